Context: an optimization exercise on an open-source flow, tuned for small area. The choices shown serve that exercise and are no tape-out recipe. Where RTL was checked, it was by simulation tests only, not by an equivalence proof against the original. Runs are listed by start time; runs that overlapped did not see each other's results, and the first one shown may already differ from the original design. Not every run is shown, and edits may drop behaviour that the tests do not exercise. Only the layout flow was run in run 1; the RTL was not checked for function there. The clock cells of runs 7 and 8 come from the design's own scripts or RTL, not from TritonCTS. The clock port is modelled as an ideal driver, which makes a skipped or thinned clock tree look cheaper than it is; a real chip needs a root buffer or a tree. Power is estimated from default activity; no workload was simulated.

==> design.v <==
module motor_driver (
    input  wire       clk,
    input  wire       rst_n,
    input  wire       en,
    input  wire [7:0] speed,
    input  wire       direction,
    output wire       pwm_out,
    output reg        in1,
    output reg        in2
);
    reg [7:0] counter;
    always @(posedge clk or negedge rst_n) begin
        if (!rst_n) begin
            counter <= 8'b0;
        end else begin
            counter <= counter + 1'b1;
        end
    end
    assign pwm_out = (en) ? (counter < speed) : 1'b0;
    always @(*) begin
        if (!en) begin
            in1 = 1'b0;
            in2 = 1'b0;
        end else begin
            if (direction == 1'b0) begin
                in1 = 1'b1;
                in2 = 1'b0;
            end else begin
                in1 = 1'b0;
                in2 = 1'b1;
            end
        end
    end
endmodule
module robot_drive_system (
    input  wire        clk,
    input  wire        rst_n,
    input  wire [2:0]  cmd,
    input  wire [7:0]  base_speed,
    output wire        left_pwm,
    output wire        left_in1,
    output wire        left_in2,
    output wire        right_pwm,
    output wire        right_in1,
    output wire        right_in2,
    output reg         robot_busy
);
    localparam CMD_STOP   = 3'b000;
    localparam CMD_FWD    = 3'b001;
    localparam CMD_LEFT   = 3'b010;
    localparam CMD_RIGHT  = 3'b011;
    localparam CMD_UTURN  = 3'b100;
    localparam IDLE         = 2'b00;
    localparam MANUAL       = 2'b01;
    localparam UTURN_ACTIVE = 2'b10;
    reg [1:0] state, next_state;
    reg [31:0] timer;
    parameter UTURN_TICKS = 32'd50_000_000;
    reg left_en, right_en;
    reg left_dir, right_dir;
    reg [7:0] left_speed, right_speed;
    always @(posedge clk or negedge rst_n) begin
        if (!rst_n) begin
            state <= IDLE;
            timer <= 0;
        end else begin
            state <= next_state;
            if (state == UTURN_ACTIVE) 
                timer <= timer + 1;
            else 
                timer <= 0;
        end
    end
    always @(*) begin
        next_state  = state;
        left_en     = 0; right_en    = 0;
        left_dir    = 0; right_dir   = 0;
        left_speed  = 0; right_speed = 0;
        robot_busy  = 0;
        case (state)
            IDLE: begin
                if (cmd == CMD_UTURN) next_state = UTURN_ACTIVE;
                else if (cmd != CMD_STOP) next_state = MANUAL;
            end
            MANUAL: begin
                case (cmd)
                    CMD_FWD: begin
                        left_en = 1; left_dir = 0; left_speed = base_speed;
                        right_en = 1; right_dir = 0; right_speed = base_speed;
                    end
                    CMD_LEFT: begin
                        left_en = 1; left_dir = 1; left_speed = base_speed;
                        right_en = 1; right_dir = 0; right_speed = base_speed;
                    end
                    CMD_RIGHT: begin
                        left_en = 1; left_dir = 0; left_speed = base_speed;
                        right_en = 1; right_dir = 1; right_speed = base_speed;
                    end
                    CMD_STOP: begin
                        next_state = IDLE;
                    end
                    CMD_UTURN: begin
                        next_state = UTURN_ACTIVE;
                    end
                    default: next_state = IDLE;
                endcase
            end
            UTURN_ACTIVE: begin
                robot_busy = 1;
                left_en = 1; left_dir = 1; left_speed = base_speed;
                right_en = 1; right_dir = 0; right_speed = base_speed;
                if (timer >= UTURN_TICKS) begin
                    next_state = IDLE;
                end
            end
        endcase
    end
    motor_driver u_motor_left (
        .clk(clk), .rst_n(rst_n),
        .en(left_en),
        .speed(left_speed),
        .direction(left_dir),
        .pwm_out(left_pwm),
        .in1(left_in1),
        .in2(left_in2)
    );
    motor_driver u_motor_right (
        .clk(clk), .rst_n(rst_n),
        .en(right_en),
        .speed(right_speed),
        .direction(right_dir),
        .pwm_out(right_pwm),
        .in1(right_in1),
        .in2(right_in2)
    );
endmodule
module t1b_ultrasonic(
    input  wire        clk_50M, 
    input  wire        reset, 
    input  wire        echo_rx,
    output reg         trig,
    output wire        op,
    output wire [15:0] distance_out
);
    localparam INIT_DELAY   = 3'd0;
    localparam PRE_TRIGGER  = 3'd1; 
    localparam TRIGGER      = 3'd2;
    localparam MEASURE_ECHO = 3'd3;
    localparam WAIT         = 3'd4;
    reg [2:0]  state;
    reg [8:0]  counter_50M;      
    reg [19:0] trig_timer;      
    reg [16:0] echo_count;      
    reg [15:0] distance_reg; 
    reg        echo_rx_dly;         
    assign distance_out = distance_reg;
    assign op = (distance_reg > 0 && distance_reg < 70) ? 1'b1 : 1'b0;
    always @(posedge clk_50M) begin
        if (reset == 0) begin
            state <= INIT_DELAY;
            trig <= 1'b0;
            counter_50M <= 0;
            trig_timer <= 0;
        end else begin
            if (trig_timer < 600_000) 
                trig_timer <= trig_timer + 1;
            case(state)
                INIT_DELAY: begin 
                    counter_50M <= counter_50M + 1;
                    if (counter_50M >= 50) begin 
                        counter_50M <= 0;
                        state <= TRIGGER;
                    end
                end
                PRE_TRIGGER: begin 
                    counter_50M <= counter_50M + 1;
                    if (counter_50M >= 51) begin 
                        counter_50M <= 0;
                        state <= TRIGGER;
                    end
                end
                TRIGGER: begin 
                    if (counter_50M == 0) 
                        trig <= 1'b1; 
                    counter_50M <= counter_50M + 1;
                    if (counter_50M >= 500) begin 
                        trig <= 1'b0;       
                        trig_timer <= 0;    
                        counter_50M <= 0;
                        state <= MEASURE_ECHO;
                    end
                end
                MEASURE_ECHO: begin 
                    if (!echo_rx) state <= WAIT; 
                end
                WAIT: begin 
                    if (trig_timer >= 600_000) begin
                        counter_50M <= 0;
                        state <= PRE_TRIGGER;
                    end
                end
                default: state <= INIT_DELAY; 
            endcase
        end
    end
    always @(posedge clk_50M) begin 
         if (reset == 0) begin
            echo_count <= 0;
        end else begin
            if (echo_rx) 
                echo_count <= echo_count + 1;
            else 
                echo_count <= 0;
        end
    end
    always @(posedge clk_50M) begin 
        if (reset == 0) begin
            distance_reg <= 0;
            echo_rx_dly  <= 1'b0;
        end
        else begin
            echo_rx_dly <= echo_rx;
            if (echo_rx_dly && !echo_rx) begin
                distance_reg <= ((echo_count * 34) / 10000) - 1;
            end
            if (counter_50M == 500 && echo_count == 0 && !echo_rx) begin 
                 distance_reg <= 16'd0;
            end
        end
    end
endmodule
module wall_follower_logic (
    input  wire        clk,
    input  wire        rst_n,
    input  wire [15:0] dist_left,
    input  wire [15:0] dist_front,
    input  wire [15:0] dist_right,
    output reg  [2:0]  drive_cmd
);
    localparam CMD_STOP   = 3'b000;
    localparam CMD_FWD    = 3'b001;
    localparam CMD_LEFT   = 3'b010;
    localparam CMD_RIGHT  = 3'b011;
    parameter WALL_DIST_MIN = 16'd15; 
    parameter WALL_DIST_MAX = 16'd30;
    parameter FRONT_STOP    = 16'd20;
    always @(posedge clk or negedge rst_n) begin
        if (!rst_n) begin
            drive_cmd <= CMD_STOP;
        end else begin
            if (dist_front > 0 && dist_front < FRONT_STOP) begin
                drive_cmd <= CMD_RIGHT;
            end
            else if (dist_left > 0 && dist_left < WALL_DIST_MIN) begin
                drive_cmd <= CMD_RIGHT; 
            end
            else if (dist_left > WALL_DIST_MAX || dist_left == 0) begin
                drive_cmd <= CMD_LEFT;
            end
            else begin
                drive_cmd <= CMD_FWD;
            end
        end
    end
endmodule
module wall_following_robot_top (
    input  wire        clk_50M,
    input  wire        rst_n,
    input  wire        echo_left,
    input  wire        echo_front,
    input  wire        echo_right,
    output wire        trig_left,
    output wire        trig_front,
    output wire        trig_right,
    output wire        left_pwm,
    output wire        left_in1,
    output wire        left_in2,
    output wire        right_pwm,
    output wire        right_in1,
    output wire        right_in2,
    output wire [2:0]  state_leds
);
    wire [15:0] dist_left;
    wire [15:0] dist_front;
    wire [15:0] dist_right;
    wire [2:0]  drive_cmd;
    wire        robot_busy;
    wire        op_l, op_f, op_r;
    t1b_ultrasonic sensor_L (
        .clk_50M(clk_50M), .reset(rst_n), .echo_rx(echo_left), 
        .trig(trig_left), .op(op_l), .distance_out(dist_left)
    );
    t1b_ultrasonic sensor_F (
        .clk_50M(clk_50M), .reset(rst_n), .echo_rx(echo_front), 
        .trig(trig_front), .op(op_f), .distance_out(dist_front)
    );
    t1b_ultrasonic sensor_R (
        .clk_50M(clk_50M), .reset(rst_n), .echo_rx(echo_right), 
        .trig(trig_right), .op(op_r), .distance_out(dist_right)
    );
    wall_follower_logic u_brain (
        .clk(clk_50M),
        .rst_n(rst_n),
        .dist_left(dist_left),
        .dist_front(dist_front),
        .dist_right(dist_right),
        .drive_cmd(drive_cmd)
    );
    assign state_leds = drive_cmd;
    robot_drive_system u_drive_sys (
        .clk(clk_50M),
        .rst_n(rst_n),
        .cmd(drive_cmd),
        .base_speed(8'd180),
        .left_pwm(left_pwm),   .left_in1(left_in1),   .left_in2(left_in2),
        .right_pwm(right_pwm), .right_in1(right_in1), .right_in2(right_in2),
        .robot_busy(robot_busy)
    );
endmodule
==> run.sh <==
#!/bin/bash
# synth_recipe.tcl (not shown) runs the flow's synth.tcl, then flattens the netlist and writes it again
# the make line also repeats each setting of config.mk as NAME=value (left out here)
make -C /OpenROAD-flow-scripts/flow DESIGN_CONFIG=/design/flow/config.mk WORK_HOME=/design/flow/orfs CLKGATE_MAP_FILE= SYNTH_SCRIPT=/design/flow/synth_recipe.tcl finish
==> config.mk <==
export PLATFORM = sky130hd
export DESIGN_NAME = wall_following_robot_top
export DESIGN_NICKNAME = wall_following_robot_top
export VERILOG_FILES = /design/flow/design.v
export SDC_FILE = /design/flow/constraint.sdc
export NUM_CORES = 4
export LEC_CHECK = 0
export CAP_MARGIN = 20
export CORE_MARGIN = 2
export CORE_UTILIZATION = 40
export SLEW_MARGIN = 20
==> constraint.sdc <==
create_clock -name core_clock -period 20.0 [get_ports {clk_50M}]
set_input_delay 4.0000 -clock core_clock [delete_from_list [all_inputs] [get_ports {clk_50M}]]
set_output_delay 4.0000 -clock core_clock [all_outputs]
set_load 0.01 [all_outputs]
==> results of run 1 <==
## layer usage
layer  track usage, %  vias up  wire (um)
met5                0        -          0
met4             3.71        0        408
met3             1.58       36       1220
met2             30.1      309      19100
met1             26.3     7738      21700
li1                 -     8300          -
## synth_stat cells, types with 18 or more instances
| cell type | n |
|---|---|
| xnor2_1 | 114 |
| o211ai_1 | 28 |
| ha_1 | 79 |
| nor2b_1 | 22 |
| a21o_1 | 28 |
| a21oi_1 | 147 |
| nand2_1 | 195 |
| o21ai_1 | 20 |
| dfxtp_1 | 167 |
| clkbuf_1 | 51 |
| a211oi_1 | 33 |
| and3_1 | 44 |
| and2_1 | 35 |
| inv_1 | 56 |
| a211o_1 | 18 |
| or3_1 | 27 |
| nor2_1 | 258 |
| a31oi_1 | 30 |
| nor3_1 | 64 |
| mux2i_1 | 19 |
| o21ai_0 | 95 |
| xor2_1 | 92 |
| nor4_1 | 29 |
| dfrtp_1 | 19 |
| o21a_1 | 33 |
| nand2b_1 | 22 |
| nand4_1 | 32 |
| nand3_1 | 102 |
## per-stage QoR
step,utilization (%),cell area (sq um)
after floorplan,-,17400
after global placement,42.0,18000
after detailed placement,42.0,18000
after CTS,43.4,18700
after global routing,43.4,18700
final,43.4,18700
## path summary, 6_finish.rpt
kind / startpoint / to / slack, ns / cells past startpoint
min reg2reg: sensor_L.distance_reg[10] / sensor_L.distance_reg[10] / 0.46 / 2
min in group asynchronous: rst_n / u_drive_sys.state[0] / 3.62 / 2
min: sensor_L.distance_reg[10] / sensor_L.distance_reg[10] / 0.46 / 2
max reg2reg: sensor_F.echo_count[3] / sensor_F.distance_reg[6] / 7.49 / 39
max: sensor_F.echo_count[3] / sensor_F.distance_reg[6] / 7.49 / 39
max in group asynchronous: rst_n / u_brain.drive_cmd[0] / 16.04 / 2
## final cells by class
cell class                      count  area [sq um]  share of cell area [%]
Clock buffer                       19           443                    2.37
Clock inverter                     13           174                   0.932
Inverter                           56           210                    1.13
Multi-Input combinational cell   1928         13100                    70.0
Sequential cell                   186          3820                    20.5
Tap cell                          585           732                    3.92
Timing Repair Buffer               25           220                    1.18
## kinds of logic after synthesis
logic type      Yosys count
buf+inv                 130
xor+xnor                211
flops                   186
compound gates          679
other cells               1
mux                      36
fa+ha+maj                84
simple gates            917
## report_power, final
part | switching [uW] | internal, uW | total (uW)
Clock | 156 | 194 | 350
Sequential | 15.5 | 384 | 399
Combinational | 46.9 | 39.6 | 86.5
Total | 218 | 617 | 835
## worst min-delay path: cells and delay by family, from the launching register on
kind,cells,cell delay (ns)
compound gates,1,0.05
simple gates,1,0.05
flops,1,0.31
==> flow_summary.yaml, run 1 <==
synth:
  synth_cell_types: 132
  synth_compound_area_share_pct: 29.2
  ys.flop_type: "dfxtp_1"
  synthArstFlopShare_pct: 10.2
  synth_top_family_by_area: "compound AO/OA/AOI/OAI gates"
  synth-edff-count: 0
  syn-num-nets: 2330
  seq_area_frac_synth_pct: 21.9
  ys_ff_latch: 186
  synthCells: 2244
  synth_top_area_share_pct: 19.2
  synth-simple-area-share_pct: 26.3
  synth_area_leader_cell: "dfxtp_1"
  yosysWarnings: 4
  muxShareOfSynthArea_pct: 2.36
  synth_area_sq_mm: 0.0174
  synthXorXnorAreaFrac_pct: 11.0
  yosys-top-cells-area: "dfxtp_1, xnor2_1, ha_1, nor2_1, xor2_1"
  syn_area_per_cell_sq_um: 7.76
  synthAdderAreaFrac_pct: 6.08
setup_path:
  cpPeakStageDelay_ns: 0.64
  worstPathMaxFanout: 15
  crit_path_start_kind: "flop"
  end_kind: "flop"
  cpLargestDelayFamily: "compound AO/OA/AOI/OAI gates"
  cp.arrival_ns: 12.89
  cp.required_ns: 20.37
  worstSetupPathType: "flop to flop"
  slowest_stage: "o21ai_2"
  cp_common_cell: "a21oi_1"
  critPathBufInv: 0
drt:
  drtIter0Drc: 1249
  vias: 16383
  drc: 0
  wl_um: 42400
  via_per_inst: 5.83
  routedWlPerCell_um: 15.1
  drt.antenna.violating_nets: 0
  drt_first_pass_iters: 5
finish:
  final_cell_mix: "nor2_1, nand2_1, dfxtp_1, a21oi_1, xnor2_1"
  num-fill-cells: 4403
  syn_to_final_growth_pct: 7.13
  diodes: 0
  drive_above_1_share_pct: 8.08
  final_cell_count_no_fill: 2812
  final_common_cell: "nor2_1"
  nets: 2300
  largest_registers: "sensor_F.trig_timer: 20 flops, sensor_L.trig_timer: 20 flops, sensor_R.trig_timer: 20 flops"
pwr:
  ir_drop_mv: 0.0616
  report.power.total_uw: 835
  power.density_cell_area_mw_per_mm2: 44.8
  leakage_uw: 0.00723
die:
  rows: 76
  die_x_um: 213
  dieArea_sq_mm: 0.0452
  start_util_pct: 40.5
  die_h_um: 213
  io_pins: 17
  core_sq_mm: 0.0430
global_routing:
  first_global_vias: 14953
  grt_first_pass_wirelength_um: 71600
  grt_max_degree: 43
  grt_antenna_before_repair: 0
  gr-total-overflow: 0
  track_usage_pct: 18.4
run:
  maxCapViolCount: 0
timing:
  layout_setup_ws_ns: 7.49
  whs_ns: 0.458
  tightest_slew_ns: 0.928
  rsz0062_at_grt: "false"
  skew_ns: 0.0130
  drv_slew: 0
  max_freq_mhz: 79.9
  finalHoldViolCount: 0
  fin_crit_ns: 12.51
  timing.slew.headroom_pct: 37.7
  fin_crit_sh_pct: 62.6
  setup_viol: 0
  finalSetupTns_ns: 0
placement:
  routabilityCongestion: 0.860
  portBuffers: 15
  post-dp-hpwl_um: 32500
  dp.cells: 2780
  pre_cts_ws_ns: 7.72
cts:
  clock_path_buffers: 2
  clk_latency_ns: 0.44
  cts_tree: "yes"
  post-cts-setup-buffers: 0
  clk_pin_slew_ns: 0.08
  htree_levels: 4
  cts_root_buffer: "clkbuf_16"
  ctsHoldBuffers: 0
  cts_resized: 0
  cts_buffers: 17
  cts.sinks: 186
min_path:
  hold_class: "flop to flop"
outcome:
  status: "timing/DRC/antenna clean"
==> inputs of run 2 (changes only) <==
==> design.v (replaced) <==
module motor_driver (
    input  wire clk,
    input  wire rst_n,
    output wire pwm_out
);
    reg [7:0] counter;
    always @(posedge clk or negedge rst_n) begin
        if (!rst_n)
            counter <= 8'b0;
        else
            counter <= counter + 1'b1;
    end
    assign pwm_out = counter < 8'd180;
endmodule
module robot_drive_system (
    input  wire       clk,
    input  wire       rst_n,
    input  wire [1:0] cmd,
    output wire       left_pwm,
    output wire       left_in1,
    output wire       left_in2,
    output wire       right_pwm,
    output wire       right_in1,
    output wire       right_in2
);
    reg manual;
    always @(posedge clk or negedge rst_n) begin
        if (!rst_n)
            manual <= 1'b0;
        else
            manual <= |cmd;
    end
    wire pwm;
    motor_driver u_pwm (.clk(clk), .rst_n(rst_n), .pwm_out(pwm));
    assign left_pwm  = manual & pwm;
    assign right_pwm = manual & pwm;
    assign left_in1  = manual & cmd[0];
    assign left_in2  = manual & ~cmd[0];
    assign right_in1 = manual & ~(cmd[1] & cmd[0]);
    assign right_in2 = manual & cmd[1] & cmd[0];
endmodule
module t1b_trigger (
    input  wire clk_50M,
    input  wire reset,
    input  wire echo_rx,
    output wire trig,
    output wire trig_end
);
    reg [19:0] t;
    reg        a, b, x;
    wire fb   = ~(t[19] ^ t[16]);
    wire d51  = (t & 20'h24c00) == (20'he07ff & 20'h24c00);
    wire d551 = (t & 20'h10272) == (20'h43220 & 20'h10272);
    wire dx   = (t & 20'hff6ff) == (20'h9a531 & 20'hff6ff);
    wire wexit = ~a & b & x;
    assign trig     = a & ~b;
    assign trig_end = a & ~b & d551;
    always @(posedge clk_50M) begin
        if (reset == 0) begin
            t <= 20'h00000;
            a <= 1'b0;
            b <= 1'b0;
            x <= 1'b0;
        end else begin
            t <= wexit ? 20'h80000 : {t[18:0], fb};
            x <= (x | dx) & ~wexit;
            case ({a, b})
                2'b00: if (d51)      a <= 1'b1;
                2'b10: if (d551)     b <= 1'b1;
                2'b11: if (!echo_rx) a <= 1'b0;
                2'b01: if (x)        b <= 1'b0;
            endcase
        end
    end
endmodule
module t1b_echo_left (
    input  wire       clk_50M,
    input  wire       reset,
    input  wire       echo_rx,
    input  wire       trig_end,
    output reg  [1:0] cls
);
    reg [16:0] e;
    reg [1:0]  r;
    reg        echo_rx_dly;
    wire en    = echo_rx & reset;
    wire fb    = ~(e[16] ^ e[13]) ^ (&e[15:0]);
    wire d588  = (e & 17'h17fff) == (17'h0c40c & 17'h17fff);
    wire d4705 = (e & 17'h07f07) == (17'h172b1 & 17'h07f07);
    wire d9411 = (e & 17'h0b3d6) == (17'h1acb6 & 17'h0b3d6);
    always @(posedge clk_50M) begin
        e           <= en ? {e[15:0], fb} : 17'd0;
        echo_rx_dly <= en;
        if (!en) r <= 2'b00;
        else case (r)
            2'b00: if (d588)  r <= 2'b01;
            2'b01: if (d4705) r <= 2'b10;
            2'b10: if (d9411) r <= 2'b00;
            default: ;
        endcase
        if (reset == 0)
            cls <= 2'b00;
        else if (!echo_rx && echo_rx_dly)
            cls <= r;
        else if (!echo_rx && trig_end)
            cls <= 2'b00;
    end
endmodule
module t1b_echo_front (
    input  wire clk_50M,
    input  wire reset,
    input  wire echo_rx,
    input  wire trig_end,
    output reg  near
);
    reg [16:0] e;
    reg        r;
    reg        echo_rx_dly;
    wire en    = echo_rx & reset;
    wire fb    = ~(e[16] ^ e[13]) ^ (&e[15:0]);
    wire d588  = (e & 17'h1ffff) == (17'h0c40c & 17'h1ffff);
    wire d6176 = (e & 17'h06e9b) == (17'h12d18 & 17'h06e9b);
    always @(posedge clk_50M) begin
        e           <= en ? {e[15:0], fb} : 17'd0;
        echo_rx_dly <= en;
        if (!en) r <= 1'b0;
        else if (!r ? d588 : d6176) r <= ~r;
        if (reset == 0)
            near <= 1'b0;
        else if (!echo_rx && echo_rx_dly)
            near <= r;
        else if (!echo_rx && trig_end)
            near <= 1'b0;
    end
endmodule
module wall_follower_logic (
    input  wire       clk,
    input  wire       rst_n,
    input  wire [1:0] left_cls,
    input  wire       front_near,
    output reg  [1:0] drive_cmd
);
    always @(posedge clk or negedge rst_n) begin
        if (!rst_n)
            drive_cmd <= 2'd0;
        else if (front_near || left_cls == 2'b01)
            drive_cmd <= 2'd3;
        else if (left_cls == 2'b10)
            drive_cmd <= 2'd1;
        else
            drive_cmd <= 2'd2;
    end
endmodule
module wall_following_robot_top (
    input  wire        clk_50M,
    input  wire        rst_n,
    input  wire        echo_left,
    input  wire        echo_front,
    input  wire        echo_right,
    output wire        trig_left,
    output wire        trig_front,
    output wire        trig_right,
    output wire        left_pwm,
    output wire        left_in1,
    output wire        left_in2,
    output wire        right_pwm,
    output wire        right_in1,
    output wire        right_in2,
    output wire [2:0]  state_leds
);
    wire       end_l, end_f, end_r;
    wire [1:0] left_cls;
    wire       front_near;
    wire [1:0] drive_cmd;
    t1b_trigger trig_L (.clk_50M(clk_50M), .reset(rst_n), .echo_rx(echo_left),
                        .trig(trig_left), .trig_end(end_l));
    t1b_trigger trig_F (.clk_50M(clk_50M), .reset(rst_n), .echo_rx(echo_front),
                        .trig(trig_front), .trig_end(end_f));
    t1b_trigger trig_R (.clk_50M(clk_50M), .reset(rst_n), .echo_rx(echo_right),
                        .trig(trig_right), .trig_end(end_r));
    t1b_echo_left  echo_L (.clk_50M(clk_50M), .reset(rst_n), .echo_rx(echo_left),
                           .trig_end(end_l), .cls(left_cls));
    t1b_echo_front echo_F (.clk_50M(clk_50M), .reset(rst_n), .echo_rx(echo_front),
                           .trig_end(end_f), .near(front_near));
    wall_follower_logic u_brain (
        .clk(clk_50M), .rst_n(rst_n),
        .left_cls(left_cls), .front_near(front_near),
        .drive_cmd(drive_cmd)
    );
    assign state_leds = {1'b0, drive_cmd};
    robot_drive_system u_drive_sys (
        .clk(clk_50M), .rst_n(rst_n), .cmd(drive_cmd),
        .left_pwm(left_pwm),   .left_in1(left_in1),   .left_in2(left_in2),
        .right_pwm(right_pwm), .right_in1(right_in1), .right_in2(right_in2)
    );
endmodule
==> run 2 against run 1 <==
Against the previous run:
- still clean on timing, DRC and antenna
- non-clock buffer count decreased by 6
- sequential power is 37% lower
- setup slack gained 6.6 ns
- worst hold slack got worse by 0.026 ns
- die area is 74% lower
- clock skew decreased by 0.0046 ns
- highest routed layer unchanged
==> flow_summary.yaml, run 2 <==
drt:
  m1WireLength_um: 3640
  drt.antenna.violating_nets: 0
  route.met3.wl_um: 275
  via_per_inst: 4.91
  top_layer: "met4"
  drtIter0Drc: 98
  vias: 2859
  dr_wl_met2_um: 3160
  drt_first_pass_iters: 6
  drc: 0
  routedWlPerCell_um: 12.5
  wl_um: 7290
timing:
  fin_crit_sh_pct: 29.5
  drv_slew: 0
  setup_viol: 0
  tightest_slew_ns: 0.567
  finalSetupTns_ns: 0
  max_freq_mhz: 170
  timing.slew.headroom_pct: 62.1
  rsz0062_at_grt: "false"
  fin_crit_ns: 5.89
  skew_ns: 0.00842
  finalHoldViolCount: 0
global_routing:
  grt_first_pass_wirelength_um: 12700
  first_global_vias: 2763
  grt_max_degree: 61
  grt_antenna_before_repair: 0
  track_usage_pct: 13.8
  gr-total-overflow: 0
synth:
  seq_area_frac_synth_pct: 56.2
  synthTopCellsByCount: "dfxtp_1, and2_1, and3_1"
  synthArstFlopShare_pct: 9.02
  synth_top_area_share_pct: 50.0
  yosys-top-cells-area: "dfxtp_1, and2_1, dfrtp_1, ha_1, and3_1"
  syn-num-nets: 431
  ys.flop_type: "dfxtp_1"
  ys_ff_latch: 122
  yosysWarnings: 6
  synthMostInstantiatedCell: "dfxtp_1"
  synth_area_sq_mm: 0.00444
  synthCells: 409
  synth-edff-count: 0
  syn_area_per_cell_sq_um: 10.9
  synth_area_leader_cell: "dfxtp_1"
  synth_cell_types: 47
cts:
  cts_root_buffer: "clkbuf_8"
  post-cts-setup-buffers: 0
  cts.sinks: 122
  clk_pin_slew_ns: 0.06
  ctsHoldBuffers: 0
  cts_resized: 0
  clock_path_buffers: 2
  cts_buffers: 17
  cts_tree: "yes"
  htree_levels: 4
  clk_latency_ns: 0.51
min_path:
  hold_depth: 1
  hold_class: "flop to flop"
  min_from: "trig_F.t[8]"
  min_to: "trig_F.t[9]"
finish:
  largest_registers: "trig_F.t: 20 flops, trig_L.t: 20 flops, trig_R.t: 20 flops"
  syn_to_final_growth_pct: 19.6
  nets: 451
  final_cell_mix: "dfxtp_1, and2_1, and3_1, inv_1, ha_1"
  drive_above_1_share_pct: 9.28
  final_area_sq_mm: 0.00531
  diodes: 0
  final_common_cell: "dfxtp_1"
  post-route-util_pct: 49.0
setup_path:
  cp.arrival_ns: 1.89
  r2r_end: "echo_L.r[1]"
  cpLargestDelayFamily: "buffers and inverters"
  worstPathMaxFanout: 5
  end_kind: "output pin"
  crit_path_start_kind: "flop"
  cp_common_cell: "nor2_1"
  cp.required_ns: 16.00
  path_cells: "nor2_1 -> nor2_1 -> o21ai_0 -> and2_1 -> clkdlybuf4s50_1"
  worstRegToRegCells: 4
  critPathBufInv: 1
  rr_startpoint: "echo_L.e[1]"
  cpPeakStageDelay_ns: 0.53
  worstSetupPathType: "flop to output pin"
  r2r_slack_ns: 18.18
  slowest_stage: "clkdlybuf4s50_1"
pwr:
  power.density_cell_area_mw_per_mm2: 110
  ir_drop_mv: 0.0463
  leakage_uw: 0.00221
die:
  core_sq_mm: 0.0108
  start_util_pct: 41.0
  dieArea_sq_mm: 0.0120
  io_pins: 17
  die_h_um: 109
  rows: 38
  die_x_um: 109
run:
  maxCapViolCount: 0
placement:
  post-dp-hpwl_um: 4910
  placed_area_sq_mm: 0.00472
  routabilityCongestion: 0.732
  portBuffers: 15
outcome:
  status: "timing/DRC/antenna clean"
==> run 2: cell types whose count changed after synthesis, sizes merged, moves of 56 or more <==
cell | previous run | this run
nand2 | 195 | 9
nor3 | 65 | 2
nand3 | 102 | 3
dfxtp | 167 | 111
o21ai | 123 | 6
xor2 | 93 | 2
nor2 | 259 | 5
a21oi | 154 | 7
xnor2 | 118 | 11
ha | 79 | 17
==> run 2: worst max-delay path by stage <==
stage / slack, ns / end / startpoint / cells after the start
6_report: 14.11 / right_pwm / u_drive_sys.u_pwm.counter[2] / 5
5_1_grt: 13.89 / right_pwm / u_drive_sys.u_pwm.counter[2] / 5
4_1_cts: 14.05 / right_pwm / u_drive_sys.u_pwm.counter[2] / 5
3_5_place_dp: 14.58 / echo_L.r[0] / echo_left / 4
3_3_place_gp: 14.62 / left_pwm / u_drive_sys.u_pwm.counter[2] / 5
2_1_floorplan: 15.03 / right_pwm / u_drive_sys.u_pwm.counter[2] / 5
==> run 2: area by class of cell <==
type                            instances  area (sq um)
Multi-Input combinational cell        250          1800
Timing Repair Buffer                   19           175
Clock buffer                           20           445
Sequential cell                       122          2500
Inverter                               19          71.3
Clock inverter                         12           148
Fill cell                             986          5530
Tap cell                              140           175
==> run 2: cell families after synthesis <==
family,synth area share [%]
buf+inv,3.30
simple gates,25.3
flops,56.2
xor+xnor,2.56
fa+ha+maj,4.79
compound gates,7.24
other cells,0.0844
mux,0.451
==> run 2: where the power goes <==
part	switching [uW]	leakage [uW]	total (uW)	internal [uW]
Sequential	4.51	0.00103	253	249
Combinational	17.3	0.000893	31.8	14.5
Clock	104	0.000290	299	195
Total	126	0.00221	584	459
==> run 2: through the flow <==
step                      worst slack [ns]  total power [uW]  std cells  hold WS [ns]
after detailed placement             14.58               290        550         0.414
after CTS                            14.05               591        582         0.438
final                                14.11               584        582         0.432
after global routing                 13.89               609        582         0.446
after floorplan                      15.03               281        409         0.406
after global placement               14.62               289        550         0.410
==> run 2: per-layer routing <==
| layer | vias to the layer above | GRT usage (%) |
|---|---|---|
| met2 | 62 | 20.3 |
| met1 | 1328 | 18.0 |
| met4 | 0 | 7.96 |
| met5 | - | 0 |
| met3 | 22 | 4.27 |
| li1 | 1447 | - |
==> inputs of run 3 (changes only) <==
--- a/design.v
+++ b/design.v
@@ -46,8 +46,10 @@
     output wire trig,
     output wire trig_end
 );
-    reg [19:0] t;
-    reg        a, b, x;
+    localparam [19:0] TINV = 20'haaaaa;
+    reg  [19:0] ts;
+    wire [19:0] t = ts ^ TINV;
+    reg         a, b, x;
     wire fb   = ~(t[19] ^ t[16]);
     wire d51  = (t & 20'h24c00) == (20'he07ff & 20'h24c00);
     wire d551 = (t & 20'h10272) == (20'h43220 & 20'h10272);
@@ -57,19 +59,15 @@
     assign trig_end = a & ~b & d551;
     always @(posedge clk_50M) begin
         if (reset == 0) begin
-            t <= 20'h00000;
+            ts <= TINV;
             a <= 1'b0;
             b <= 1'b0;
             x <= 1'b0;
         end else begin
-            t <= wexit ? 20'h80000 : {t[18:0], fb};
+            ts <= (wexit ? 20'h80000 : {t[18:0], fb}) ^ TINV;
             x <= (x | dx) & ~wexit;
-            case ({a, b})
-                2'b00: if (d51)      a <= 1'b1;
-                2'b10: if (d551)     b <= 1'b1;
-                2'b11: if (!echo_rx) a <= 1'b0;
-                2'b01: if (x)        b <= 1'b0;
-            endcase
+            a <= a ? (~b | echo_rx) : (~b & d51);
+            b <= b ? (a | ~x) : (a & d551);
         end
     end
 endmodule
@@ -80,27 +78,24 @@
     input  wire       trig_end,
     output reg  [1:0] cls
 );
-    reg [16:0] e;
-    reg [1:0]  r;
-    reg        echo_rx_dly;
+    localparam [16:0] EINV   = 17'h0aaaa;
+    localparam [16:0] ESTART = 17'h14b89;
+    reg  [16:0] es;
+    wire [16:0] e = es ^ EINV;
+    reg  [1:0]  r;
     wire en    = echo_rx & reset;
-    wire fb    = ~(e[16] ^ e[13]) ^ (&e[15:0]);
-    wire d588  = (e & 17'h17fff) == (17'h0c40c & 17'h17fff);
-    wire d4705 = (e & 17'h07f07) == (17'h172b1 & 17'h07f07);
-    wire d9411 = (e & 17'h0b3d6) == (17'h1acb6 & 17'h0b3d6);
+    wire ones  = &e[15:0];
+    wire fb    = ~(e[16] ^ e[13]) ^ ones;
+    wire d588  = ones & e[16];
+    wire d4705 = (e & 17'h0fb43) == (17'h1545b & 17'h0fb43);
+    wire d9411 = (e & 17'h00faf) == (17'h0cfaa & 17'h00faf);
     always @(posedge clk_50M) begin
-        e           <= en ? {e[15:0], fb} : 17'd0;
-        echo_rx_dly <= en;
-        if (!en) r <= 2'b00;
-        else case (r)
-            2'b00: if (d588)  r <= 2'b01;
-            2'b01: if (d4705) r <= 2'b10;
-            2'b10: if (d9411) r <= 2'b00;
-            default: ;
-        endcase
+        es <= (en ? {e[15:0], fb} : ESTART) ^ EINV;
+        r[1] <= en & (~r[0] | (r[1] ? ~d588 : d4705));
+        r[0] <= en & (r[1] ? (r[0] | d9411) : ~(r[0] & d4705));
         if (reset == 0)
             cls <= 2'b00;
-        else if (!echo_rx && echo_rx_dly)
+        else if (!echo_rx && r != 2'b00)
             cls <= r;
         else if (!echo_rx && trig_end)
             cls <= 2'b00;
@@ -113,18 +108,21 @@
     input  wire trig_end,
     output reg  near
 );
-    reg [16:0] e;
-    reg        r;
-    reg        echo_rx_dly;
+    localparam [16:0] EINV   = 17'h0aaaa;
+    localparam [16:0] ESTART = 17'h14b89;
+    reg  [16:0] es;
+    wire [16:0] e = es ^ EINV;
+    reg         r;
+    reg         echo_rx_dly;
     wire en    = echo_rx & reset;
-    wire fb    = ~(e[16] ^ e[13]) ^ (&e[15:0]);
-    wire d588  = (e & 17'h1ffff) == (17'h0c40c & 17'h1ffff);
-    wire d6176 = (e & 17'h06e9b) == (17'h12d18 & 17'h06e9b);
+    wire ones  = &e[15:0];
+    wire fb    = ~(e[16] ^ e[13]) ^ ones;
+    wire d588  = ones & e[16];
+    wire d6176 = (e & 17'h106ff) == (17'h0e914 & 17'h106ff);
     always @(posedge clk_50M) begin
-        e           <= en ? {e[15:0], fb} : 17'd0;
+        es          <= (en ? {e[15:0], fb} : ESTART) ^ EINV;
         echo_rx_dly <= en;
-        if (!en) r <= 1'b0;
-        else if (!r ? d588 : d6176) r <= ~r;
+        r           <= en & (r ? ~d6176 : d588);
         if (reset == 0)
             near <= 1'b0;
         else if (!echo_rx && echo_rx_dly)
--- a/config.mk
+++ b/config.mk
@@ -8,4 +8,7 @@
 export CAP_MARGIN = 20
 export CORE_MARGIN = 2
 export CORE_UTILIZATION = 40
+export CTS_BUF_LIST = sky130_fd_sc_hd__clkbuf_4
+export CTS_CLUSTER_DIAMETER = 100
+export CTS_CLUSTER_SIZE = 30
 export SLEW_MARGIN = 20
==> run 3 against run 2 <==
Against the previous run:
- still clean
- count of clock-buffer cells in the layout down 1
- design area shrank 17%
- via count is 13% lower
- wire length shrank 14%
==> flow_summary.yaml, run 3 <==
synth:
  synthCells: 373
  syn-num-nets: 379
  yosysWarnings: 6
  seq_area_frac_synth_pct: 64.5
  ys.flop_type: "dfxtp_1"
  syn_area_per_cell_sq_um: 10.3
  synthArstFlopShare_pct: 9.09
  yosys-top-cells-area: "dfxtp_1, dfrtp_1, nor2_1, nand2_1, xnor2_1"
  synth_area_leader_cell: "dfxtp_1"
  synthTopCellsByCount: "dfxtp_1, nor2_1, nand2_1"
  synth_top_area_share_pct: 57.3
  synth-edff-count: 0
  synth_cell_types: 47
  synthMostInstantiatedCell: "dfxtp_1"
  ys_ff_latch: 121
  synth_area_sq_mm: 0.00384
pwr:
  power.density_cell_area_mw_per_mm2: 98.8
  leakage_uw: 0.00169
  ir_drop_mv: 0.0479
placement:
  routabilityCongestion: 0.834
  post-dp-hpwl_um: 4280
  portBuffers: 15
  pre_cts_ws_ns: 14.43
die:
  io_pins: 17
  dieArea_sq_mm: 0.0104
  die_h_um: 102
  start_util_pct: 41.4
  die_x_um: 102
  rows: 35
  core_sq_mm: 0.00928
global_routing:
  grt_antenna_before_repair: 0
  gr-total-overflow: 0
  grt_max_degree: 33
  track_usage_pct: 13.9
  grt_first_pass_wirelength_um: 11100
  first_global_vias: 2463
run:
  maxCapViolCount: 0
timing:
  skew_ns: 0.0102
  tightest_slew_ns: 0.544
  fin_crit_ns: 5.87
  layout_setup_ws_ns: 14.13
  timing.slew.headroom_pct: 63.3
  finalSetupTns_ns: 0
  fin_crit_sh_pct: 29.4
  drv_slew: 0
  setup_viol: 0
  max_freq_mhz: 170
  finalHoldViolCount: 0
  rsz0062_at_grt: "false"
finish:
  diodes: 0
  drive_above_1_share_pct: 8.07
  num-fill-cells: 892
  nets: 403
  final_common_cell: "dfxtp_1"
  final_cell_mix: "dfxtp_1, nor2_1, nand2_1, clkbuf_4, clkdlybuf4s50_1"
  largest_registers: "trig_F.ts: 20 flops, trig_L.ts: 20 flops, trig_R.ts: 20 flops"
  syn_to_final_growth_pct: 14.1
cts:
  clk_pin_slew_ns: 0.09
  cts_tree: "yes"
  cts_resized: 0
  post-cts-setup-buffers: 0
  clock_path_buffers: 2
  ctsHoldBuffers: 0
  htree_levels: 4
  clk_latency_ns: 0.49
  cts_root_buffer: "clkbuf_4"
  cts_buffers: 17
  cts.sinks: 121
drt:
  drt_first_pass_iters: 4
  drc: 0
  drtIter0Drc: 44
  routedWlPerCell_um: 11.6
  drt.antenna.violating_nets: 0
  vias: 2481
  wl_um: 6260
  via_per_inst: 4.61
setup_path:
  worstPathMaxFanout: 4
  cp.required_ns: 16.00
  worstSetupPathType: "flop to output pin"
  end_kind: "output pin"
  crit_path_start_kind: "flop"
  cp.arrival_ns: 1.87
outcome:
  status: "timing/DRC/antenna clean"
min_path:
  hold_class: "flop to flop"
## run 3: cell type report
cell class                 instances  area [sq um]  area share [%]
clock inverter                    12           133            3.02
tap                              129           161            3.68
inverter                          12          45.0            1.03
sequential                       121          2480            56.5
multi-input combinational        229          1270            28.9
timing repair buffer              16           158            3.59
clock buffer                      19           143            3.25
## run 3: worst paths after layout
check / start / to / cells past startpoint / slack (ns)
max in group asynchronous: rst_n / u_drive_sys.u_pwm.counter[3] / 2 / 15.89
worst min-delay path: trig_L.ts[8] / trig_L.ts[9] / 1 / 0.37
min in group asynchronous: rst_n / u_drive_sys.u_pwm.counter[4] / 2 / 3.87
worst min register to register: trig_L.ts[8] / trig_L.ts[9] / 1 / 0.37
worst max-delay path: u_drive_sys.u_pwm.counter[2] / left_pwm / 5 / 14.13
worst max register to register: echo_L.es[1] / echo_L.es[0] / 4 / 18.55
## run 3: kinds of logic after synthesis
kind of cell / share of synthesized area (%)
AO/OA/AOI/OAI: 5.86
AND/OR/NAND/NOR: 23.8
buffers and inverters: 2.51
other: 0.0976
XOR/XNOR: 2.96
adder cells (fa/ha/maj): 0.326
flip-flops: 64.5
## run 3: worst max-delay path, cell delays in order (launching register included)
cell             delay, ns
dfrtp_1               0.43
nor2_1                0.11
nor2_1                0.05
o21ai_0               0.11
and2_1                0.15
clkdlybuf4s50_1       0.53
## run 3: where the power goes
part	total (uW)	internal [uW]	switching, uW	leakage, uW
registers	250	247	3.92	0.00103
clock network	168	86.3	81.2	0.000152
logic	15.3	7.32	7.94	0.000512
## run 3: through the flow
step | cell area, sq um | utilization, % | hold WS [ns] | cells | power (uW)
finish | 4390 | 47.2 | 0.370 | 538 | 433
global route | 4390 | 47.2 | 0.391 | 538 | 453
CTS | 4390 | 47.2 | 0.375 | 538 | 438
detailed placement | 4110 | 44.3 | 0.351 | 507 | 271
global placement | 4110 | 44.3 | 0.346 | 507 | 271
floorplan | 3840 | - | 0.343 | 373 | 264
## run 3: metal layers
metal | vias up | share of wire [%] | GRT usage (%) | wire length [um]
met4 | 0 | 2.1 | 7.08 | 129
met5 | - | 0 | 0 | 0
met3 | 13 | 3.6 | 5.34 | 223
met2 | 32 | 42 | 20.1 | 2660
li1 | 1291 | - | - | -
met1 | 1145 | 52 | 18.1 | 3250
==> inputs of run 4 (changes only) <==
==> flow/run.sh (new file) <==
#!/bin/bash
# Standard layout with smaller port buffers and a clock tree without dummy loads.
set -euo pipefail
export BUFFER_PORTS_ARGS="-buffer_cell sky130_fd_sc_hd__buf_1"
export CTS_ARGS="-sink_clustering_enable -repair_clock_nets -dont_use_dummy_load -buf_list sky130_fd_sc_hd__clkbuf_8 -sink_clustering_size 40 -sink_clustering_max_diameter 200"
bash standard.sh > standard.log 2>&1
==> standard.sh (new file) <==
#!/bin/bash
# synth_recipe.tcl (not shown) runs the flow's synth.tcl, then flattens the netlist and writes it again
# the make line also repeats each setting of config.mk as NAME=value (left out here)
make -C /OpenROAD-flow-scripts/flow DESIGN_CONFIG=/design/flow/config.mk WORK_HOME=/design/flow/orfs CLKGATE_MAP_FILE= SYNTH_SCRIPT=/design/flow/synth_recipe.tcl "${@:-finish}"
--- a/config.mk
+++ b/config.mk
@@ -7,8 +7,5 @@
 export LEC_CHECK = 0
 export CAP_MARGIN = 20
 export CORE_MARGIN = 2
-export CORE_UTILIZATION = 40
-export CTS_BUF_LIST = sky130_fd_sc_hd__clkbuf_4
-export CTS_CLUSTER_DIAMETER = 100
-export CTS_CLUSTER_SIZE = 30
+export CORE_UTILIZATION = 60
 export SLEW_MARGIN = 20
removed: run.sh
==> run 4 against run 3 <==
Against the previous run:
- utilization grew 19 points
- via count grew 0.20%
- worst hold slack lost 0.0049 ns
- critical path depth is the same
- power shrank 5.0%
- critical path type unchanged
- critical endpoint unchanged
==> flow_summary.yaml, run 4 <==
outcome:
  status: "timing/DRC/antenna clean"
timing:
  timing.slew.headroom_pct: 63.2
  fin_crit_sh_pct: 27.1
  finalSetupTns_ns: 0
  layout_setup_ws_ns: 14.59
  whs_ns: 0.365
  setup_viol: 0
  drv_slew: 0
  tightest_slew_ns: 0.545
  skew_ns: 0.0245
  fin_crit_ns: 5.41
  finalHoldViolCount: 0
  max_freq_mhz: 185
  rsz0062_at_grt: "false"
setup_path:
  worstSetupPathType: "flop to output pin"
  worstRegToRegCells: 4
  cp_common_cell: "nor2_1"
  cp.required_ns: 16.00
  cp.arrival_ns: 1.41
  worstPathMaxFanout: 4
  end_kind: "output pin"
  path_cells: "nor2_1 -> nor2_1 -> o21ai_0 -> and2_1 -> buf_1"
  cpPeakStageDelay_ns: 0.41
  slowest_stage: "dfrtp_1"
  crit_path_start_kind: "flop"
pwr:
  ir_drop_mv: 0.0636
  leakage_uw: 0.00162
  power.density_cell_area_mw_per_mm2: 98.3
  report.power.total_uw: 412
synth:
  synth_area_leader_cell: "dfxtp_1"
  synthTopCellsByCount: "dfxtp_1, nor2_1, nand2_1"
  yosys-top-cells-area: "dfxtp_1, dfrtp_1, nor2_1, nand2_1, xnor2_1"
  synth_cell_types: 47
  ys_ff_latch: 121
  synthArstFlopShare_pct: 9.09
  synth_top_family_by_area: "simple AND/OR/NAND/NOR gates"
  seq_area_frac_synth_pct: 64.5
  synth_top_area_share_pct: 57.3
  syn-num-nets: 379
  synth_compound_area_share_pct: 5.86
  synthMostInstantiatedCell: "dfxtp_1"
  synthXorXnorAreaFrac_pct: 2.96
  synthAdderAreaFrac_pct: 0.326
  synth_area_sq_mm: 0.00384
  muxShareOfSynthArea_pct: 0
  synthCells: 373
  ys.flop_type: "dfxtp_1"
  synth-edff-count: 0
  synth-simple-area-share_pct: 23.8
  yosysWarnings: 6
  syn_area_per_cell_sq_um: 10.3
placement:
  dp.cells: 455
  post-dp-hpwl_um: 4210
  portBuffers: 15
  routabilityCongestion: 0.811
  pre_cts_ws_ns: 14.76
min_path:
  hold_depth: 1
  hold_class: "flop to flop"
finish:
  drive_above_1_share_pct: 5.82
  nets: 403
  final_cell_mix: "dfxtp_1, nor2_1, nand2_1, clkbuf_8, buf_1"
  syn_to_final_growth_pct: 8.92
  largest_registers: "trig_F.ts: 20 flops, trig_L.ts: 20 flops, trig_R.ts: 20 flops"
  num-fill-cells: 525
  regArea_sq_mm: 0.00248
  diodes: 0
  final_cell_count_no_fill: 472
  final_common_cell: "dfxtp_1"
  multiInputGateArea_sq_mm: 0.00127
drt:
  drc: 0
  drtIter0Drc: 137
  vias: 2486
  drt_first_pass_iters: 4
  via_per_inst: 5.27
  drt.antenna.violating_nets: 0
  routedWlPerCell_um: 12.9
  wl_um: 6080
global_routing:
  grt_max_degree: 33
  grt_first_pass_wirelength_um: 11100
  track_usage_pct: 20.1
  first_global_vias: 2470
  gr-total-overflow: 0
  grt_antenna_before_repair: 0
cts:
  clock_path_buffers: 2
  cts_resized: 0
  cts_tree: "yes"
  cts_root_buffer: "clkbuf_8"
  cts.sinks: 121
  cts_buffers: 17
  clk_latency_ns: 0.42
  htree_levels: 4
  post-cts-setup-buffers: 0
  clk_pin_slew_ns: 0.07
  ctsHoldBuffers: 0
die:
  die_h_um: 84.0
  core_sq_mm: 0.00628
  io_pins: 17
  start_util_pct: 61.2
  dieArea_sq_mm: 0.00706
  rows: 29
  die_x_um: 84.0
run:
  maxCapViolCount: 0
==> run 4: report_power, final <==
| group | switching (uW) | internal, uW |
|---|---|---|
| Clock | 73.7 | 74.3 |
| Sequential | 3.89 | 247 |
| Combinational | 7.83 | 4.77 |
==> run 4: cell type report <==
type	count	share of cell area, %
sequential	121	59.2
multi-input combinational	229	30.3
clock buffer	17	5.59
tap	77	2.30
timing repair buffer	16	1.52
inverter	12	1.08
==> run 4: worst paths after layout <==
check | startpoint | endpoint | slack (ns)
worst max-delay path | u_drive_sys.u_pwm.counter[2] | left_pwm | 14.59
worst min-delay path | trig_F.ts[8] | trig_F.ts[9] | 0.37
worst max register to register | echo_L.es[10] | echo_L.es[0] | 18.58
worst min register to register | trig_F.ts[8] | trig_F.ts[9] | 0.37
max in group asynchronous | rst_n | u_drive_sys.u_pwm.counter[2] | 16.18
min in group asynchronous | rst_n | u_drive_sys.manual | 3.57
==> run 4: critical path, delay by kind of cell, from the launching register on <==
| kind | cells | cell delay (ns) |
|---|---|---|
| and+or+nand+nor | 3 | 0.32 |
| buffers and inverters | 1 | 0.15 |
| DFF | 1 | 0.41 |
| AOI/OAI and AO/OA | 1 | 0.14 |
==> run 4: logic make-up (layout without fill, tap and decap cells) <==
group / count (synthesis) / count (layout)
compound gates: 35 / 35
xor+xnor: 13 / 13
fa+ha+maj: 1 / 1
buf+inv: 23 / 45
flops: 121 / 121
other cells: 1 / 1
simple gates: 179 / 179
==> run 4: layer usage <==
| layer | vias up | share of wire (%) | track usage (%) |
|---|---|---|---|
| li1 | 1267 | - | - |
| met1 | 1167 | 50 | 26.9 |
| met2 | 40 | 44 | 28.8 |
| met3 | 12 | 3.9 | 7.52 |
| met4 | 0 | 1.8 | 9.24 |
| met5 | - | 0 | 0 |
==> run 4: per-stage QoR <==
| step | cell area [sq um] | utilization (%) |
|---|---|---|
| 3_5_place_dp | 3950 | 62.9 |
| 2_1_floorplan | 3840 | - |
| 5_1_grt | 4190 | 66.7 |
| 3_3_place_gp | 3950 | 62.9 |
| 6_report | 4190 | 66.7 |
| 4_1_cts | 4190 | 66.7 |
==> inputs of run 5 (changes only) <==
==> flow/run.sh (replaced) <==
#!/bin/bash
# Standard layout with smaller port buffers and a clock tree without dummy loads.
set -euo pipefail
export BUFFER_PORTS_ARGS="-buffer_cell sky130_fd_sc_hd__buf_1"
export CTS_ARGS="-sink_clustering_enable -repair_clock_nets -dont_use_dummy_load -buf_list sky130_fd_sc_hd__clkbuf_4"
bash standard.sh > standard.log 2>&1
--- a/config.mk
+++ b/config.mk
@@ -7,5 +7,5 @@
 export LEC_CHECK = 0
 export CAP_MARGIN = 20
 export CORE_MARGIN = 2
-export CORE_UTILIZATION = 60
+export CORE_UTILIZATION = 40
 export SLEW_MARGIN = 20
==> run 5 against run 4 <==
Against the previous run:
- register-to-register slack about the same
- sequential power about the same
- synthesized area stayed put
- non-clock buffer count is the same
- via count decreased by 0.40%
- sequential share of layout area rose by 0.59 points
- worst hold slack worse by 0.0073 ns
- first-iteration DRC count fell by 36%
- wire length up 1.6%
- cell count up 11%
- fmax decreased by 1.4%
- critical path type unchanged
==> flow_summary.yaml, run 5 <==
finish:
  final_cell_mix: "dfxtp_1, nor2_1, nand2_1, clkbuf_4, buf_1"
  largest_registers: "trig_F.ts: 20 flops, trig_L.ts: 20 flops, trig_R.ts: 20 flops"
  diodes: 0
  drive_above_1_share_pct: 5.82
  nets: 403
  final_common_cell: "dfxtp_1"
  post-route-util_pct: 44.6
  syn_to_final_growth_pct: 7.85
pwr:
  leakage_uw: 0.00158
  clockPowerShare_pct: 28.8
  combPwrFrac_pct: 3.4
  p_sw_share_pct: 21.5
  power.internal_uw: 290
  power.density_cell_area_mw_per_mm2: 89.2
  p_sw_uw: 79.7
  ir_drop_mv: 0.0371
  seqPwrFrac_pct: 67.7
timing:
  drv_slew: 0
  finalHoldViolCount: 0
  setup_viol: 0
  skew_ns: 0.0400
  fin_crit_ns: 5.49
  timing.slew.headroom_pct: 66.5
  rsz0062_at_grt: "false"
  tightest_slew_ns: 0.498
  max_freq_mhz: 182
  finalSetupTns_ns: 0
  fin_crit_sh_pct: 27.5
cts:
  cts_resized: 0
  post-cts-setup-buffers: 0
  ctsHoldBuffers: 0
  clock_path_buffers: 2
  cts_root_buffer: "clkbuf_4"
  cts_tree: "yes"
  cts_buffers: 17
  clk_pin_slew_ns: 0.11
  htree_levels: 4
  cts.sinks: 121
  clk_latency_ns: 0.49
run:
  maxCapViolCount: 0
drt:
  drt.antenna.violating_nets: 0
  wl_um: 6180
  vias: 2476
  drt_first_pass_iters: 4
  routedWlPerCell_um: 11.8
  drc: 0
  via_per_inst: 4.73
  drtIter0Drc: 87
global_routing:
  gr-total-overflow: 0
  grt_first_pass_wirelength_um: 10600
  track_usage_pct: 13.3
  grt_antenna_before_repair: 0
  first_global_vias: 2409
  grt_max_degree: 33
synth:
  seq_area_frac_synth_pct: 64.5
  syn_area_per_cell_sq_um: 10.3
  synthArstFlopShare_pct: 9.09
  synth_cell_types: 47
  synthMostInstantiatedCell: "dfxtp_1"
  synthTopCellsByCount: "dfxtp_1, nor2_1, nand2_1"
  muxShareOfSynthArea_pct: 0
  synth_top_family_by_area: "simple AND/OR/NAND/NOR gates"
  synth_top_area_share_pct: 57.3
  synth_area_leader_cell: "dfxtp_1"
  synth_area_sq_mm: 0.00384
  synth-simple-area-share_pct: 23.8
  yosys-top-cells-area: "dfxtp_1, dfrtp_1, nor2_1, nand2_1, xnor2_1"
  synth-edff-count: 0
  synthXorXnorAreaFrac_pct: 2.96
  synth_compound_area_share_pct: 5.86
  synthAdderAreaFrac_pct: 0.326
  syn-num-nets: 379
  synthCells: 373
  yosysWarnings: 6
  ys_ff_latch: 121
  ys.flop_type: "dfxtp_1"
setup_path:
  cpPeakStageDelay_ns: 0.42
  cpLargestDelayFamily: "flip-flops"
  slowest_stage: "dfrtp_1"
  rr_startpoint: "echo_L.es[9]"
  cp_common_cell: "nor2_1"
  end_kind: "output pin"
  critPathBufInv: 1
  cp.arrival_ns: 1.49
  crit_path_start_kind: "flop"
  worstRegToRegCells: 4
  path_cells: "nor2_1 -> nor2_1 -> o21ai_0 -> and2_1 -> buf_1"
  startpoint: "u_drive_sys.u_pwm.counter[2]"
  crit_cells: 5
  cp.required_ns: 16.00
  cp-endpoint: "right_pwm"
  worstPathMaxFanout: 4
  r2r_slack_ns: 18.57
  worstSetupPathType: "flop to output pin"
  r2r_end: "echo_L.es[0]"
min_path:
  min_from: "echo_L.es[7]"
  hold_class: "flop to flop"
die:
  dieArea_sq_mm: 0.0104
  io_pins: 17
  die_h_um: 102
  start_util_pct: 41.4
  core_sq_mm: 0.00928
  rows: 35
  die_x_um: 102
outcome:
  status: "timing/DRC/antenna clean"
placement:
  routabilityCongestion: 0.813
  portBuffers: 15
  post-dp-hpwl_um: 4240
==> run 5: worst min path at each step <==
stage,endpoint,cells past startpoint
final,echo_L.es[8],1
after global routing,echo_L.es[8],1
after CTS,echo_L.es[8],1
after detailed placement,trig_L.ts[9],1
after global placement,trig_R.ts[9],1
after floorplan,trig_F.ts[9],1
==> run 5: layout make-up <==
type | count | area, sq um
Timing Repair Buffer | 16 | 63.8
Fill cell | 909 | 5140
Tap cell | 129 | 161
Multi-Input combinational cell | 229 | 1270
Inverter | 12 | 45.0
Sequential cell | 121 | 2480
Clock buffer | 17 | 128
==> run 5: cells by family (layout without fill, tap and decap cells) <==
| kind of cell | after synthesis | after routing |
|---|---|---|
| other cells | 1 | 1 |
| xor+xnor | 13 | 13 |
| flops | 121 | 121 |
| fa+ha+maj | 1 | 1 |
| compound gates | 35 | 35 |
| buf+inv | 23 | 45 |
| simple gates | 179 | 179 |
==> run 5: routing by layer <==
metal / track usage, % / up-vias / share of wire, %
li1: - / 1274 / -
met1: 16.8 / 1159 / 51
met2: 19.7 / 38 / 44
met3: 5.75 / 5 / 3.9
met4: 6.15 / 0 / 1.1
met5: 0 / - / 0
==> run 5: power groups by stage <==
stage / combinational (uW) / sequential, uW / clock, uW
after floorplan: 9.46 / 255 / 0
after global placement: 12.7 / 256 / 0
after detailed placement: 13.0 / 256 / 0
after CTS: 13.0 / 250 / 113
after global routing: 14.6 / 251 / 121
final: 12.7 / 250 / 107
==> run 5: stage by stage <==
step | std cells | total power, uW | cell area (sq um) | hold WS (ns) | setup WS [ns]
floorplan | 373 | 264 | 3840 | 0.343 | 15.04
global placement | 507 | 269 | 4020 | 0.347 | 14.80
detailed placement | 507 | 269 | 4020 | 0.353 | 14.78
CTS | 524 | 376 | 4140 | 0.364 | 14.45
global route | 524 | 387 | 4140 | 0.392 | 14.32
finish | 524 | 370 | 4140 | 0.358 | 14.51
==> inputs of run 6 (changes only) <==
--- a/flow/run.sh
+++ b/flow/run.sh
@@ -3,4 +3,5 @@
 set -euo pipefail
 export BUFFER_PORTS_ARGS="-buffer_cell sky130_fd_sc_hd__buf_1"
 export CTS_ARGS="-sink_clustering_enable -repair_clock_nets -dont_use_dummy_load -buf_list sky130_fd_sc_hd__clkbuf_4"
+export RECOVER_POWER=100
 bash standard.sh > standard.log 2>&1
==> run 6 against run 5 <==
Against the previous run:
- via count down 0.48%
- design area hardly changed
- count of clock-buffer cells in the layout did not move
- clock skew about the same
- critical endpoint is now echo_F.r
- largest cell class unchanged
==> flow_summary.yaml, run 6 <==
outcome:
  status: "timing/DRC/antenna clean"
drt:
  drt.antenna.violating_nets: 0
  drtIter0Drc: 85
  routedWlPerCell_um: 11.8
  drt_first_pass_iters: 4
  vias: 2464
  wl_um: 6170
  drc: 0
  via_per_inst: 4.70
synth:
  seq_area_frac_synth_pct: 64.5
  synth_top_area_share_pct: 57.3
  syn_area_per_cell_sq_um: 10.3
  synth_cell_types: 47
  synth_area_sq_mm: 0.00384
  synth-edff-count: 0
  ys.flop_type: "dfxtp_1"
  ys_ff_latch: 121
  yosys-top-cells-area: "dfxtp_1, dfrtp_1, nor2_1, nand2_1, xnor2_1"
  synthCells: 373
  synth_area_leader_cell: "dfxtp_1"
  synthMostInstantiatedCell: "dfxtp_1"
  syn-num-nets: 379
  synthTopCellsByCount: "dfxtp_1, nor2_1, nand2_1"
  synthArstFlopShare_pct: 9.09
  yosysWarnings: 6
setup_path:
  crit_cells: 5
  critPathBufInv: 3
  end_kind: "flop"
  path_cells: "buf_1 -> clkbuf_1 -> nand2_1 -> clkinv_1 -> o311a_1"
  crit_path_start_kind: "primary input"
  worstPathMaxFanout: 32
  cpPeakStageDelay_ns: 0.94
  cp.arrival_ns: 5.96
  cp.required_ns: 20.42
  worstSetupPathType: "primary input to flop"
  slowest_stage: "clkbuf_1"
  worstRegToRegCells: 4
  cpLargestDelayFamily: "buffers and inverters"
timing:
  fin_crit_ns: 5.55
  max_freq_mhz: 180
  finalHoldViolCount: 0
  tightest_slew_ns: 1.30
  layout_setup_ws_ns: 14.45
  finalSetupTns_ns: 0
  setup_viol: 0
  rsz0062_at_grt: "false"
  drv_slew: 0
  fin_crit_sh_pct: 27.7
  skew_ns: 0.0399
  whs_ns: 0.358
  timing.slew.headroom_pct: 13.4
cts:
  cts_buffers: 17
  cts_root_buffer: "clkbuf_4"
  clk_pin_slew_ns: 0.11
  cts_resized: 0
  cts_tree: "yes"
  clk_latency_ns: 0.49
  ctsHoldBuffers: 0
  htree_levels: 4
  clock_path_buffers: 2
  post-cts-setup-buffers: 0
  cts.sinks: 121
finish:
  nets: 403
  largest_registers: "trig_F.ts: 20 flops, trig_L.ts: 20 flops, trig_R.ts: 20 flops"
  final_area_sq_mm: 0.00414
  final_common_cell: "dfxtp_1"
  final_cell_mix: "dfxtp_1, nor2_1, nand2_1, clkbuf_4, buf_1"
  drive_above_1_share_pct: 5.57
  diodes: 0
  syn_to_final_growth_pct: 7.75
global_routing:
  gr-total-overflow: 0
  use_met2_pct: 19.7
  grtUsageMet3_pct: 5.75
  first_global_vias: 2409
  grt_max_degree: 33
  track_usage_pct: 13.3
  grt_busiest_layer: "met2"
  use_met1_pct: 16.8
  grt_first_pass_wirelength_um: 10600
  grt_antenna_before_repair: 0
die:
  core_sq_mm: 0.00928
  start_util_pct: 41.4
  io_pins: 17
  rows: 35
  die_h_um: 102
  dieArea_sq_mm: 0.0104
  die_x_um: 102
placement:
  portBuffers: 15
  placed_area_sq_mm: 0.00402
  pre_cts_ws_ns: 14.78
  post-dp-hpwl_um: 4240
  routabilityCongestion: 0.813
pwr:
  p_sw_share_pct: 21.6
  power.internal_uw: 290
  clockPowerShare_pct: 28.8
  combPwrFrac_pct: 3.4
  seqPwrFrac_pct: 67.8
  ir_drop_mv: 0.0371
  leakage_uw: 0.00157
  power.density_cell_area_mw_per_mm2: 89.3
  p_sw_uw: 79.7
min_path:
  hold_depth: 1
  hold_class: "flop to flop"
run:
  maxCapViolCount: 0
-- run 6: routing by layer --
| layer | routed length, um | vias to the layer above |
|---|---|---|
| li1 | - | 1273 |
| met1 | 3180 | 1148 |
| met2 | 2690 | 36 |
| met3 | 231 | 7 |
| met4 | 73 | 0 |
| met5 | 0 | - |
-- run 6: power by group through the flow --
stage | clock, uW | sequential, uW | combinational [uW]
after floorplan | 0 | 255 | 9.46
after global placement | 0 | 256 | 12.7
after detailed placement | 0 | 256 | 13.0
after CTS | 113 | 250 | 13.0
after global routing | 121 | 251 | 14.5
final | 107 | 250 | 12.6
-- run 6: final timing paths --
kind,startpoint,endpoint,slack [ns]
max reg2reg,echo_L.es[9],echo_L.es[0],18.56
min reg2reg,echo_L.es[7],echo_L.es[8],0.36
max,rst_n,echo_F.r,14.45
min,echo_L.es[7],echo_L.es[8],0.36
min in group asynchronous,rst_n,u_drive_sys.manual,3.88
max in group asynchronous,rst_n,u_drive_sys.u_pwm.counter[0],15.35
-- run 6: stage by stage --
stage          total power (uW)  instances  util (%)
2_1_floorplan               264        373         -
3_3_place_gp                269        507      43.3
3_5_place_dp                269        507      43.3
4_1_cts                     376        524      44.6
5_1_grt                     387        524      44.6
6_report                    370        524      44.6
-- run 6: final cells by class --
type,count,area [sq um]
Multi-Input combinational cell,229,1270
Tap cell,129,161
Timing Repair Buffer,16,60.1
Clock buffer,17,128
Inverter,12,45.0
Sequential cell,121,2480
Fill cell,911,5140
-- run 6: logic make-up after synthesis --
kind of cell | after synthesis | share of synthesized area [%]
flip-flops | 121 | 64.5
AND/OR/NAND/NOR | 179 | 23.8
buffers and inverters | 23 | 2.51
XOR/XNOR | 13 | 2.96
other | 1 | 0.0976
AO/OA/AOI/OAI | 35 | 5.86
adder cells (fa/ha/maj) | 1 | 0.326
==> inputs of run 7 (changes only) <==
==> flow/run.sh (replaced) <==
#!/bin/bash
# Standard layout, except: port buffers are buf_1, timing-slack power
# recovery is on, and after CTS the clock tree is replaced by four
# clkbuf_16 driven from the clock port (flow/post_cts.tcl).
set -euo pipefail
export BUFFER_PORTS_ARGS="-buffer_cell sky130_fd_sc_hd__buf_1"
export CTS_ARGS="-sink_clustering_enable -repair_clock_nets -dont_use_dummy_load -buf_list sky130_fd_sc_hd__clkbuf_4"
export POST_CTS_TCL="$(pwd)/flow/post_cts.tcl"
export RECOVER_POWER=100
bash standard.sh > standard.log 2>&1
==> flow/post_cts.tcl (new file) <==
# Sourced by ORFS's cts.tcl after clock_tree_synthesis (POST_CTS_TCL).
# Replaces the CTS tree with NBUF clock buffers driven straight from the
# clock port, each driving one k-means cluster of flip-flops, then
# legalizes the new buffers.
set nbuf 4
set bufcell sky130_fd_sc_hd__clkbuf_16

set block [ord::get_db_block]
set clk [$block findNet clk_50M]

# put every clock pin of a register back on the port net
foreach inst [$block getInsts] {
  set it [$inst findITerm CLK]
  if {$it == "NULL" || $it == ""} { continue }
  if {![[$inst getMaster] isSequential]} { continue }
  set n [$it getNet]
  if {$n != "NULL" && $n != "" && [$n getName] ne "clk_50M"} {
    $it disconnect
    $it connect $clk
  }
}
# remove the buffers and nets CTS made
foreach inst [$block getInsts] {
  set name [$inst getName]
  if {[string match clkbuf_* $name] || [string match clkload* $name]} {
    puts "post_cts: removing $name ([[$inst getMaster] getName])"
    odb::dbInst_destroy $inst
  }
}
foreach net [$block getNets] {
  if {[string match clknet_* [$net getName]] && [llength [$net getITerms]] == 0} {
    odb::dbNet_destroy $net
  }
}

set sinks {}
foreach it [$clk getITerms] {
  set inst [$it getInst]
  set loc [$inst getLocation]
  set w [[$inst getMaster] getWidth]
  set h [[$inst getMaster] getHeight]
  lappend sinks [list $it [expr {[lindex $loc 0] + $w / 2}] [expr {[lindex $loc 1] + $h / 2}]]
}
set n [llength $sinks]
puts "post_cts: $n clock sinks"
set sorted [lsort -real -index 1 $sinks]
set cent {}
for {set k 0} {$k < $nbuf} {incr k} {
  set s [lindex $sorted [expr {int(($k + 0.5) * $n / $nbuf)}]]
  lappend cent [list [lindex $s 1] [lindex $s 2]]
}
for {set iter 0} {$iter < 100} {incr iter} {
  set assign {}
  foreach s $sinks {
    set best -1; set bd 1e30
    for {set k 0} {$k < $nbuf} {incr k} {
      set d [expr {abs([lindex $s 1] - [lindex $cent $k 0]) + abs([lindex $s 2] - [lindex $cent $k 1])}]
      if {$d < $bd} { set bd $d; set best $k }
    }
    lappend assign $best
  }
  set newc {}
  for {set k 0} {$k < $nbuf} {incr k} {
    set sx 0; set sy 0; set c 0
    foreach s $sinks a $assign {
      if {$a == $k} { set sx [expr {$sx + [lindex $s 1]}]; set sy [expr {$sy + [lindex $s 2]}]; incr c }
    }
    if {$c > 0} { lappend newc [list [expr {$sx / $c}] [expr {$sy / $c}]] } else { lappend newc [lindex $cent $k] }
  }
  set cent $newc
}
set master [[ord::get_db] findMaster $bufcell]
for {set k 0} {$k < $nbuf} {incr k} {
  set buf [odb::dbInst_create $block $master "clkbuf_manual_$k"]
  set net [odb::dbNet_create $block "clknet_manual_$k"]
  $net setSigType CLOCK
  [$buf findITerm A] connect $clk
  [$buf findITerm X] connect $net
  set cnt 0
  foreach s $sinks a $assign {
    if {$a == $k} {
      set it [lindex $s 0]
      $it disconnect
      $it connect $net
      incr cnt
    }
  }
  $buf setLocation [expr {int([lindex $cent $k 0])}] [expr {int([lindex $cent $k 1])}]
  $buf setPlacementStatus PLACED
  puts "post_cts: buffer $k at [lindex $cent $k] drives $cnt sinks"
}
detailed_placement
estimate_parasitics -placement
report_clock_skew
==> run 7 against run 6 <==
Against the previous run:
- utilization shrank 0.30 points
- combinational power is essentially flat
- first-iteration DRC count grew 15%
- critical path type unchanged
- via count shrank 1.9%
- clock skew shrank 0.015 ns
==> flow_summary.yaml, run 7 <==
timing:
  whs_ns: 0.360
  tightest_slew_ns: 1.30
  setup_viol: 0
  finalHoldViolCount: 0
  finalSetupTns_ns: 0
  drv_slew: 0
  skew_ns: 0.0247
  timing.slew.headroom_pct: 13.2
  max_freq_mhz: 171
  layout_setup_ws_ns: 14.16
  fin_crit_sh_pct: 29.2
  rsz0062_at_grt: "false"
  fin_crit_ns: 5.84
min_path:
  hold_class: "flop to flop"
  hold_depth: 1
  min_to: "trig_L.ts[1]"
  min_from: "trig_L.ts[0]"
synth:
  yosysWarnings: 6
  synth_area_sq_mm: 0.00384
  synth_area_leader_cell: "dfxtp_1"
  synthTopCellsByCount: "dfxtp_1, nor2_1, nand2_1"
  synth_cell_types: 47
  synth_top_area_share_pct: 57.3
  synthArstFlopShare_pct: 9.09
  seq_area_frac_synth_pct: 64.5
  synthCells: 373
  synthMostInstantiatedCell: "dfxtp_1"
  syn-num-nets: 379
  ys_ff_latch: 121
  ys.flop_type: "dfxtp_1"
  yosys-top-cells-area: "dfxtp_1, dfrtp_1, nor2_1, nand2_1, xnor2_1"
  synth-edff-count: 0
  syn_area_per_cell_sq_um: 10.3
drt:
  drt_first_pass_iters: 4
  routedWlPerCell_um: 11.6
  wl_um: 5940
  drtIter0Drc: 98
  via_per_inst: 4.73
  drt.antenna.violating_nets: 0
  drc: 0
  vias: 2417
die:
  dieArea_sq_mm: 0.0104
  core_sq_mm: 0.00928
  die_x_um: 102
  start_util_pct: 41.4
  die_h_um: 102
  rows: 35
  io_pins: 17
cts:
  cts.sinks: 121
  clk_pin_slew_ns: 0.12
  clk_latency_ns: 0.17
setup_path:
  worstSetupPathType: "primary input to flop"
  crit_path_start_kind: "primary input"
  r2r_end: "echo_L.es[0]"
  end_kind: "flop"
  worstRegToRegCells: 4
  path_cells: "buf_1 -> clkbuf_1 -> nand2_1 -> clkinv_1 -> o311a_1"
  startpoint: "rst_n"
  cpPeakStageDelay_ns: 0.95
  worstPathMaxFanout: 32
  r2r_slack_ns: 18.59
  cp.arrival_ns: 5.97
  rr_startpoint: "echo_L.es[9]"
  cp.required_ns: 20.13
  slowest_stage: "clkbuf_1"
pwr:
  power.density_cell_area_mw_per_mm2: 86.5
  clockPowerShare_pct: 26.0
  leakage_uw: 0.00154
  report.power.total_uw: 356
  p_sw_share_pct: 18.9
  p_sw_uw: 67.3
  ir_drop_mv: 0.0501
  power.internal_uw: 288
  combPwrFrac_pct: 3.6
  seqPwrFrac_pct: 70.4
finish:
  final_cell_mix: "dfxtp_1, nor2_1, nand2_1, buf_1, o21ai_0"
  drive_above_1_share_pct: 2.36
  largest_registers: "trig_F.ts: 20 flops, trig_L.ts: 20 flops, trig_R.ts: 20 flops"
  diodes: 0
  final_cell_count_no_fill: 511
  final_common_cell: "dfxtp_1"
  syn_to_final_growth_pct: 7.03
  nets: 390
placement:
  dp.cells: 507
  portBuffers: 15
  routabilityCongestion: 0.813
  pre_cts_ws_ns: 14.78
  post-dp-hpwl_um: 4240
outcome:
  status: "timing/DRC/antenna clean"
global_routing:
  track_usage_pct: 12.3
  gr-total-overflow: 0
  grtUsageMet3_pct: 2.87
  grt_antenna_before_repair: 0
  use_met2_pct: 19.4
  grt_first_pass_wirelength_um: 10400
  use_met1_pct: 17.2
  grt_busiest_layer: "met2"
  first_global_vias: 2315
  grt_max_degree: 35
run:
  maxCapViolCount: 0
-- run 7: kinds of logic (layout without fill, tap and decap cells) --
kind of cell,Yosys count,after routing,synth area share [%]
AND/OR/NAND/NOR,179,179,23.8
flip-flops,121,121,64.5
AO/OA/AOI/OAI,35,35,5.86
buffers and inverters,23,32,2.51
XOR/XNOR,13,13,2.96
adder cells (fa/ha/maj),1,1,0.326
other,1,1,0.0976
-- run 7: metal layers --
metal	vias to the layer above	wire length, um
met1	1132	3090
met3	5	181
met5	-	0
met2	33	2610
li1	1247	-
met4	0	60
-- run 7: worst max-delay path, delay by kind of cell --
kind | cells | cell delay (ns)
buffers and inverters | 3 | 1.30
AO/OA/AOI/OAI | 1 | 0.19
AND/OR/NAND/NOR | 1 | 0.47
-- run 7: area by class of cell --
class,count,area [sq um]
tap,129,161
timing repair buffer,16,60.1
sequential,121,2480
inverter,12,45.0
multi-input combinational,229,1270
fill,892,5170
buffer,4,100
-- run 7: worst max path at each step --
stage / to / slack [ns] / depth (start not counted)
5_1_grt: echo_F.r / 13.79 / 5
6_report: echo_F.r / 14.16 / 5
3_3_place_gp: echo_F.r / 14.80 / 5
2_1_floorplan: right_pwm / 15.04 / 5
3_5_place_dp: echo_F.r / 14.78 / 5
-- run 7: per-stage QoR --
| stage | util [%] | instance area [sq um] |
|---|---|---|
| floorplan | - | 3840 |
| global placement | 43.3 | 4020 |
| detailed placement | 43.3 | 4020 |
| global route | 44.3 | 4110 |
| finish | 44.3 | 4110 |
-- run 7: power by group through the flow --
stage | Combinational (uW) | Sequential [uW] | Clock [uW]
2_1_floorplan | 9.46 | 255 | 0
3_3_place_gp | 12.7 | 256 | 0
3_5_place_dp | 13.0 | 256 | 0
5_1_grt | 14.6 | 251 | 104
6_report | 12.6 | 251 | 92.5
==> inputs of run 8 (changes only) <==
--- a/config.mk
+++ b/config.mk
@@ -7,5 +7,5 @@
 export LEC_CHECK = 0
 export CAP_MARGIN = 20
 export CORE_MARGIN = 2
-export CORE_UTILIZATION = 40
+export CORE_UTILIZATION = 70
 export SLEW_MARGIN = 20
==> run 8 against run 7 <==
Against the previous run:
- still clean on timing, DRC and antenna
- cell count shrank 12%
- fmax shrank 0.76%
- wire length grew 6.5%
- clock power barely moved
- register-to-register slack got worse by 0.07 ns
- sequential share of layout area rose by 1.1 points
- utilization increased by 33 points
- sequential power about the same
- global-route usage is 10 points higher
- first-iteration DRC count rose by 21%
- largest cell class unchanged
==> flow_summary.yaml, run 8 <==
global_routing:
  first_global_vias: 2449
  track_usage_pct: 22.3
  grt_antenna_before_repair: 0
  gr-total-overflow: 0
  grt_max_degree: 33
  grt_first_pass_wirelength_um: 10900
synth:
  synth_area_sq_mm: 0.00384
  synthArstFlopShare_pct: 9.09
  synth_top_area_share_pct: 57.3
  ys_ff_latch: 121
  seq_area_frac_synth_pct: 64.5
  yosysWarnings: 6
  synth_cell_types: 47
  synthTopCellsByCount: "dfxtp_1, nor2_1, nand2_1"
  ys.flop_type: "dfxtp_1"
  synth-edff-count: 0
  syn-num-nets: 379
  synth_area_leader_cell: "dfxtp_1"
  syn_area_per_cell_sq_um: 10.3
  yosys-top-cells-area: "dfxtp_1, dfrtp_1, nor2_1, nand2_1, xnor2_1"
  synthMostInstantiatedCell: "dfxtp_1"
  synthCells: 373
drt:
  dr_wl_met2_um: 2980
  m1WireLength_um: 3100
  routedWlPerCell_um: 14.0
  via_per_inst: 5.45
  drt.antenna.violating_nets: 0
  wl_um: 6330
  drc: 0
  drt_first_pass_iters: 4
  route.met3.wl_um: 191
  top_layer: "met4"
  vias: 2463
  drtIter0Drc: 119
placement:
  portBuffers: 15
  placed_area_sq_mm: 0.00394
  routabilityCongestion: 0.834
  dp.cells: 448
  post-dp-hpwl_um: 4370
die:
  rows: 26
  die_x_um: 78.1
  io_pins: 17
  dieArea_sq_mm: 0.00610
  start_util_pct: 73.8
  die_h_um: 78.1
  core_sq_mm: 0.00520
run:
  maxCapViolCount: 0
timing:
  finalHoldViolCount: 0
  fin_crit_ns: 5.88
  rsz0062_at_grt: "false"
  drv_slew: 0
  tightest_slew_ns: 1.30
  fin_crit_sh_pct: 29.4
  setup_viol: 0
  skew_ns: 0.00574
  timing.slew.headroom_pct: 13.4
  finalSetupTns_ns: 0
  whs_ns: 0.377
  max_freq_mhz: 170
pwr:
  combPwrFrac_pct: 3.6
  ir_drop_mv: 0.0732
  power.density_cell_area_mw_per_mm2: 88.1
  power.internal_uw: 288
  report.power.total_uw: 356
  p_sw_uw: 67.4
  leakage_uw: 0.00154
  clockPowerShare_pct: 25.9
  p_sw_share_pct: 18.9
  seqPwrFrac_pct: 70.5
finish:
  num-fill-cells: 349
  diodes: 0
  final_cell_count_no_fill: 452
  syn_to_final_growth_pct: 5.11
  final_cell_mix: "dfxtp_1, nor2_1, nand2_1, buf_1, o21ai_0"
  final_common_cell: "dfxtp_1"
  regArea_sq_mm: 0.00248
  final_area_sq_mm: 0.00404
  drive_above_1_share_pct: 2.36
  multiInputGateArea_sq_mm: 0.00127
  nets: 390
  largest_registers: "trig_F.ts: 20 flops, trig_L.ts: 20 flops, trig_R.ts: 20 flops"
setup_path:
  path_cells: "buf_1 -> clkbuf_1 -> nand2_1 -> clkinv_1 -> o311a_1"
  cp.required_ns: 20.11
  worstPathMaxFanout: 32
  slowest_stage: "clkbuf_1"
  cp.arrival_ns: 6.00
  end_kind: "flop"
  crit_path_start_kind: "primary input"
  r2r_slack_ns: 18.52
  cpPeakStageDelay_ns: 0.94
  rr_startpoint: "echo_L.es[10]"
  r2r_end: "echo_L.es[0]"
  worstSetupPathType: "primary input to flop"
  worstRegToRegCells: 4
cts:
  clk_pin_slew_ns: 0.10
  clk_latency_ns: 0.17
  cts.sinks: 121
min_path:
  hold_class: "flop to flop"
  min_from: "trig_F.ts[8]"
  min_to: "trig_F.ts[9]"
  hold_depth: 1
outcome:
  status: "timing/DRC/antenna clean"
==> run 8: routing by layer <==
metal | global-route usage, % | vias to the layer above
li1 | - | 1245
met3 | 4.71 | 6
met5 | 0 | -
met2 | 37.0 | 33
met4 | 4.56 | 0
met1 | 30.8 | 1179
==> run 8: cells by family after synthesis <==
kind of cell | after synthesis | share of synthesized area [%]
xor+xnor | 13 | 2.96
buf+inv | 23 | 2.51
fa+ha+maj | 1 | 0.326
compound gates | 35 | 5.86
flops | 121 | 64.5
other cells | 1 | 0.0976
simple gates | 179 | 23.8
==> run 8: worst max-delay path, delay by kind of cell <==
kind / cells / cell delay [ns]
buffers and inverters: 3 / 1.31
AO/OA/AOI/OAI: 1 / 0.20
AND/OR/NAND/NOR: 1 / 0.48
==> run 8: worst max-delay path by stage <==
stage | from | endpoint | slack [ns] | depth (start not counted)
after floorplan | u_drive_sys.u_pwm.counter[2] | right_pwm | 15.04 | 5
after global placement | rst_n | echo_F.r | 14.83 | 5
after detailed placement | rst_n | echo_F.r | 14.79 | 5
after global routing | rst_n | echo_F.r | 13.81 | 5
final | rst_n | echo_F.r | 14.12 | 5
==> run 8: layout make-up <==
class / instances / area share, %
Multi-Input combinational cell: 229 / 31.4
Sequential cell: 121 / 61.3
Timing Repair Buffer: 16 / 1.49
Tap cell: 70 / 2.17
Inverter: 12 / 1.12
Buffer: 4 / 2.48
==> run 8: per-stage QoR <==
stage	setup WS (ns)	util [%]
after floorplan	15.04	-
after global placement	14.83	75.7
after detailed placement	14.79	75.7
after global routing	13.81	77.6
final	14.12	77.6
==> run 8: power by group through the flow <==
stage / Clock (uW) / Sequential [uW] / Combinational [uW]
after floorplan: 0 / 255 / 9.46
after global placement: 0 / 256 / 12.3
after detailed placement: 0 / 256 / 12.8
after global routing: 102 / 252 / 14.6
final: 92.3 / 251 / 12.7

==> port drivers added, routing unchanged <==
The flow's constraints put no driver on any port. The routed layouts listed below were extracted and timed again, unchanged, in two steps.
Step 1 (the two cells are an assumption about what drives the block):
set clk [get_ports {clk_50M}]
set_driving_cell -lib_cell sky130_fd_sc_hd__clkbuf_16 $clk
set_driving_cell -lib_cell sky130_fd_sc_hd__buf_2 [delete_from_list [all_inputs] $clk]
Step 2 adds t to the input delays and takes it off the output delays; t is the mean of the earliest and latest rising clock arrival at the registers after step 1. Input paths then give back, and output paths get back, about the clock's delay inside the block.
Slacks: ideal ports / drivers / drivers and shift; pairs: ideal ports / drivers.
| run | shift t [ns] | setup WS [ns] | worst data-port slew with drivers (ns) |
|---|---|---|---|
| run 1 | 0.473 | 7.486 / 7.486 / 7.486 | 0.03 |
| run 2 | 0.536 | 14.106 / 14.075 / 14.568 | 0.04 |
| run 3 | 0.514 | 14.129 / 14.100 / 14.414 | 0.03 |
| run 4 | 0.433 | 14.589 / 14.560 / 14.782 | 0.04 |
| run 5 | 0.500 | 14.510 / 14.479 / 14.780 | 0.04 |
| run 6 | 0.500 | 14.453 / 14.460 / 13.960 | 0.04 |
| run 7 | 0.238 | 14.160 / 14.214 / 13.975 | 0.04 |
| run 8 | 0.235 | 14.116 / 14.167 / 13.932 | 0.04 |
After both steps every run listed still meets setup and hold. The setup slack of run 6, which loses most, moves by +0.007 ns with the drivers and by -0.493 ns with both steps.
